This design comes from an exercise in tuning for small area and a short achievable clock period on the open sky130 flow, not from production work.
The RTL was checked by simulation tests, not by an equivalence proof against the original design.
Runs are listed by start time; runs that overlapped did not see each other's results, and the first one shown may already differ from the original design.
Some runs may be left out. An edit can pass the tests and still lose a function that they never use.
No activity file was given, so power comes from the tool's default toggle rates.

$ cat constraint.sdc
create_clock -name core_clock -period 40.0 [get_ports {clk}]
set_input_delay 8.0000 -clock core_clock [delete_from_list [all_inputs] [get_ports {clk}]]
set_output_delay 8.0000 -clock core_clock [all_outputs]
set_load 0.01 [all_outputs]
$ cat run.sh
#!/bin/bash
# synth_recipe.tcl (not shown) runs the flow's synth.tcl, then flattens the netlist and writes it again
# the make line also repeats each setting of config.mk as NAME=value (left out here)
make -C /OpenROAD-flow-scripts/flow DESIGN_CONFIG=/design/flow/config.mk WORK_HOME=/design/flow/orfs CLKGATE_MAP_FILE= SYNTH_SCRIPT=/design/flow/synth_recipe.tcl finish
$ cat design.v
package noc_params;
  typedef enum logic [2:0] {LOCAL, NORTH, SOUTH, WEST, EAST} port_t;
  localparam int PORT_NUM  = 5;
  localparam int PORT_SIZE = (PORT_NUM <= 1) ? 1 : $clog2(PORT_NUM);
  localparam int VC_NUM    = 2;
  localparam int VC_SIZE   = (VC_NUM <= 1) ? 1 : $clog2(VC_NUM);
endpackage : noc_params
import noc_params::*;
module wavefront_allocator #(
  parameter int VC_NUM = 2
)(
  input  logic clk,
  input  logic RSTn,
  input  logic [PORT_NUM-1:0][VC_NUM-1:0] vc_request,
  input  logic [PORT_NUM-1:0][VC_NUM-1:0][2:0] vc_target_port,
  output logic [PORT_NUM-1:0][VC_NUM-1:0] vc_grant_final
);
  localparam int VC_PTR_W = (VC_NUM <= 1) ? 1 : $clog2(VC_NUM);
  logic [PORT_NUM-1:0][PORT_NUM-1:0] output_port_request;
  logic [PORT_NUM-1:0][PORT_NUM-1:0] output_port_winner;
  logic [PORT_SIZE-1:0] wf_start;
  logic [VC_PTR_W-1:0]  vc_start [PORT_NUM-1:0];
  logic [PORT_NUM-1:0]  in_matched;
  logic [VC_PTR_W-1:0]  selected_vc_idx [PORT_NUM-1:0];
  function automatic int unsigned add_wrap(
    input int unsigned a,
    input int unsigned b,
    input int unsigned n
  );
    int unsigned sum;
    begin
      sum = a + b;
      add_wrap = (sum >= n) ? (sum - n) : sum;
    end
  endfunction
  always_comb begin
    output_port_request = '0;
    for (int in_p = 0; in_p < PORT_NUM; in_p++) begin
      for (int vc = 0; vc < VC_NUM; vc++) begin
        if (vc_request[in_p][vc]) begin
          output_port_request[vc_target_port[in_p][vc]][in_p] = 1'b1;
        end
      end
    end
  end
  always_comb begin
    logic [PORT_NUM-1:0] in_taken;
    logic [PORT_NUM-1:0] out_taken;
    output_port_winner = '0;
    in_taken           = '0;
    out_taken          = '0;
    for (int k = 0; k < PORT_NUM; k++) begin
      int unsigned out_idx;
      out_idx = add_wrap(wf_start, k, PORT_NUM);
      for (int d = 0; d < PORT_NUM; d++) begin
        int unsigned in_idx;
        in_idx = add_wrap(out_idx, d, PORT_NUM);
        if (!out_taken[out_idx] && !in_taken[in_idx] && output_port_request[out_idx][in_idx]) begin
          output_port_winner[out_idx][in_idx] = 1'b1;
          out_taken[out_idx]                  = 1'b1;
          in_taken[in_idx]                    = 1'b1;
        end
      end
    end
  end
  always_comb begin
    vc_grant_final = '0;
    in_matched     = '0;
    for (int p = 0; p < PORT_NUM; p++) begin
      selected_vc_idx[p] = '0;
    end
    for (int out_p = 0; out_p < PORT_NUM; out_p++) begin
      for (int in_p = 0; in_p < PORT_NUM; in_p++) begin
        if (output_port_winner[out_p][in_p]) begin
          for (int ofs = 0; ofs < VC_NUM; ofs++) begin
            int unsigned vc_idx;
            vc_idx = add_wrap(vc_start[in_p], ofs, VC_NUM);
            if (!in_matched[in_p] && vc_request[in_p][vc_idx] && (vc_target_port[in_p][vc_idx] == 3'(out_p))) begin
              vc_grant_final[in_p][vc_idx] = 1'b1;
              in_matched[in_p]             = 1'b1;
              selected_vc_idx[in_p]        = vc_idx[VC_PTR_W-1:0];
            end
          end
        end
      end
    end
  end
  always_ff @(posedge clk) begin
    if (!RSTn) begin
      wf_start <= '0;
      for (int p = 0; p < PORT_NUM; p++) begin
        vc_start[p] <= '0;
      end
    end
    else begin
      if (|output_port_winner) begin
        wf_start <= (wf_start == PORT_NUM-1) ? '0 : (wf_start + 1'b1);
      end
      for (int p = 0; p < PORT_NUM; p++) begin
        if (in_matched[p]) begin
          vc_start[p] <= (selected_vc_idx[p] == VC_NUM-1) ? '0 : (selected_vc_idx[p] + 1'b1);
        end
      end
    end
  end
endmodule
$ cat config.mk
export PLATFORM = sky130hd
export DESIGN_NAME = wavefront_allocator
export DESIGN_NICKNAME = wavefront_allocator
export VERILOG_FILES = /design/flow/design.v
export SDC_FILE = /design/flow/constraint.sdc
export NUM_CORES = 4
export LEC_CHECK = 0
export CAP_MARGIN = 20
export CORE_MARGIN = 2
export CORE_UTILIZATION = 40
export SLEW_MARGIN = 20
==> metrics.cfg, run 1 <==
[die]
rows=169
initial_utilization_pct=40.3
ios=52
dieWidth_um=467
core_area_um2=213000
die_h_um=467
dieArea_um2=218000

[logic_synthesis]
synth.top_cell.area_share_pct=15.6
ys_warn_count=3
synth_edf_count=0
yosys.area.top_type=ha_1
synth-seq-cells=8
synth_area_um2=85600
ys_async_sr_fraction_pct=0
ys_seq_area_share_pct=0.187
synthCells=12700
synth_ff_type=dfxtp_1
synth_cell_types=146
synthTopCellsByArea=ha_1, xnor2_1, nor2_1, nand2_1, a21oi_1
syn_avg_cell_area_um2=6.76
synth.net_count=13800

[grt]
grt_max_degree=62
grt-ovfl-total=0
grt_antenna_before_repair=16
grt_pass1_wl_mm=556
grt_pass1_vias=90300
grt_usage_pct=32.2

[timing]
max_freq_ghz=0.0255
fin_setup_tns_ps=0
finalCriticalPeriod_ps=39270
hold_slack_ps=743
timing.final.hold_violations=0
max_slew.worst_pin.slew_ps=1290
slew_viol_final=0
post-route-period-util_pct=98.2
setup_viol=0
skew_ps=17.9
slew_headroom_pct=13.8

[critical_path]
criticalPathCategory=in2out
crit_family=compound AO/OA/AOI/OAI gates
required_ps=32000
endpoint_kind=output port
critPathMaxFanout=13
timing.rr.start=wf_start[0]
cp-startpoint=vc_target_port[12]
worstPathArrival_ps=31270
cp_num_buf_inv=11
cp_common_cell=buf_4
critPathMaxStageDelay_ps=660
cp_slowest_cell=or4b_1
start_kind=primary input

[finish]
drive_above_1_share_pct=7.00
final_core_util_pct=42.7
layout_common_cells=nor2_1, nand2_1, ha_1, a21oi_1, xnor2_1
final_cell_area_um2=90700
fillers=22800
areaGrowthSynthToFinish_pct=5.97
finalNetCount=13700
final_common_cell=nor2_1

[drt]
ant_nets=0
routedWlPerCell_um=24.0
routed_wl_mm=370
drtIter0Drc=11600
vias=99600
first_pass_iters=7
via_per_inst=6.47
route.detailed.drc=0

[clock_tree]
clock_path_buffers=2
cts_root_buf=clkbuf_16
clk_pin_slew_ps=80
insertion_delay_ps=290
htree_levels=1
cts_tree=built
ctsHoldBuffers=0
cts_sinks=8
numCtsBuffers=3

[worst_hold_path]
min_path_type=reg2reg

[status]
status=timing/DRC/antenna clean

[flow_run]
drv_cap=0

[place]
gp_congestion=1.07
dpl.hpwl_mm=303
portBuffers=51
place_area_um2=90300

## final timing paths
kind	to	slack, ps	cells after the start
hold / removal	register	740	3
setup reg to reg	register	12080	94
setup / recovery	vc_grant_final[4]	730	80
hold reg to reg	register	740	3
## tightest hold or removal path, delay by kind of cell (launching register included)
kind                   cells  cell delay, ps
and+or+nand+nor            1             110
AOI/OAI and AO/OA          1              60
DFF                        1             300
buffers and inverters      1             230
## per-stage QoR
stage | setup WS, ps | std cells
2_1_floorplan | 5760 | 12700
3_3_place_gp | -282 | 15400
3_5_place_dp | -667 | 15400
4_1_cts | 84.7 | 15400
5_1_grt | -41.9 | 15400
6_report | 726 | 15400
## metal layers
metal	vias to the layer above	GRT usage [%]	routed length, um
li1	47300	-	-
met1	46800	45.1	165000
met2	4702	49.5	156000
met3	747	5.26	34700
met4	14	10.8	14600
met5	-	0	98
## cell families after synthesis
| kind of cell | synth area share, % |
|---|---|
| flops | 0.187 |
| xor+xnor | 11.8 |
| fa+ha+maj | 16.2 |
| buf+inv | 4.90 |
| mux | 5.37 |
| compound gates | 29.6 |
| simple gates | 32.0 |
## final cells by class
cell class | count | area, um^2 | share of cell area [%]
timing repair buffer | 346 | 2740 | 3.02
tap | 2821 | 3530 | 3.89
clock buffer | 3 | 75.1 | 0.0828
inverter | 659 | 2470 | 2.73
multi-input combinational | 11600 | 81700 | 90.1
antenna | 4 | 10.0 | 0.0110
sequential | 8 | 160 | 0.177
## synth_stat cells, types with 38 or more instances
library cell	n
ha_1	1069
a31oi_1	142
a21oi_1	811
a2111oi_0	57
a211oi_1	80
nor3_1	634
o22ai_1	95
o21ai_0	533
o31ai_1	92
nand2b_1	339
o21a_1	199
nand3b_1	41
o221ai_1	102
or2_2	161
clkbuf_1	358
a21o_1	425
nor4_1	194
a221o_1	41
a41oi_1	38
nand4_1	184
o2111ai_1	53
o211ai_1	106
buf_1	38
nor2_1	1216
and2_1	129
xnor2_1	739
mux2i_1	83
nor3b_1	68
and3_1	117
or3_1	172
xor2_1	409
inv_1	629
a221oi_1	78
or4_1	81
a22oi_1	62
nand3_1	419
nand2_1	1164
o21ai_1	64
nor2b_1	247
o21bai_1	193
mux4_2	148
## what timing repair did
action,CTS,global route
resized for setup,7,52
setup buffers,1,8
endpoints found under the setup margin,8,10
pin swaps,1,8
Power of run 1 is not shown: default switching activity piles up to over one toggle a cycle in this logic, so the estimate is an artifact.
==> inputs of run 2 (changes only) <==
==> design.v (replaced) <==
package noc_params;
  typedef enum logic [2:0] {LOCAL, NORTH, SOUTH, WEST, EAST} port_t;
  localparam int PORT_NUM  = 5;
  localparam int PORT_SIZE = (PORT_NUM <= 1) ? 1 : $clog2(PORT_NUM);
  localparam int VC_NUM    = 2;
  localparam int VC_SIZE   = (VC_NUM <= 1) ? 1 : $clog2(VC_NUM);
endpackage : noc_params
import noc_params::*;
module wavefront_allocator #(
  parameter int VC_NUM = 2
)(
  input  logic clk,
  input  logic RSTn,
  input  logic [PORT_NUM-1:0][VC_NUM-1:0] vc_request,
  input  logic [PORT_NUM-1:0][VC_NUM-1:0][2:0] vc_target_port,
  output logic [PORT_NUM-1:0][VC_NUM-1:0] vc_grant_final
);
  logic [2:0] wf_start;
  logic [4:0] vc_start;
  logic [4:0][1:0][4:0] hit;
  logic [4:0][4:0] req;       
  logic [4:0][4:0] win;       
  logic [4:0]      avail;
  always_comb begin
    for (int i = 0; i < 5; i++)
      for (int v = 0; v < 2; v++) begin
        logic [2:0] t;
        logic       r;
        t = vc_target_port[i][v];
        r = vc_request[i][v];
        hit[i][v][0] = r & ~t[2] & ~t[1] & ~t[0];
        hit[i][v][1] = r & ~t[1] &  t[0];
        hit[i][v][2] = r &  t[1] & ~t[0];
        hit[i][v][3] = r &  t[1] &  t[0];
        hit[i][v][4] = r &  t[2];
      end
    for (int o = 0; o < 5; o++)
      for (int i = 0; i < 5; i++)
        req[o][i] = hit[i][0][o] | hit[i][1][o];
  end
  always_comb begin
    logic       np;
    logic       act;
    logic       c;
    avail = '1;
    win   = '0;
    for (int p = 0; p < 2; p++) begin
      for (int o = 0; o < 5; o++) begin
        act = (p == 0) ? (wf_start <= 3'(o)) : (wf_start > 3'(o));
        np = act;
        for (int d = 0; d < 5; d++) begin
          int i;
          i = (o + d) % 5;
          c = req[o][i] & np;
          win[o][i] = win[o][i] | (c & avail[i]);
          np = np & ~(req[o][i] & avail[i]);
          avail[i] = avail[i] & ~c;
        end
      end
    end
  end
  logic [4:0] sel1, eq;
  always_comb begin
    for (int i = 0; i < 5; i++) begin
      sel1[i] = 1'b0;
      for (int o = 0; o < 5; o++)
        sel1[i] = sel1[i] | (win[o][i] & hit[i][1][o]);
      eq[i] = vc_request[i][0] & (vc_target_port[i][0] == vc_target_port[i][1]);
      vc_grant_final[i][1] = sel1[i] & (vc_start[i] | ~eq[i]);
      vc_grant_final[i][0] = ~avail[i] & ~vc_grant_final[i][1];
    end
  end
  always_ff @(posedge clk) begin
    if (!RSTn) begin
      wf_start <= '0;
      vc_start <= '0;
    end else begin
      if (|vc_request)
        wf_start <= (wf_start == 3'd4) ? 3'd0 : wf_start + 3'd1;
      for (int i = 0; i < 5; i++)
        vc_start[i] <= vc_grant_final[i][0] | (vc_start[i] & ~vc_grant_final[i][1]);
    end
  end
endmodule
--- a/config.mk
+++ b/config.mk
@@ -6,4 +6,5 @@
 export NUM_CORES = 4
 export LEC_CHECK = 0
+export ABC_AREA = 1
 export CAP_MARGIN = 20
 export CORE_MARGIN = 2
==> run 2 against run 1 <==
  * Design area down 96%
  * Routed wire length down 98%
  * Fmax up 89%
  * Critical path type unchanged
  * Still clean on timing, DRC and antenna
  * Register-to-register slack better by 23000 ps
  * Via count down 97%
  * Sequential share of layout area up 4.7 points
==> metrics.cfg, run 2 <==
[logic_synthesis]
ys_seq_area_share_pct=6.07  ; +5.9 points
synth_area_um2=2640  ; -97%
synth-simple-area-share_pct=54.3  ; +22 points
synth.top_cell.area_share_pct=13.9  ; -1.7 points
synth-compound-area-share_pct=19.9  ; -9.7 points
yosys.area.top_type=nand2_1
synth_edf_count=0  ; unchanged
ys_warn_count=1  ; -2
synth.net_count=538  ; -96%
yosys.cell_count.top_type=nand2_1
synthTopCellsByCount=nand2_1, inv_1, nand3_1
synthTopCellsByArea=nand2_1, nand3_1, inv_1, nand3_2, inv_2
syn_avg_cell_area_um2=5.37  ; -21%
synthCells=491  ; -96%
ys_async_sr_fraction_pct=0  ; unchanged
synth-seq-cells=8  ; unchanged
synth_xor_area_share_pct=0.332  ; -11 points
muxShareOfSynthArea_pct=0  ; -5.4 points
synthAdderAreaFrac_pct=2.37  ; -14 points
synth_ff_type=dfxtp_1
synth_cell_types=40  ; -73%
synth_top_family_by_area=simple AND/OR/NAND/NOR gates

[die]
core_area_um2=6350  ; -97%
die_h_um=85.2  ; -82%
initial_utilization_pct=41.5  ; +1.3 points
dieWidth_um=85.2  ; -82%
dieArea_um2=7260  ; -97%
ios=52  ; unchanged
rows=29  ; -83%

[place]
dp_cells=620  ; -96%
gp_congestion=0.977  ; -8.4%
dpl.hpwl_mm=7.52  ; -98%
place_area_um2=3250  ; -96%
portBuffers=51  ; unchanged

[finish]
diodes=0  ; -4
final_cell_area_um2=3290  ; -96%
layout_common_cells=nand2_1, inv_1, nand3_1, clkdlybuf4s50_1, inv_2
largest_reg_flops=5
areaGrowthSynthToFinish_pct=24.9
finalNetCount=595  ; -96%
layout.cells.non_filler=623  ; -96%
regMostFlops=vc_start
drive_above_1_share_pct=20.0  ; +13 points
final_common_cell=nand2_1
reg_top3=vc_start: 5 flops, wf_start: 3 flops

[clock_tree]
numCtsBuffers=3  ; unchanged
post_cts_buffers=0  ; -1
htree_levels=1  ; unchanged
insertion_delay_ps=260  ; -30 ps
cts_tree=built
cts_root_buf=clkbuf_8
ctsResizeCount=0  ; -7
ctsHoldBuffers=0  ; unchanged
clk_pin_slew_ps=70  ; about the same
cts_sinks=8  ; unchanged
clock_path_buffers=2  ; unchanged

[critical_path]
critPathMaxFanout=5  ; -8
cp_slowest_cell=clkdlybuf4s50_1
required_ps=32000  ; about the same
cp_common_cell=nand3_1
start_kind=primary input
rrSetupSlack_ps=35500  ; +23420 ps
endpoint_kind=output port
critPathMaxStageDelay_ps=540  ; -120 ps
criticalPathCategory=in2out
worstPathArrival_ps=12770  ; -18500 ps

[power]
p_switching_mw=0.0438
p_sw_share_pct=53.2
power_frac_comb_pct=72.6
p_leak_nw=1.68
intPower_mw=0.0386
clkPwrFrac_pct=14.9
ir_drop_uv=16.0
power_frac_seq_pct=12.5
p_per_area_nw_per_um2=25.0

[grt]
grt_usage_pct=24.6  ; -7.6 points
grt_antenna_before_repair=0  ; -16
grt-ovfl-total=0  ; unchanged
grt_pass1_wl_mm=14.4  ; -97%
grt_max_degree=9  ; -85%
grt_pass1_vias=3119  ; -97%

[timing]
slew_headroom_pct=56.5  ; +43 points
timing.final.hold_violations=0  ; unchanged
post-route-period-util_pct=51.9  ; -46 points
skew_ps=16.2  ; -1.64 ps
finalCriticalPeriod_ps=20770  ; -18500 ps
slew_viol_final=0  ; unchanged
setup_viol=0  ; unchanged
max_freq_ghz=0.0481  ; +89%
max_slew.worst_pin.slew_ps=651  ; -643 ps
fin_setup_tns_ps=0  ; unchanged
rsz0062_at_grt=no

[drt]
first_pass_iters=5  ; -2
vias=3385  ; -97%
routedWlPerCell_um=14.2  ; -41%
ant_nets=0  ; unchanged
route.detailed.drc=0  ; unchanged
via_per_inst=5.43  ; -16%
drtIter0Drc=201  ; -98%
routed_wl_mm=8.86  ; -98%

[worst_hold_path]
min_path_type=reg2reg

[flow_run]
drv_cap=0  ; unchanged

[status]
status=timing/DRC/antenna clean

-- run 2: cell types whose count changed in the layout (fill, tap and decap cells not counted), sizes merged, moves of 630 or more --
cell,before,now
a21oi,820,18
ha,1069,5
nand2,1165,121
nor2,1220,43
nor3,637,7
xnor2,740,0
-- run 2: path summary, 6_finish.rpt --
check,from,endpoint,cells past startpoint
min,vc_start[0],vc_start[0],2
min reg2reg,vc_start[0],vc_start[0],2
max,vc_request[3],vc_grant_final[7],36
max reg2reg,wf_start[1],vc_start[3],39
-- run 2: critical path, delay by kind of cell --
family                 cells  cell delay, ps
buffers and inverters      8            1520
AND/OR/NAND/NOR           27            3030
AO/OA/AOI/OAI              1             210
-- run 2: metal layers --
layer | global-route usage, % | vias to the layer above | routed length [um]
met5 | 0 | - | 0
met4 | 6.78 | 0 | 146
met3 | 5.35 | 9 | 677
met2 | 40.1 | 115 | 3980
met1 | 32.6 | 1520 | 4060
li1 | - | 1741 | -
-- run 2: through the flow --
step                power [mW]  hold WS (ps)  worst slack [ps]  util, %
floorplan               0.0502           443             21090        -
global placement        0.0698           463             19280     51.2
detailed placement      0.0695           464             19310     51.2
CTS                     0.0818           476             19300     51.9
global route            0.0895           500             18730     51.9
finish                  0.0824           471             19230     51.9
-- run 2: cell families after synthesis --
| kind of cell | Yosys count |
|---|---|
| simple gates | 278 |
| buf+inv | 119 |
| compound gates | 80 |
| flops | 8 |
| fa+ha+maj | 5 |
| xor+xnor | 1 |
-- run 2: area by class of cell --
class	instances	area (um^2)
Fill cell	707	3060
Sequential cell	8	160
Inverter	119	448
Multi-Input combinational cell	364	2030
Timing Repair Buffer	52	518
Tap cell	77	96.3
Clock buffer	3	41.3
-- run 2: power by group through the flow --
stage / Sequential, mW / Combinational (mW) / Clock, mW
after floorplan: 0.0102 / 0.0400 / 0
after global placement: 0.0105 / 0.0593 / 0
after detailed placement: 0.0105 / 0.0590 / 0
after CTS: 0.0103 / 0.0593 / 0.0122
after global routing: 0.0106 / 0.0663 / 0.0126
final: 0.0103 / 0.0598 / 0.0123
==> inputs of run 3 (changes only) <==
==> flow/run.sh (new file) <==
#!/bin/bash
set -euo pipefail
W=$(pwd)
F=$W/flow

sed 's#log_cmd abc {\*}\$abc_args#log_cmd abc -script '"$F"'/area.abc {*}[lrange $abc_args 2 end]#' \
  "$FLOW_HOME/scripts/synth.tcl" > "$W/my_synth.tcl"
grep -q "area.abc" "$W/my_synth.tcl"
sed 's#\$::env(SCRIPTS_DIR)/synth.tcl#'"$W"'/my_synth.tcl#' synth_recipe.tcl > my_synth_recipe.tcl
grep -q my_synth.tcl my_synth_recipe.tcl

cp config.mk my_config.mk
echo 'export BUFFER_PORTS_ARGS = -buffer_cell sky130_fd_sc_hd__buf_1' >> my_config.mk

sed -e 's#SYNTH_SCRIPT=[^ ]*#SYNTH_SCRIPT='"$W"'/my_synth_recipe.tcl#' \
    -e 's#DESIGN_CONFIG=[^ ]*#DESIGN_CONFIG='"$W"'/my_config.mk#' standard.sh > my_standard.sh
grep -q my_synth_recipe.tcl my_standard.sh
grep -q my_config.mk my_standard.sh

bash my_standard.sh > flow.log 2>&1
==> flow/area.abc (new file) <==
strash
&get -n
&syn2
&dch -f
&nf -R 1000
&put
strash
&get -n
&dch -f
&nf -R 1000
&put
topo
==> standard.sh (new file) <==
#!/bin/bash
# synth_recipe.tcl (not shown) runs the flow's synth.tcl, then flattens the netlist and writes it again
# the make line also repeats each setting of config.mk as NAME=value (left out here)
make -C /OpenROAD-flow-scripts/flow DESIGN_CONFIG=/design/flow/config.mk WORK_HOME=/design/flow/orfs CLKGATE_MAP_FILE= SYNTH_SCRIPT=/design/flow/synth_recipe.tcl "${@:-finish}"
--- a/config.mk
+++ b/config.mk
@@ -6,5 +6,4 @@
 export NUM_CORES = 4
 export LEC_CHECK = 0
-export ABC_AREA = 1
 export CAP_MARGIN = 20
 export CORE_MARGIN = 2
removed: run.sh
==> run 3 against run 2 <==
  * Final cell count fell by 24%
  * Non-clock buffer count fell by 1
  * Fmax fell by 10%
  * Sequential share of layout area rose by 1.8 points
  * Critical path depth rose by 2
  * Largest cell class unchanged
  * Setup slack got worse by 2400 ps
  * Via count fell by 19%
  * Area after synthesis fell by 21%
  * Flip-flop and latch count did not move
  * Design area fell by 27%
  * Register-to-register slack got worse by 2900 ps
  * Clock-buffer cell count did not move
==> metrics.cfg, run 3 <==
[grt]
grt_usage_pct=23.5  ; -1.1 points
grt_pass1_wl_mm=11.4  ; -21%
grt_antenna_before_repair=0  ; unchanged
grt_max_degree=9  ; unchanged
grt-ovfl-total=0  ; unchanged
grt_pass1_vias=2443  ; -22%

[timing]
timing.final.hold_violations=0  ; unchanged
post-route-period-util_pct=57.8  ; +5.9 points
rsz0062_at_grt=no
fin_setup_tns_ps=0  ; unchanged
slew_headroom_pct=54.0  ; -2.5 points
slew_viol_final=0  ; unchanged
max_freq_ghz=0.0432  ; -10%
finalCriticalPeriod_ps=23140  ; +2370 ps
max_slew.worst_pin.slew_ps=683  ; +31.9 ps
setup_viol=0  ; unchanged
skew_ps=12.2  ; -4.02 ps

[worst_hold_path]
holdPathStages=2  ; unchanged
min_path_type=reg2reg

[critical_path]
critPathMaxStageDelay_ps=370  ; -170 ps
criticalPathCategory=in2out
worst_r2r_path_depth=38  ; -2.6%
critPathMaxFanout=8  ; +3
worstPathArrival_ps=15140  ; +2370 ps
cp_slowest_cell=o21ai_0
required_ps=32000  ; about the same
endpoint_kind=output port
start_kind=primary input

[place]
dpl.hpwl_mm=5.51  ; -27%
dp_cells=470  ; -24%
gp_congestion=0.946  ; -3.2%
portBuffers=51  ; unchanged

[drt]
route.detailed.drc=0  ; unchanged
routed_wl_mm=6.69  ; -24%
routedWlPerCell_um=14.2  ; -0.50%
drtIter0Drc=221  ; +10%
ant_nets=0  ; unchanged
via_per_inst=5.77  ; +6.2%
vias=2730  ; -19%
first_pass_iters=5  ; unchanged

[die]
initial_utilization_pct=41.1  ; -0.47 points
die_h_um=76.0  ; -11%
rows=26  ; -10%
core_area_um2=5040  ; -21%
dieArea_um2=5770  ; -21%
dieWidth_um=76.0  ; -11%
ios=52  ; unchanged

[logic_synthesis]
ys_seq_area_share_pct=7.73  ; +1.7 points
synth_edf_count=0  ; unchanged
synth-seq-cells=8  ; unchanged
synth.top_cell.area_share_pct=9.24  ; -4.7 points
yosys.area.top_type=nor2_1
syn_avg_cell_area_um2=5.93  ; +10%
synth.net_count=396  ; -26%
synthCells=349  ; -29%
ys_warn_count=1  ; unchanged
synth_ff_type=dfxtp_1
yosys.cell_count.top_type=nor2_1
synthTopCellsByCount=nor2_1, nand2_1, a21oi_1
synth_area_um2=2070  ; -21%
synth_cell_types=42  ; +5.0%
ys_async_sr_fraction_pct=0  ; unchanged
synthTopCellsByArea=nor2_1, a21oi_1, nand2_1, dfxtp_1, o21ai_0

[finish]
reg_top3=vc_start: 5 flops, wf_start: 3 flops
layout.cells.non_filler=473  ; -24%
areaGrowthSynthToFinish_pct=15.5
drive_above_1_share_pct=0.744  ; -19 points
regMostFlops=vc_start
largest_reg_flops=5  ; unchanged
diodes=0  ; unchanged
finalNetCount=452  ; -24%
layout_common_cells=nor2_1, buf_1, nand2_1, a21oi_1, o21ai_0

[clock_tree]
clk_pin_slew_ps=60  ; about the same
cts_tree=built
numCtsBuffers=3  ; unchanged
cts_sinks=8  ; unchanged
post_cts_buffers=0  ; unchanged
clock_path_buffers=2  ; unchanged
insertion_delay_ps=250  ; about the same
ctsResizeCount=0  ; unchanged
ctsHoldBuffers=0  ; unchanged
cts_root_buf=clkbuf_8
htree_levels=1  ; unchanged

[power]
p_per_area_nw_per_um2=28.6  ; +14%
power_frac_seq_pct=15.4  ; +2.9 points
p_switching_mw=0.0358  ; -18%
p_sw_share_pct=52.3  ; -0.85 points
power_frac_comb_pct=67.7  ; -4.9 points
clkPwrFrac_pct=16.9  ; +2.0 points
ir_drop_uv=18.1  ; +13%
intPower_mw=0.0327  ; -15%
p_leak_nw=0.890  ; -47%

[status]
status=timing/DRC/antenna clean

[flow_run]
drv_cap=0  ; unchanged

## run 3: cell types whose count changed after synthesis, moves of 21 or more
cell and delta:
inv_2 -46, nand2_1 -52, clkinv_1 +24, nand3_1 -51
inv_1 -72, nand3_2 -21
## run 3: logic make-up after synthesis
group | synth area share (%)
buffers and inverters | 4.35
and+or+nand+nor | 37.0
AOI/OAI and AO/OA | 41.6
xor gates and xnor gates | 6.34
DFF | 7.73
adders and majority gates | 3.02
## run 3: path summary, 6_finish.rpt
check	slack, ps	start	end
worst max-delay path	16860	vc_request[1]	vc_grant_final[6]
worst min-delay path	520	vc_start[0]	vc_start[0]
worst max register to register	32570	wf_start[0]	vc_start[3]
worst min register to register	520	vc_start[0]	vc_start[0]
## run 3: final cells by class
type / count / area (um^2)
clock buffers: 3 / 41.3
fillers: 559 / 2650
inverters: 24 / 90.1
multi-input cells: 317 / 1820
flip-flops and latches: 8 / 160
well taps: 70 / 87.6
repair buffers: 51 / 191
## run 3: stage by stage
step,total power [mW],cell area [um^2],worst slack [ps],util (%),hold slack [ps]
3_5_place_dp,0.0562,2350,16990,46.6,511
5_1_grt,0.0753,2390,16050,47.4,558
4_1_cts,0.0681,2390,16950,47.4,526
6_report,0.0685,2390,16860,47.4,520
2_1_floorplan,0.0428,2070,18370,-,480
3_3_place_gp,0.0565,2350,17270,46.6,500
## run 3: power by group through the flow
stage / logic [mW] / registers, mW / clock network [mW]
after floorplan: 0.0324 / 0.0104 / 0
after global placement: 0.0458 / 0.0106 / 0
after detailed placement: 0.0455 / 0.0107 / 0
after CTS: 0.0459 / 0.0105 / 0.0117
after global routing: 0.0526 / 0.0107 / 0.0120
final: 0.0464 / 0.0105 / 0.0116
## run 3: critical path, delay by kind of cell
family | cells | cell delay, ps
AO/OA/AOI/OAI | 22 | 4840
buffers and inverters | 7 | 910
AND/OR/NAND/NOR | 9 | 1390
## run 3: per-layer routing
metal  GRT usage [%]  share of wire [%]  vias to the layer above
met5               0                  0                        -
met4            5.45                1.9                        0
met3            3.10                6.2                       12
met2            38.5                 44                      101
met1            32.7                 48                     1231
li1                -                  -                     1386
==> inputs of run 4 (changes only) <==
--- a/design.v
+++ b/design.v
@@ -16,15 +16,16 @@
   output logic [PORT_NUM-1:0][VC_NUM-1:0] vc_grant_final
 );
-  logic [2:0] wf_start;
+  logic [3:0] wf_start;  
   logic [4:0] vc_start;
   logic [4:0][1:0][4:0] hit;
-  logic [4:0][4:0] req;       
-  logic [4:0][4:0] win;       
-  logic [4:0]      avail;
+  logic [4:0][4:0] req;
+  logic [4:0] avail;
+  logic [4:0] g1;
+  logic [1:0][4:0] act;
   always_comb begin
     for (int i = 0; i < 5; i++)
       for (int v = 0; v < 2; v++) begin
         logic [2:0] t;
-        logic       r;
+        logic r;
         t = vc_target_port[i][v];
         r = vc_request[i][v];
@@ -40,32 +41,29 @@
   end
   always_comb begin
-    logic       np;
-    logic       act;
-    logic       c;
+    for (int o = 0; o < 5; o++) begin
+      act[1][o] = (o < 4) ? wf_start[o] : 1'b0;
+      act[0][o] = ~act[1][o];
+    end
+  end
+  always_comb begin
+    logic np, c;
     avail = '1;
-    win   = '0;
-    for (int p = 0; p < 2; p++) begin
+    g1 = '0;
+    for (int p = 0; p < 2; p++)
       for (int o = 0; o < 5; o++) begin
-        act = (p == 0) ? (wf_start <= 3'(o)) : (wf_start > 3'(o));
-        np = act;
+        np = act[p][o];
         for (int d = 0; d < 5; d++) begin
           int i;
           i = (o + d) % 5;
           c = req[o][i] & np;
-          win[o][i] = win[o][i] | (c & avail[i]);
+          g1[i] = g1[i] | (avail[i] & np & hit[i][1][o]);
           np = np & ~(req[o][i] & avail[i]);
           avail[i] = avail[i] & ~c;
         end
       end
-    end
   end
-  logic [4:0] sel1, eq;
   always_comb begin
     for (int i = 0; i < 5; i++) begin
-      sel1[i] = 1'b0;
-      for (int o = 0; o < 5; o++)
-        sel1[i] = sel1[i] | (win[o][i] & hit[i][1][o]);
-      eq[i] = vc_request[i][0] & (vc_target_port[i][0] == vc_target_port[i][1]);
-      vc_grant_final[i][1] = sel1[i] & (vc_start[i] | ~eq[i]);
+      vc_grant_final[i][1] = g1[i] & (vc_start[i] | ~(|(hit[i][0] & hit[i][1])));
       vc_grant_final[i][0] = ~avail[i] & ~vc_grant_final[i][1];
     end
@@ -76,6 +74,7 @@
       vc_start <= '0;
     end else begin
-      if (|vc_request)
-        wf_start <= (wf_start == 3'd4) ? 3'd0 : wf_start + 3'd1;
+      if (|vc_request) begin
+        wf_start <= wf_start[3] ? 4'b0000 : {wf_start[2:0], 1'b1};
+      end
       for (int i = 0; i < 5; i++)
         vc_start[i] <= vc_grant_final[i][0] | (vc_start[i] & ~vc_grant_final[i][1]);
--- a/config.mk
+++ b/config.mk
@@ -9,3 +9,4 @@
 export CORE_MARGIN = 2
 export CORE_UTILIZATION = 40
+export CTS_BUF_LIST = sky130_fd_sc_hd__clkbuf_2
 export SLEW_MARGIN = 20
==> run 4 against run 3 <==
  * Area after synthesis fell by 9.0%
  * Clock-buffer cell count grew 1
  * Critical path depth decreased by 9
  * Routed wire length is 8.9% lower
  * Hold slack got worse by 59 ps
  * Global-route usage is 0.74 points higher
  * Largest power group unchanged
  * Fmax is 2.7% higher
  * Final cell count fell by 6.6%
  * Clock power down 43%
  * Non-clock buffer count did not move
==> metrics.cfg, run 4 <==
[status]
status=timing/DRC/antenna clean

[finish]
diodes=0  ; unchanged
regMostFlops=vc_start
largest_reg_flops=5  ; unchanged
fillers=481  ; -14%
drive_above_1_share_pct=1.03  ; +0.28 points
final_core_util_pct=48.6  ; +1.2 points
layout.cells.non_filler=442  ; -6.6%
areaGrowthSynthToFinish_pct=14.7
final_common_cell=nor2_1
finalNetCount=433  ; -4.2%
reg_top3=vc_start: 5 flops, wf_start: 4 flops
layout_common_cells=nor2_1, nand2_1, buf_1, o21ai_0, a21oi_1

[timing]
slew_viol_final=0  ; unchanged
finalCriticalPeriod_ps=22530  ; -609 ps
rsz0062_at_grt=no
max_freq_ghz=0.0444  ; +2.7%
slew_headroom_pct=49.1  ; -4.9 points
timing.final.hold_violations=0  ; unchanged
post-route-period-util_pct=56.3  ; -1.5 points
fin_setup_tns_ps=0  ; unchanged
setup_viol=0  ; unchanged
max_slew.worst_pin.slew_ps=753  ; +70.0 ps
skew_ps=7.82  ; -4.38 ps
setup_ws_ps=17470  ; +609 ps

[critical_path]
crit_family=simple AND/OR/NAND/NOR gates
criticalPathCategory=in2out
worstPathArrival_ps=14530  ; -610 ps
cp_num_buf_inv=2  ; -5
critPathMaxFanout=8  ; unchanged
cp_common_cell=a21oi_1
endpoint_kind=output port
critPathMaxStageDelay_ps=640  ; +270 ps
cp_slowest_cell=nor4b_1
start_kind=primary input
required_ps=32000  ; about the same

[clock_tree]
post_cts_buffers=0  ; unchanged
ctsResizeCount=0  ; unchanged
insertion_delay_ps=260  ; about the same
numCtsBuffers=3  ; unchanged
clock_path_buffers=2  ; unchanged
htree_levels=1  ; unchanged
ctsHoldBuffers=0  ; unchanged
clk_pin_slew_ps=120  ; +60 ps
cts_sinks=9  ; +1
cts_root_buf=clkbuf_2
cts_tree=built

[power]
ir_drop_uv=15.8  ; -13%
p_leak_nw=0.724  ; -19%
p_per_area_nw_per_um2=21.6  ; -25%
total_power_mw=0.0466  ; -32%

[place]
dp_cells=438  ; -6.8%
portBuffers=51  ; unchanged
dpl.hpwl_mm=5.04  ; -8.6%
post-place-ws_ps=17570  ; +587 ps
gp_congestion=0.962  ; +1.8%

[drt]
vias=2655  ; -2.7%
route.detailed.drc=0  ; unchanged
first_pass_iters=4  ; -1
ant_nets=0  ; unchanged
drtIter0Drc=134  ; -39%
via_per_inst=6.01  ; +4.1%
routed_wl_mm=6.10  ; -8.9%
routedWlPerCell_um=13.8  ; -2.5%

[die]
dieWidth_um=72.6  ; -4.4%
die_h_um=72.6  ; -4.4%
core_area_um2=4440  ; -12%
rows=24  ; -7.7%
ios=52  ; unchanged
initial_utilization_pct=42.4  ; +1.3 points
dieArea_um2=5280  ; -8.5%

[logic_synthesis]
yosys.area.top_type=nor2_1
synth_area_um2=1880  ; -9.0%
ys_seq_area_share_pct=9.56  ; +1.8 points
synth-seq-cells=9  ; +1
synth.net_count=377  ; -4.8%
yosys.cell_count.top_type=nor2_1
synth_ff_type=dfxtp_1
synthCells=335  ; -4.0%
ys_warn_count=1  ; unchanged
synthTopCellsByCount=nor2_1, nand2_1, o21ai_0
synth.top_cell.area_share_pct=11.6  ; +2.3 points
ys_async_sr_fraction_pct=0  ; unchanged
synth_cell_types=39  ; -7.1%
synthTopCellsByArea=nor2_1, nand2_1, dfxtp_1, o21ai_0, a21oi_1
synth_edf_count=0  ; unchanged
syn_avg_cell_area_um2=5.62  ; -5.2%

[grt]
grt_usage_pct=24.2  ; +0.74 points
grt_max_degree=10  ; +1
grt_antenna_before_repair=0  ; unchanged
grt_pass1_wl_mm=10.4  ; -8.9%
grt-ovfl-total=0  ; unchanged
grt_pass1_vias=2325  ; -4.8%

[flow_run]
drv_cap=0  ; unchanged

[worst_hold_path]
min_path_type=reg2reg

## run 4: changes by cell type after synthesis, sizes merged, moves of 6 or more
cell and delta:
a21oi -7, clkinv -8, nand2 +10, nand3b +10, nor2 +7, nor2b -14, nor3 +15, o22ai -6
xnor2 -7, xor2 -8
## run 4: kinds of logic (layout without fill, tap and decap cells)
| kind of cell | Yosys count | after routing | share of synthesized area (%) |
|---|---|---|---|
| and+or+nand+nor | 199 | 199 | 50.4 |
| muxes | 1 | 1 | 0.531 |
| AOI/OAI and AO/OA | 110 | 110 | 36.3 |
| DFF | 9 | 9 | 9.56 |
| buffers and inverters | 16 | 71 | 3.19 |
## run 4: per-stage QoR
stage / hold slack [ps] / area, um^2
2_1_floorplan: 422 / 1880
5_1_grt: 475 / 2160
3_3_place_gp: 446 / 2140
3_5_place_dp: 444 / 2140
4_1_cts: 464 / 2160
6_report: 461 / 2160
## run 4: worst min-delay path: cells and delay by family (launching register included)
family / cells / cell delay [ps]
AOI/OAI and AO/OA: 1 / 50
buffers and inverters: 1 / 50
DFF: 1 / 320
## run 4: cell type report
cell class / count / area (um^2) / area share, %
Inverter: 16 / 60.1 / 2.78
Tap cell: 52 / 65.1 / 3.01
Clock buffer: 4 / 20.0 / 0.926
Multi-Input combinational cell: 310 / 1640 / 76.1
Timing Repair Buffer: 51 / 191 / 8.86
Sequential cell: 9 / 180 / 8.34
## run 4: worst paths after layout
path            startpoint                end  slack (ps)  cells after the start
max          vc_request[3]  vc_grant_final[4]       17470                     29
min            vc_start[3]        vc_start[3]         460                      2
max reg2reg    wf_start[0]        vc_start[2]       34210                     25
min reg2reg    vc_start[3]        vc_start[3]         460                      2
## run 4: per-layer routing
metal	global-route usage, %	share of wire [%]	vias up
li1	-	-	1358
met1	34.3	48	1206
met2	39.8	45	88
met3	3.87	6.1	3
met4	2.67	0.31	0
met5	0	0	-
## run 4: power breakdown
group          switching (mW)  internal [mW]  total [mW]
Clock                 0.00395        0.00265     0.00660
Combinational          0.0192        0.00987      0.0290
Sequential           0.000895         0.0101      0.0110
Total                  0.0240         0.0226      0.0466
==> inputs of run 5 (changes only) <==
--- a/config.mk
+++ b/config.mk
@@ -9,4 +9,4 @@
 export CORE_MARGIN = 2
 export CORE_UTILIZATION = 40
-export CTS_BUF_LIST = sky130_fd_sc_hd__clkbuf_2
+export CTS_BUF_LIST = sky130_fd_sc_hd__clkbuf_4
 export SLEW_MARGIN = 20
==> run 5 against run 4 <==
  * Sequential power barely moved
  * Highest routed layer unchanged
  * Sequential share of layout area about the same
  * Setup slack got worse by 31 ps
==> metrics.cfg, run 5 <==
[status]
status=timing/DRC/antenna clean

[logic_synthesis]
ys_async_sr_fraction_pct=0  ; unchanged
synth-seq-cells=9  ; unchanged
syn_avg_cell_area_um2=5.62  ; unchanged
synth_area_um2=1880  ; unchanged
synth_edf_count=0  ; unchanged
yosys.cell_count.top_type=nor2_1
synth.top_cell.area_share_pct=11.6  ; unchanged
yosys.area.top_type=nor2_1
ys_warn_count=1  ; unchanged
synth.net_count=377  ; unchanged
synthTopCellsByArea=nor2_1, nand2_1, dfxtp_1, o21ai_0, a21oi_1
synthTopCellsByCount=nor2_1, nand2_1, o21ai_0
ys_seq_area_share_pct=9.56  ; unchanged
synth_cell_types=39  ; unchanged
synthCells=335  ; unchanged
synth_ff_type=dfxtp_1

[worst_hold_path]
min_path_type=reg2reg

[timing]
slew_headroom_pct=49.0  ; -0.081 points
finalCriticalPeriod_ps=22560  ; +30.7 ps
setup_viol=0  ; unchanged
skew_ps=0.532  ; -7.29 ps
max_freq_ghz=0.0443  ; -0.14%
timing.final.hold_violations=0  ; unchanged
rsz0062_at_grt=no
slew_viol_final=0  ; unchanged
post-route-period-util_pct=56.4  ; +0.077 points
max_slew.worst_pin.slew_ps=754  ; +1.20 ps
fin_setup_tns_ps=0  ; unchanged

[finish]
final_common_cell=nor2_1
reg_top3=vc_start: 5 flops, wf_start: 4 flops
regMostFlops=vc_start
layout_common_cells=nor2_1, nand2_1, buf_1, o21ai_0, a21oi_1
diodes=0  ; unchanged
areaGrowthSynthToFinish_pct=15.2
largest_reg_flops=5  ; unchanged
finalNetCount=433  ; unchanged
drive_above_1_share_pct=1.03  ; unchanged
fillers=482  ; +0.21%

[critical_path]
cp_common_cell=a21oi_1
critPathMaxFanout=8  ; unchanged
worstPathArrival_ps=14560  ; +30 ps
required_ps=32000  ; about the same
critPathMaxStageDelay_ps=660  ; +20 ps
endpoint_kind=output port
cp_slowest_cell=nor4b_1
criticalPathCategory=in2out
start_kind=primary input

[grt]
grt-ovfl-total=0  ; unchanged
grt_pass1_vias=2322  ; -0.13%
grt_antenna_before_repair=0  ; unchanged
grt_max_degree=10  ; unchanged
grt_usage_pct=24.2  ; unchanged
grt_pass1_wl_mm=10.4  ; about the same

[die]
core_area_um2=4440  ; unchanged
initial_utilization_pct=42.4  ; unchanged
rows=24  ; unchanged
ios=52  ; unchanged
dieArea_um2=5280  ; unchanged
die_h_um=72.6  ; unchanged
dieWidth_um=72.6  ; unchanged

[clock_tree]
cts_tree=built
cts_sinks=9  ; unchanged
ctsResizeCount=0  ; unchanged
clock_path_buffers=2  ; unchanged
post_cts_buffers=0  ; unchanged
clk_pin_slew_ps=80  ; -40 ps
htree_levels=1  ; unchanged
insertion_delay_ps=270  ; about the same
cts_root_buf=clkbuf_4
ctsHoldBuffers=0  ; unchanged
numCtsBuffers=3  ; unchanged

[power]
intPower_mw=0.0245  ; +8.4%
power_frac_comb_pct=59.5  ; -2.8 points
p_per_area_nw_per_um2=22.5  ; +4.1%
total_power_mw=0.0488  ; +4.6%
power_frac_seq_pct=22.5  ; -1.1 points
p_sw_share_pct=49.7  ; -1.8 points
ir_drop_uv=13.5  ; -14%
clkPwrFrac_pct=18.0  ; +3.9 points
p_leak_nw=0.725  ; +0.25%
p_switching_mw=0.0243  ; +0.99%

[drt]
via_per_inst=6.02  ; +0.26%
routed_wl_mm=6.12  ; +0.38%
vias=2662  ; +0.26%
route.detailed.drc=0  ; unchanged
first_pass_iters=5  ; +1
drtIter0Drc=149  ; +11%
routedWlPerCell_um=13.8  ; +0.38%
ant_nets=0  ; unchanged

[place]
dpl.hpwl_mm=5.04  ; unchanged
gp_congestion=0.962  ; unchanged
portBuffers=51  ; unchanged

[flow_run]
drv_cap=0  ; unchanged

==> run 5: changes by cell type in the layout (fill, tap and decap cells not counted) <==
| cell | delta |
|---|---|
| clkbuf_4 | +4 |
| clkbuf_2 | -4 |
==> run 5: layout make-up <==
class                           count  area [um^2]  area share [%]
Inverter                           16         60.1            2.77
Sequential cell                     9          180            8.30
Timing Repair Buffer               51          191            8.82
Clock buffer                        4         30.0            1.38
Multi-Input combinational cell    310         1640            75.7
Tap cell                           52         65.1            3.00
==> run 5: final timing paths <==
check	slack [ps]	start	cells past startpoint	to
hold / removal	460	vc_start[3]	2	vc_start[3]
hold reg to reg	460	vc_start[3]	2	vc_start[3]
setup / recovery	17440	vc_request[3]	29	vc_grant_final[4]
setup reg to reg	34190	wf_start[0]	25	vc_start[2]
==> run 5: power by group through the flow <==
stage          Clock, mW  Sequential [mW]  Combinational, mW
5_1_grt          0.00947           0.0111             0.0332
2_1_floorplan          0           0.0109             0.0195
4_1_cts          0.00900           0.0110             0.0287
3_5_place_dp           0           0.0112             0.0286
3_3_place_gp           0           0.0112             0.0285
6_report         0.00876           0.0110             0.0290
==> run 5: cell families after synthesis <==
family	after synthesis	share of synthesized area (%)
compound gates	110	36.3
buf+inv	16	3.19
flops	9	9.56
mux	1	0.531
simple gates	199	50.4
==> run 5: per-layer routing <==
| metal | global-route usage, % | vias up | share of wire, % |
|---|---|---|---|
| met5 | 0 | - | 0 |
| met3 | 3.87 | 4 | 7.2 |
| met4 | 2.67 | 0 | 0.39 |
| li1 | - | 1359 | - |
| met1 | 34.4 | 1195 | 47 |
| met2 | 39.7 | 104 | 45 |
==> run 5: worst max-delay path, delay by kind of cell <==
kind	cells	cell delay [ps]
AND/OR/NAND/NOR	14	3130
AO/OA/AOI/OAI	13	3050
buffers and inverters	2	360
==> run 5: through the flow <==
| stage | std cells | setup slack [ps] | utilization, % | area, um^2 | hold slack, ps |
|---|---|---|---|---|---|
| after floorplan | 335 | 18960 | - | 1880 | 422 |
| after CTS | 442 | 17550 | 48.8 | 2170 | 457 |
| after detailed placement | 438 | 17570 | 48.2 | 2140 | 444 |
| after global placement | 438 | 17540 | 48.2 | 2140 | 446 |
| after global routing | 442 | 16520 | 48.8 | 2170 | 470 |
| final | 442 | 17440 | 48.8 | 2170 | 455 |
==> inputs of run 6 (changes only) <==
--- a/flow/run.sh
+++ b/flow/run.sh
@@ -11,4 +11,5 @@
 
 cp config.mk my_config.mk
+echo 'export SETUP_SLACK_MARGIN = 19.5' >> my_config.mk
 echo 'export BUFFER_PORTS_ARGS = -buffer_cell sky130_fd_sc_hd__buf_1' >> my_config.mk
 
==> run 6 against run 5 <==
  * Synthesized cell count stayed put
  * Largest cell class unchanged
  * Clock skew is 11 ps higher
  * First-iteration DRC count is 130% higher
  * Area after synthesis stayed put
  * Routed wire length is 54% higher
  * Global-route usage is 6.0 points higher
  * Fmax is 7.1% higher
  * Non-clock buffer count is 61 higher
  * Critical endpoint unchanged
  * Combinational power is 95% higher
  * Sequential power is 4% higher
==> metrics.cfg, run 6 <==
[finish]
final_common_cell=buf_4
areaGrowthSynthToFinish_pct=73.2
layout.cells.non_filler=503  ; +14%
diodes=0  ; unchanged
drive_above_1_share_pct=35.5  ; +34 points
final_core_util_pct=73.4  ; +25 points
layout_common_cells=buf_4, nand2_1, nor2_1, buf_1, o21ai_0
finalNetCount=494  ; +14%
final_cell_area_um2=3260  ; +50%
regMostFlops=vc_start
reg_top3=vc_start: 5 flops, wf_start: 4 flops
largest_reg_flops=5  ; unchanged

[logic_synthesis]
syn_avg_cell_area_um2=5.62  ; unchanged
synth-simple-area-share_pct=50.4  ; unchanged
synthAdderAreaFrac_pct=0  ; unchanged
synthTopCellsByArea=nor2_1, nand2_1, dfxtp_1, o21ai_0, a21oi_1
synth-seq-cells=9  ; unchanged
ys_async_sr_fraction_pct=0  ; unchanged
synth_ff_type=dfxtp_1
ys_seq_area_share_pct=9.56  ; unchanged
muxShareOfSynthArea_pct=0.531  ; unchanged
yosys.cell_count.top_type=nor2_1
yosys.area.top_type=nor2_1
synth.net_count=377  ; unchanged
synthTopCellsByCount=nor2_1, nand2_1, o21ai_0
synthCells=335  ; unchanged
synth-compound-area-share_pct=36.3  ; unchanged
synth.top_cell.area_share_pct=11.6  ; unchanged
synth_xor_area_share_pct=0  ; unchanged
synth_top_family_by_area=simple AND/OR/NAND/NOR gates
synth_edf_count=0  ; unchanged
synth_cell_types=39  ; unchanged
synth_area_um2=1880  ; unchanged
ys_warn_count=1  ; unchanged

[critical_path]
cp-startpoint=vc_request[1]
crit_family=simple AND/OR/NAND/NOR gates
timing.rr.start=wf_start[0]
start_kind=primary input
criticalPathCategory=in2out
endpoint_kind=output port
critPathMaxStageDelay_ps=330  ; -330 ps
critPathMaxFanout=8  ; unchanged
rrSetupSlack_ps=34740  ; +550 ps
required_ps=32000  ; about the same
cp_slowest_cell=or3_1
cp_num_buf_inv=6  ; +4
cp_common_cell=nor2_4
worstPathArrival_ps=13070  ; -1490 ps

[die]
die_h_um=72.6  ; unchanged
core_area_um2=4440  ; unchanged
rows=24  ; unchanged
initial_utilization_pct=42.4  ; unchanged
ios=52  ; unchanged
dieWidth_um=72.6  ; unchanged
dieArea_um2=5280  ; unchanged

[timing]
slew_viol_final=0  ; unchanged
finalCriticalPeriod_ps=21070  ; -1490 ps
setup_ws_ps=18930  ; +1490 ps
slew_headroom_pct=36.6  ; -12 points
fin_setup_tns_ps=0  ; unchanged
setup_viol=0  ; unchanged
max_freq_ghz=0.0475  ; +7.1%
post-route-period-util_pct=52.7  ; -3.7 points
max_slew.worst_pin.slew_ps=941  ; +187 ps
rsz0062_at_grt=yes
timing.final.hold_violations=0  ; unchanged
skew_ps=11.5  ; +10.9 ps

[place]
dp_cells=438  ; unchanged
place_area_um2=2200  ; +2.7%
dpl.hpwl_mm=5.28  ; +4.8%
post-place-ws_ps=18260  ; +684 ps
gp_congestion=0.930  ; -3.3%
portBuffers=51  ; unchanged

[flow_run]
drv_cap=0  ; unchanged

[clock_tree]
clock_path_buffers=2  ; unchanged
numCtsBuffers=3  ; unchanged
htree_levels=1  ; unchanged
cts_sinks=9  ; unchanged
insertion_delay_ps=290  ; +20 ps
cts_root_buf=clkbuf_4
clk_pin_slew_ps=90  ; about the same
cts_tree=built
ctsHoldBuffers=0  ; unchanged

[drt]
route.detailed.drc=0  ; unchanged
drtIter0Drc=337  ; +130%
vias=3332  ; +25%
first_pass_iters=6  ; +1
routed_wl_mm=9.40  ; +54%
routedWlPerCell_um=18.7  ; +35%
ant_nets=0  ; unchanged
via_per_inst=6.62  ; +10%

[worst_hold_path]
min_path_type=reg2reg
hp-start=vc_start[3]

[power]
p_per_area_nw_per_um2=23.7  ; +5.5%
p_leak_nw=1.25  ; +72%
ir_drop_uv=12.0  ; -11%

[grt]
grt_usage_pct=30.1  ; +6.0 points
grt_max_degree=10  ; unchanged
grt-ovfl-total=0  ; unchanged
grt_pass1_wl_mm=12.7  ; +23%
grt_antenna_before_repair=0  ; unchanged
grt_pass1_vias=2820  ; +21%

[status]
status=timing/DRC/antenna clean

[run 6: worst paths after layout]
path / end / cells after the start
setup reg to reg: vc_start[0] / 33
hold reg to reg: vc_start[3] / 2
setup / recovery: vc_grant_final[4] / 38
hold / removal: vc_start[3] / 2
[run 6: cells by family after synthesis]
kind of cell,count (synthesis)
compound gates,110
buf+inv,16
flops,9
mux,1
simple gates,199
[run 6: area by class of cell]
| cell class | instances | area (um^2) |
|---|---|---|
| Multi-Input combinational cell | 310 | 2160 |
| Sequential cell | 9 | 180 |
| Inverter | 16 | 65.1 |
| Clock buffer | 4 | 30.0 |
| Fill cell | 353 | 1180 |
| Tap cell | 52 | 65.1 |
| Timing Repair Buffer | 112 | 758 |
[run 6: worst min-delay path, stage by stage, from the launching register on]
cell	delay, ps
dfxtp_1	320
clkinv_1	60
a211oi_1	60
[run 6: where the power goes]
group | total, mW | switching, mW | internal [mW]
combinational | 0.0566 | 0.0316 | 0.0250
clock | 0.00932 | 0.00477 | 0.00455
sequential | 0.0114 | 0.00131 | 0.0101
total | 0.0773 | 0.0377 | 0.0396
[run 6: metrics by stage]
| step | hold slack, ps | power (mW) |
|---|---|---|
| after global placement | 441 | 0.0409 |
| after detailed placement | 442 | 0.0409 |
| final | 475 | 0.0773 |
| after global routing | 510 | 0.0808 |
| after floorplan | 422 | 0.0312 |
| after CTS | 449 | 0.0653 |
[run 6: what timing repair did]
item | in CTS | in global routing
setup buffers | 49 | 12
resized for setup | 114 | 45
pin swaps | 41 | 35
endpoints found under the hold margin | 0 | 0
setup endpoints to repair | 10 | 10
[run 6: layer usage]
metal / wire length (um) / global-route usage (%)
met5: 0 / 0
met4: 719 / 14.4
met3: 811 / 1.93
met2: 4350 / 52.4
met1: 3520 / 37.7
==> inputs of run 7 (changes only) <==
--- a/flow/run.sh
+++ b/flow/run.sh
@@ -11,5 +11,5 @@
 
 cp config.mk my_config.mk
-echo 'export SETUP_SLACK_MARGIN = 19.5' >> my_config.mk
+echo 'export SETUP_SLACK_MARGIN = 18' >> my_config.mk
 echo 'export BUFFER_PORTS_ARGS = -buffer_cell sky130_fd_sc_hd__buf_1' >> my_config.mk
 
==> run 7 against run 6 <==
  * Via count down 18%
  * Die area unchanged
  * Highest routed layer unchanged
  * Clock-buffer cell count unchanged
  * Hold slack worse by 19 ps
  * Power down 32%
  * Synthesized cell count unchanged
  * Sequential power down 4%
  * Critical path depth down 3
==> metrics.cfg, run 7 <==
[status]
status=timing/DRC/antenna clean

[power]
p_sw_share_pct=50.4  ; +1.6 points
p_per_area_nw_per_um2=22.3  ; -6.0%
power_frac_seq_pct=21.1  ; +6.3 points
ir_drop_uv=13.4  ; +12%
intPower_mw=0.0259  ; -35%
power_frac_comb_pct=61.7  ; -12 points
clkPwrFrac_pct=17.2  ; +5.1 points
total_power_mw=0.0522  ; -32%
p_leak_nw=0.787  ; -37%
p_switching_mw=0.0263  ; -30%

[critical_path]
cp_common_cell=nand2_1
start_kind=primary input
critPathMaxFanout=8  ; unchanged
cp_num_buf_inv=4  ; -2
required_ps=32000  ; about the same
endpoint_kind=output port
rrSetupSlack_ps=34700  ; -40 ps
critPathMaxStageDelay_ps=390  ; +60 ps
criticalPathCategory=in2out
timing.rr.start=wf_start[0]
worstPathArrival_ps=13490  ; +420 ps
cp-startpoint=vc_request[1]
cp_slowest_cell=or3_1
crit_family=simple AND/OR/NAND/NOR gates

[place]
gp_congestion=0.962  ; +3.4%
dpl.hpwl_mm=5.04  ; -4.6%
portBuffers=51  ; unchanged
dp_cells=438  ; unchanged

[logic_synthesis]
muxShareOfSynthArea_pct=0.531  ; unchanged
synth-simple-area-share_pct=50.4  ; unchanged
synth_xor_area_share_pct=0  ; unchanged
synth_edf_count=0  ; unchanged
yosys.area.top_type=nor2_1
synth_area_um2=1880  ; unchanged
synthTopCellsByCount=nor2_1, nand2_1, o21ai_0
synthAdderAreaFrac_pct=0  ; unchanged
ys_seq_area_share_pct=9.56  ; unchanged
synth_top_family_by_area=simple AND/OR/NAND/NOR gates
synth.net_count=377  ; unchanged
ys_warn_count=1  ; unchanged
synth_cell_types=39  ; unchanged
synthCells=335  ; unchanged
syn_avg_cell_area_um2=5.62  ; unchanged
synth_ff_type=dfxtp_1
synthTopCellsByArea=nor2_1, nand2_1, dfxtp_1, o21ai_0, a21oi_1
synth.top_cell.area_share_pct=11.6  ; unchanged
yosys.cell_count.top_type=nor2_1
synth-seq-cells=9  ; unchanged
ys_async_sr_fraction_pct=0  ; unchanged
synth-compound-area-share_pct=36.3  ; unchanged

[timing]
setup_viol=0  ; unchanged
slew_viol_final=0  ; unchanged
skew_ps=1.11  ; -10.3 ps
max_slew.worst_pin.slew_ps=576  ; -364 ps
timing.final.hold_violations=0  ; unchanged
finalCriticalPeriod_ps=21490  ; +423 ps
slew_headroom_pct=61.0  ; +24 points
fin_setup_tns_ps=0  ; unchanged
max_freq_ghz=0.0465  ; -2.0%
post-route-period-util_pct=53.7  ; +1.1 points
rsz0062_at_grt=no
hold_slack_ps=455  ; -19.4 ps

[drt]
first_pass_iters=4  ; -2
route.detailed.drc=0  ; unchanged
ant_nets=0  ; unchanged
vias=2734  ; -18%
drtIter0Drc=185  ; -45%
routed_wl_mm=6.43  ; -32%
routedWlPerCell_um=14.4  ; -23%
via_per_inst=6.13  ; -7.5%

[clock_tree]
clk_pin_slew_ps=80  ; about the same
insertion_delay_ps=280  ; about the same
clock_path_buffers=2  ; unchanged
cts_root_buf=clkbuf_4
htree_levels=1  ; unchanged
cts_sinks=9  ; unchanged
numCtsBuffers=3  ; unchanged
cts_tree=built
ctsHoldBuffers=0  ; unchanged

[die]
dieArea_um2=5280  ; unchanged
core_area_um2=4440  ; unchanged
rows=24  ; unchanged
ios=52  ; unchanged
die_h_um=72.6  ; unchanged
dieWidth_um=72.6  ; unchanged
initial_utilization_pct=42.4  ; unchanged

[finish]
layout.cells.non_filler=446  ; -11%
diodes=0  ; unchanged
drive_above_1_share_pct=8.63  ; -27 points
reg_top3=vc_start: 5 flops, wf_start: 4 flops
areaGrowthSynthToFinish_pct=24.4
final_common_cell=nand2_1
layout_common_cells=nand2_1, nor2_1, buf_1, o21ai_0, a21oi_1
finalNetCount=437  ; -12%
final_core_util_pct=52.8  ; -21 points
largest_reg_flops=5  ; unchanged
regMostFlops=vc_start

[grt]
grt_pass1_vias=2322  ; -18%
busiest_layer=met2
grt_max_degree=10  ; unchanged
grt_util_met3_pct=3.87  ; +1.9 points
grt_usage_pct=24.2  ; -6.0 points
grt_pass1_wl_mm=10.4  ; -18%
grt.met2_usage_pct=39.7  ; -13 points
grt_antenna_before_repair=0  ; unchanged
use_met1_pct=34.4  ; -3.3 points
grt-ovfl-total=0  ; unchanged

[worst_hold_path]
min_path_type=reg2reg
hp-start=vc_start[3]

[flow_run]
drv_cap=0  ; unchanged

==> run 7: kinds of logic (layout without fill, tap and decap cells) <==
group                  count (synthesis)  in the layout
buffers and inverters                 16             75
flip-flops                             9              9
AO/OA/AOI/OAI                        110            110
multiplexers                           1              1
AND/OR/NAND/NOR                      199            199
==> run 7: final cells by class <==
| type | instances | area [um^2] |
|---|---|---|
| inverter | 16 | 60.1 |
| timing repair buffer | 55 | 224 |
| fill | 465 | 2100 |
| tap | 52 | 65.1 |
| clock buffer | 4 | 30.0 |
| multi-input combinational | 310 | 1790 |
| sequential | 9 | 180 |
==> run 7: path summary, 6_finish.rpt <==
check                                          to  cells past startpoint
worst min-delay path                  vc_start[3]                      2
worst min register to register        vc_start[3]                      2
worst max-delay path            vc_grant_final[4]                     35
worst max register to register        vc_start[2]                     31
==> run 7: what timing repair did <==
| action | CTS | global route |
|---|---|---|
| pin swaps | 0 | 2 |
| buffers inserted | 0 | 4 |
| cloned | 0 | 0 |
| setup endpoints to repair | 2 | 8 |
| gates resized for setup | 3 | 34 |
==> run 7: per-stage QoR <==
stage	setup slack [ps]	instance area [um^2]
2_1_floorplan	18960	1880
3_3_place_gp	17540	2140
3_5_place_dp	17570	2140
4_1_cts	18010	2190
5_1_grt	17970	2340
6_report	18510	2340
==> run 7: power by group through the flow <==
stage | Clock [mW] | Combinational (mW) | Sequential (mW)
2_1_floorplan | 0 | 0.0195 | 0.0109
5_1_grt | 0.00966 | 0.0362 | 0.0112
3_5_place_dp | 0 | 0.0286 | 0.0112
6_report | 0.00898 | 0.0322 | 0.0110
3_3_place_gp | 0 | 0.0285 | 0.0112
4_1_cts | 0.00900 | 0.0289 | 0.0110
==> run 7: per-layer routing <==
layer  up-vias  wire (um)  part of all wire, %
met3        14        462                  7.2
met5         -          0                    0
met4         0        102                  1.6
met2       104       2930                   45
li1       1367          -                    -
met1      1249       2940                   46
==> run 7: worst register-to-register path, delay by kind of cell (launching register included) <==
family,cells,cell delay (ps)
compound gates,11,1930
buf+inv,2,210
flops,1,410
simple gates,18,2660
==> inputs of run 8 (changes only) <==
==> design.v (replaced) <==
package noc_params;
  typedef enum logic [2:0] {LOCAL, NORTH, SOUTH, WEST, EAST} port_t;
  localparam int PORT_NUM  = 5;
  localparam int PORT_SIZE = (PORT_NUM <= 1) ? 1 : $clog2(PORT_NUM);
  localparam int VC_NUM    = 2;
  localparam int VC_SIZE   = (VC_NUM <= 1) ? 1 : $clog2(VC_NUM);
endpackage : noc_params
import noc_params::*;
module wavefront_allocator #(
  parameter int VC_NUM = 2
)(
  input  logic clk,
  input  logic RSTn,
  input  logic [PORT_NUM-1:0][VC_NUM-1:0] vc_request,
  input  logic [PORT_NUM-1:0][VC_NUM-1:0][2:0] vc_target_port,
  output logic [PORT_NUM-1:0][VC_NUM-1:0] vc_grant_final
);
  logic [3:0] wf_start;
  logic [4:0] vc_start;
  logic [4:0][1:0][4:0] hit;
  logic [4:0][4:0] req;
  for (genvar i = 0; i < 5; i++) begin : g_dec
    for (genvar v = 0; v < 2; v++) begin : g_vc
      wire [2:0] t = vc_target_port[i][v];
      wire       r = vc_request[i][v];
      assign hit[i][v][0] = r & ~t[2] & ~t[1] & ~t[0];
      assign hit[i][v][1] = r & ~t[1] &  t[0];
      assign hit[i][v][2] = r &  t[1] & ~t[0];
      assign hit[i][v][3] = r &  t[1] &  t[0];
      assign hit[i][v][4] = r &  t[2];
    end
    for (genvar o = 0; o < 5; o++) begin : g_req
      assign req[o][i] = hit[i][0][o] | hit[i][1][o];
    end
  end
  logic [9:0][4:0] avail;
  logic [8:0][4:0] pick;
  assign avail[0] = '1;
  for (genvar k = 0; k < 9; k++) begin : g_stage
    localparam int O = k % 5;
    wire act = (k < 5) ? ((O == 4) ? 1'b1 : ~wf_start[O]) : wf_start[O];
    wire [4:0] cand;      
    wire [5:0] free;      
    assign free[0] = act;
    for (genvar d = 0; d < 5; d++) begin : g_scan
      localparam int I = (O + d) % 5;
      assign cand[d]    = req[O][I] & avail[k][I];
      assign free[d+1]  = free[d] & ~cand[d];
      assign pick[k][I] = cand[d] & free[d];
      assign avail[k+1][I] = avail[k][I] & ~pick[k][I];
    end
  end
  for (genvar i = 0; i < 5; i++) begin : g_grant
    logic sel1;
    always_comb begin
      sel1 = 1'b0;
      for (int k = 0; k < 9; k++)
        sel1 = sel1 | (pick[k][i] & hit[i][1][k % 5]);
    end
    wire same = |(hit[i][0] & hit[i][1]);
    assign vc_grant_final[i][1] = sel1 & (vc_start[i] | ~same);
    assign vc_grant_final[i][0] = ~avail[9][i] & ~vc_grant_final[i][1];
  end
  always_ff @(posedge clk) begin
    if (!RSTn) begin
      wf_start <= '0;
      vc_start <= '0;
    end else begin
      if (|vc_request)
        wf_start <= wf_start[3] ? 4'b0000 : {wf_start[2:0], 1'b1};
      for (int i = 0; i < 5; i++)
        vc_start[i] <= vc_grant_final[i][0] | (vc_start[i] & ~vc_grant_final[i][1]);
    end
  end
endmodule
--- a/flow/run.sh
+++ b/flow/run.sh
@@ -11,5 +11,4 @@
 
 cp config.mk my_config.mk
-echo 'export SETUP_SLACK_MARGIN = 18' >> my_config.mk
 echo 'export BUFFER_PORTS_ARGS = -buffer_cell sky130_fd_sc_hd__buf_1' >> my_config.mk
 
==> flow/area.abc (replaced) <==
strash
&get -n
&deepsyn -T 60
&put
strash
&get -n
&dch -f
&nf -R 1000
&put
topo
--- a/config.mk
+++ b/config.mk
@@ -10,3 +10,5 @@
 export CORE_UTILIZATION = 40
 export CTS_BUF_LIST = sky130_fd_sc_hd__clkbuf_4
+export CTS_CLUSTER_DIAMETER = 300
+export CTS_CLUSTER_SIZE = 30
 export SLEW_MARGIN = 20
==> run 8 against run 7 <==
  * Still clean on timing, DRC and antenna
  * Power fell by 13%
  * Global-route usage shrank 0.71 points
  * Routed wire length fell by 12%
  * Area after synthesis shrank 4.9%
  * Flip-flop and latch count did not move
  * Clock power is 2.3% lower
  * Sequential share of layout area is 0.99 points higher
  * Design area fell by 11%
  * Core utilization down 4.7 points
  * Combinational power is 19% lower
==> metrics.cfg, run 8 <==
[die]
initial_utilization_pct=41.4  ; -0.96 points
ios=52  ; unchanged
dieArea_um2=5030  ; -4.7%
rows=24  ; unchanged
dieWidth_um=70.9  ; -2.4%
die_h_um=70.9  ; -2.4%
core_area_um2=4320  ; -2.7%

[logic_synthesis]
yosys.area.top_type=nand2_1
synth_cell_types=43  ; +10%
synthCells=313  ; -6.6%
synth-simple-area-share_pct=57.0  ; +6.6 points
ys_warn_count=1  ; unchanged
synth_ff_type=dfxtp_1
yosys.cell_count.top_type=nand2_1
muxShareOfSynthArea_pct=0  ; -0.53 points
synth_area_um2=1790  ; -4.9%
synth-compound-area-share_pct=30.7  ; -5.7 points
synth_edf_count=0  ; unchanged
syn_avg_cell_area_um2=5.72  ; +1.8%
synth_top_family_by_area=simple AND/OR/NAND/NOR gates
ys_async_sr_fraction_pct=0  ; unchanged
ys_seq_area_share_pct=10.1  ; +0.49 points
synth-seq-cells=9  ; unchanged
synth.top_cell.area_share_pct=11.7  ; +0.18 points
synthAdderAreaFrac_pct=0  ; unchanged
synth_xor_area_share_pct=0  ; unchanged
synth.net_count=355  ; -5.8%
synthTopCellsByArea=nand2_1, nor2_1, dfxtp_1, o21ai_0, a21oi_1
synthTopCellsByCount=nand2_1, nor2_1, o21ai_0

[drt]
vias=2430  ; -11%
route.detailed.drc=0  ; unchanged
via_per_inst=5.79  ; -5.6%
drtIter0Drc=130  ; -30%
routed_wl_mm=5.64  ; -12%
first_pass_iters=5  ; +1
ant_nets=0  ; unchanged
routedWlPerCell_um=13.4  ; -6.8%

[finish]
drive_above_1_share_pct=1.09  ; -7.5 points
diodes=0  ; unchanged
largest_reg_flops=5  ; unchanged
final_cell_area_um2=2080  ; -11%
final_common_cell=nand2_1
layout_common_cells=nand2_1, nor2_1, buf_1, o21ai_0, a21oi_1
areaGrowthSynthToFinish_pct=16.0
reg_top3=vc_start: 5 flops, wf_start: 4 flops
regMostFlops=vc_start
final_core_util_pct=48.1  ; -4.7 points
finalNetCount=411  ; -5.9%

[clock_tree]
post_cts_buffers=0  ; unchanged
ctsHoldBuffers=0  ; unchanged
cts_tree=built
ctsResizeCount=0  ; -3
cts_sinks=9  ; unchanged
htree_levels=1  ; unchanged
numCtsBuffers=3  ; unchanged
clock_path_buffers=2  ; unchanged
clk_pin_slew_ps=70  ; about the same
cts_root_buf=clkbuf_4
insertion_delay_ps=280  ; about the same

[worst_hold_path]
min_path_type=reg2reg
min_to=vc_start[0]
hp-start=vc_start[0]
holdPathStages=2  ; unchanged

[critical_path]
timing.rr.start=wf_start[0]
cp_slowest_cell=nor4_1
critPathMaxStageDelay_ps=550  ; +160 ps
critPathMaxFanout=6  ; -2
start_kind=primary input
endpoint_kind=output port
worst_r2r_path_depth=33  ; +6.5%
criticalPathCategory=in2out
worstPathArrival_ps=14930  ; +1440 ps
required_ps=32000  ; about the same
cp_common_cell=nor2_1
rrSetupSlack_ps=33270  ; -1430 ps
r2r_end=vc_start[2]

[place]
post-place-ws_ps=17170  ; -407 ps
dpl.hpwl_mm=4.72  ; -6.2%
place_area_um2=2050  ; -4.3%
gp_congestion=0.885  ; -8.1%
portBuffers=51  ; unchanged

[timing]
max_slew.worst_pin.slew_ps=598  ; +21.8 ps
skew_ps=1.14  ; +0.0342 ps
post-route-period-util_pct=57.3  ; +3.6 points
finalCriticalPeriod_ps=22930  ; +1440 ps
setup_ws_ps=17070  ; -1440 ps
max_freq_ghz=0.0436  ; -6.3%
setup_viol=0  ; unchanged
slew_headroom_pct=59.1  ; -1.9 points
slew_viol_final=0  ; unchanged
rsz0062_at_grt=no
timing.final.hold_violations=0  ; unchanged
fin_setup_tns_ps=0  ; unchanged

[grt]
grt_max_degree=10  ; unchanged
grt-ovfl-total=0  ; unchanged
grt_pass1_wl_mm=9.71  ; -6.5%
grt_antenna_before_repair=0  ; unchanged
grt_usage_pct=23.5  ; -0.71 points
grt_pass1_vias=2209  ; -4.9%

[power]
total_power_mw=0.0457  ; -13%
ir_drop_uv=11.7  ; -13%
p_per_area_nw_per_um2=22.0  ; -1.3%
p_leak_nw=0.690  ; -12%

[flow_run]
drv_cap=0  ; unchanged

[status]
status=timing/DRC/antenna clean

-- run 8: changes by cell type after synthesis, sizes merged, moves of 3 or more --
cell,delta
o21ai,-4
a31oi,-4
nor3,-7
nor2,-5
clkinv,-5
nor2b,+7
a21boi,+3
a211oi,-5
o311ai,-3
a21oi,-3
-- run 8: worst max path at each step --
stage | from | endpoint | slack, ps | cells past startpoint
3_5_place_dp | vc_request[1] | vc_grant_final[4] | 17170 | 33
6_report | vc_request[1] | vc_grant_final[4] | 17070 | 33
4_1_cts | vc_request[1] | vc_grant_final[4] | 17120 | 33
2_1_floorplan | vc_target_port[5] | vc_grant_final[0] | 18510 | 33
5_1_grt | vc_request[1] | vc_grant_final[4] | 16320 | 33
3_3_place_gp | vc_request[1] | vc_grant_final[4] | 17350 | 33
-- run 8: cells by family after synthesis --
family	count (synthesis)
AOI/OAI and AO/OA	89
buffers and inverters	11
and+or+nand+nor	204
DFF	9
-- run 8: routing by layer --
metal / routed length, um / up-vias / GRT usage, %
li1: - / 1267 / -
met1: 2760 / 1083 / 32.5
met2: 2490 / 72 / 37.6
met3: 306 / 8 / 3.70
met4: 91 / 0 / 7.13
met5: 0 / - / 0
-- run 8: critical path, delay by kind of cell --
kind	cells	cell delay (ps)
AND/OR/NAND/NOR	23	4270
AO/OA/AOI/OAI	7	2190
buffers and inverters	3	440
-- run 8: cell type report --
cell class              instances  area [um^2]
flip-flops and latches          9          180
well taps                      52         65.1
multi-input cells             293         1570
clock buffers                   4         30.0
fillers                       498         2250
repair buffers                 51          191
inverters                      11         41.3
-- run 8: metrics by stage --
step,cells,hold slack [ps]
floorplan,313,472
global placement,416,499
detailed placement,416,504
CTS,420,525
global route,420,561
finish,420,520
-- run 8: power breakdown --
group	leakage (nW)	internal (mW)	total [mW]	switching, mW
Combinational	0.597	0.00933	0.0260	0.0167
Clock	0.0184	0.00455	0.00877	0.00422
Sequential	0.0749	0.0100	0.0109	0.000899
==> inputs of run 9 (changes only) <==
--- a/config.mk
+++ b/config.mk
@@ -8,5 +8,5 @@
 export CAP_MARGIN = 20
 export CORE_MARGIN = 2
-export CORE_UTILIZATION = 40
+export CORE_UTILIZATION = 55
 export CTS_BUF_LIST = sky130_fd_sc_hd__clkbuf_4
 export CTS_CLUSTER_DIAMETER = 300
==> run 9 against run 8 <==
  * Routed wire length fell by 2.7%
  * Core utilization rose by 19 points
  * Register-to-register slack got worse by 40 ps
  * Area after synthesis did not move
  * Still clean on timing, DRC and antenna
  * Fmax fell by 0.45%
  * Via count rose by 2.8%
  * Clock skew rose by 13 ps
  * Setup slack got worse by 100 ps
  * Final cell count fell by 1.9%
==> metrics.cfg, run 9 <==
[status]
status=timing/DRC/antenna clean

[finish]
reg_top3=vc_start: 5 flops, wf_start: 4 flops
areaGrowthSynthToFinish_pct=15.3
layout.cells.non_filler=412  ; -1.9%
drive_above_1_share_pct=1.09  ; unchanged
diodes=0  ; unchanged
regMostFlops=vc_start
layout_common_cells=nand2_1, nor2_1, buf_1, o21ai_0, a21oi_1
final_cell_area_um2=2070  ; -0.60%
largest_reg_flops=5  ; unchanged
finalNetCount=411  ; unchanged
final_common_cell=nand2_1

[clock_tree]
clk_pin_slew_ps=70  ; about the same
cts_tree=built
clock_path_buffers=2  ; unchanged
ctsResizeCount=0  ; unchanged
insertion_delay_ps=300  ; +20 ps
cts_sinks=9  ; unchanged
post_cts_buffers=0  ; unchanged
htree_levels=1  ; unchanged
cts_root_buf=clkbuf_4
numCtsBuffers=3  ; unchanged
ctsHoldBuffers=0  ; unchanged

[power]
p_switching_mw=0.0225  ; +3.4%
p_leak_nw=0.690  ; about the same
intPower_mw=0.0231  ; -3.4%
ir_drop_uv=13.0  ; +11%
total_power_mw=0.0456  ; -0.17%
power_frac_comb_pct=57.2  ; +0.3 points
clkPwrFrac_pct=18.8  ; -0.4 points
p_sw_share_pct=49.4  ; +1.7 points
power_frac_seq_pct=23.9  ; about the same
p_per_area_nw_per_um2=22.1  ; +0.44%

[logic_synthesis]
muxShareOfSynthArea_pct=0  ; unchanged
ys_seq_area_share_pct=10.1  ; unchanged
syn_avg_cell_area_um2=5.72  ; unchanged
synth_edf_count=0  ; unchanged
synthAdderAreaFrac_pct=0  ; unchanged
synth-seq-cells=9  ; unchanged
ys_async_sr_fraction_pct=0  ; unchanged
synthTopCellsByCount=nand2_1, nor2_1, o21ai_0
synthCells=313  ; unchanged
synth_xor_area_share_pct=0  ; unchanged
synth.net_count=355  ; unchanged
synth-compound-area-share_pct=30.7  ; unchanged
synth_top_family_by_area=simple AND/OR/NAND/NOR gates
synth_ff_type=dfxtp_1
synthTopCellsByArea=nand2_1, nor2_1, dfxtp_1, o21ai_0, a21oi_1
ys_warn_count=1  ; unchanged
yosys.cell_count.top_type=nand2_1
yosys.area.top_type=nand2_1
synth_cell_types=43  ; unchanged
synth.top_cell.area_share_pct=11.7  ; unchanged
synth_area_um2=1790  ; unchanged
synth-simple-area-share_pct=57.0  ; unchanged

[place]
place_area_um2=2040  ; -0.49%
post-place-ws_ps=17200  ; +30.2 ps
portBuffers=51  ; unchanged
dpl.hpwl_mm=4.49  ; -4.9%
dp_cells=408  ; -1.9%
gp_congestion=0.975  ; +10%

[die]
die_h_um=61.1  ; -14%
dieArea_um2=3730  ; -26%
rows=20  ; -17%
core_area_um2=3080  ; -29%
initial_utilization_pct=58.2  ; +17 points
ios=52  ; unchanged
dieWidth_um=61.1  ; -14%

[timing]
finalCriticalPeriod_ps=23030  ; +104 ps
rsz0062_at_grt=no
slew_viol_final=0  ; unchanged
fin_setup_tns_ps=0  ; unchanged
skew_ps=14.6  ; +13.5 ps
slew_headroom_pct=54.5  ; -4.6 points
max_freq_ghz=0.0434  ; -0.45%
setup_ws_ps=16970  ; -104 ps
post-route-period-util_pct=57.6  ; +0.26 points
timing.final.hold_violations=0  ; unchanged
max_slew.worst_pin.slew_ps=673  ; +74.5 ps
setup_viol=0  ; unchanged

[grt]
grt_usage_pct=31.2  ; +7.7 points
grt-ovfl-total=0  ; unchanged
grt_pass1_wl_mm=8.96  ; -7.7%
grt_antenna_before_repair=0  ; unchanged
grt_max_degree=10  ; unchanged
grt_pass1_vias=2141  ; -3.1%

[critical_path]
cp_common_cell=nor2_1
r2r_end=vc_start[2]
critPathMaxFanout=6  ; unchanged
worst_r2r_path_depth=33  ; unchanged
criticalPathCategory=in2out
required_ps=32000  ; about the same
crit_family=simple AND/OR/NAND/NOR gates
rrSetupSlack_ps=33230  ; -40 ps
critPathMaxStageDelay_ps=590  ; +40 ps
worstPathArrival_ps=15030  ; +100 ps
endpoint_kind=output port
endpoint=vc_grant_final[4]
cp-startpoint=vc_request[1]
timing.rr.start=wf_start[0]
worst-path-stages=33  ; unchanged
start_kind=primary input
cp_num_buf_inv=3  ; unchanged
cp_slowest_cell=nor4b_1

[drt]
drtIter0Drc=210  ; +62%
first_pass_iters=7  ; +2
routed_wl_mm=5.49  ; -2.7%
routedWlPerCell_um=13.3  ; -0.84%
route.detailed.drc=0  ; unchanged
via_per_inst=6.06  ; +4.8%
ant_nets=0  ; unchanged
vias=2497  ; +2.8%

[worst_hold_path]
min_path_type=reg2reg

[flow_run]
drv_cap=0  ; unchanged

==> run 9: worst min path at each step <==
stage               slack, ps   startpoint  cells after the start     endpoint
finish                    520  vc_start[1]                      2  vc_start[1]
global route              550  vc_start[4]                      2  vc_start[4]
CTS                       530  vc_start[1]                      2  vc_start[1]
detailed placement        510  vc_start[1]                      2  vc_start[1]
global placement          500  vc_start[3]                      2  vc_start[3]
floorplan                 470  vc_start[0]                      2  vc_start[0]
==> run 9: power by group through the flow <==
stage,clock (mW),sequential [mW],combinational (mW)
6_report,0.00860,0.0109,0.0261
5_1_grt,0.00887,0.0110,0.0296
4_1_cts,0.00859,0.0109,0.0256
3_5_place_dp,0,0.0111,0.0255
3_3_place_gp,0,0.0111,0.0252
2_1_floorplan,0,0.0108,0.0177
==> run 9: layout make-up <==
type                       instances  area (um^2)
fill                             327         1010
tap                               44         55.1
timing repair buffer              51          191
inverter                          11         41.3
multi-input combinational        293         1570
clock buffer                       3         22.5
clock inverter                     1         5.00
sequential                         9          180
==> run 9: logic make-up after synthesis <==
logic type | count (synthesis)
simple gates | 204
flops | 9
compound gates | 89
buf+inv | 11
==> run 9: stage by stage <==
stage	util (%)	hold WS, ps
2_1_floorplan	-	472
3_3_place_gp	66.2	505
3_5_place_dp	66.2	510
4_1_cts	67.1	528
5_1_grt	67.1	553
6_report	67.1	524
==> run 9: worst min-delay path, stage by stage, from the launching register on <==
cell and delay [ps]:
dfxtp_1 340, o31ai_1 80, nor2_1 70
==> run 9: per-layer routing <==
metal	track usage, %	vias up	part of all wire, %
met5	0	-	0
met4	4.04	0	0.69
met3	5.88	7	7.6
met2	55.2	126	46
met1	40.3	1102	45
li1	-	1262	-
==> inputs of run 10 (changes only) <==
--- a/flow/run.sh
+++ b/flow/run.sh
@@ -11,4 +11,5 @@
 
 cp config.mk my_config.mk
+echo 'export CTS_ARGS = -sink_clustering_enable -repair_clock_nets -dont_use_dummy_load -sink_clustering_size 30 -sink_clustering_max_diameter 300 -buf_list sky130_fd_sc_hd__clkbuf_4' >> my_config.mk
 echo 'export BUFFER_PORTS_ARGS = -buffer_cell sky130_fd_sc_hd__buf_1' >> my_config.mk
 
--- a/config.mk
+++ b/config.mk
@@ -8,7 +8,6 @@
 export CAP_MARGIN = 20
 export CORE_MARGIN = 2
-export CORE_UTILIZATION = 55
+export CORE_UTILIZATION = 70
 export CTS_BUF_LIST = sky130_fd_sc_hd__clkbuf_4
-export CTS_CLUSTER_DIAMETER = 300
-export CTS_CLUSTER_SIZE = 30
+export PLACE_DENSITY = 0.85
 export SLEW_MARGIN = 20
==> run 10 against run 9 <==
  * Still clean on timing, DRC and antenna
  * Via count up 4.1%
  * Register-to-register slack worse by 150 ps
  * Setup slack better by 20 ps
  * Critical endpoint unchanged
  * Largest cell class unchanged
==> metrics.cfg, run 10 <==
[status]
status=timing/DRC/antenna clean

[critical_path]
worstPathArrival_ps=15010  ; -20 ps
required_ps=32000  ; about the same
critPathMaxFanout=6  ; unchanged
critPathMaxStageDelay_ps=540  ; -50 ps
start_kind=primary input
cp_slowest_cell=nor4_1
cp_common_cell=nor2_1
endpoint_kind=output port
cp_num_buf_inv=3  ; unchanged
crit_family=simple AND/OR/NAND/NOR gates
criticalPathCategory=in2out

[place]
portBuffers=51  ; unchanged
place_area_um2=2020  ; -0.86%
dpl.hpwl_mm=4.48  ; -0.28%
dp_cells=394  ; -3.4%
gp_congestion=1.06  ; +8.4%

[grt]
grt_usage_pct=38.5  ; +7.3 points
grt_pass1_wl_mm=8.49  ; -5.2%
grt_util_met3_pct=4.10  ; -1.8 points
use_met1_pct=47.1  ; +6.8 points
grt_max_degree=10  ; unchanged
grt-ovfl-total=0  ; unchanged
grt_antenna_before_repair=0  ; unchanged
grt.met2_usage_pct=66.7  ; +11 points
grt_pass1_vias=2140  ; -0.047%
busiest_layer=met2

[drt]
drtIter0Drc=190  ; -9.5%
via_per_inst=6.55  ; +8.0%
vias=2599  ; +4.1%
routedWlPerCell_um=13.9  ; +4.3%
routed_wl_mm=5.52  ; +0.53%
route.detailed.drc=0  ; unchanged
ant_nets=0  ; unchanged
first_pass_iters=5  ; -2

[clock_tree]
clk_pin_slew_ps=80  ; about the same
insertion_delay_ps=280  ; -20 ps
post_cts_buffers=0  ; unchanged
cts_sinks=9  ; unchanged
ctsHoldBuffers=0  ; unchanged
clock_path_buffers=2  ; unchanged
cts_root_buf=clkbuf_4
numCtsBuffers=3  ; unchanged
htree_levels=1  ; unchanged
ctsResizeCount=0  ; unchanged
cts_tree=built

[logic_synthesis]
synth_area_um2=1790  ; unchanged
synth.top_cell.area_share_pct=11.7  ; unchanged
synthTopCellsByCount=nand2_1, nor2_1, o21ai_0
synthCells=313  ; unchanged
ys_warn_count=1  ; unchanged
synth_edf_count=0  ; unchanged
yosys.area.top_type=nand2_1
synth_ff_type=dfxtp_1
ys_seq_area_share_pct=10.1  ; unchanged
syn_avg_cell_area_um2=5.72  ; unchanged
synth.net_count=355  ; unchanged
synthTopCellsByArea=nand2_1, nor2_1, dfxtp_1, o21ai_0, a21oi_1
synth-seq-cells=9  ; unchanged
yosys.cell_count.top_type=nand2_1
ys_async_sr_fraction_pct=0  ; unchanged
synth_cell_types=43  ; unchanged

[power]
p_leak_nw=0.686  ; -0.57%
p_per_area_nw_per_um2=22.1  ; +0.22%
ir_drop_uv=22.3  ; +72%

[die]
rows=18  ; -10%
die_h_um=54.6  ; -11%
initial_utilization_pct=73.0  ; +15 points
dieArea_um2=2980  ; -20%
ios=52  ; unchanged
core_area_um2=2450  ; -20%
dieWidth_um=54.6  ; -11%

[worst_hold_path]
min_path_type=reg2reg

[finish]
finalNetCount=411  ; unchanged
areaGrowthSynthToFinish_pct=14.0
reg_top3=vc_start: 5 flops, wf_start: 4 flops
largest_reg_flops=5  ; unchanged
diodes=0  ; unchanged
final_cell_area_um2=2040  ; -1.1%
final_common_cell=nand2_1
drive_above_1_share_pct=0.817  ; -0.27 points
layout_common_cells=nand2_1, nor2_1, buf_1, o21ai_0, a21oi_1
layout.cells.non_filler=397  ; -3.6%
regMostFlops=vc_start

[timing]
setup_viol=0  ; unchanged
post-route-period-util_pct=57.5  ; about the same
slew_headroom_pct=54.9  ; +0.38 points
skew_ps=5.91  ; -8.72 ps
rsz0062_at_grt=no
max_slew.worst_pin.slew_ps=659  ; -13.3 ps
max_freq_ghz=0.0435  ; about the same
slew_viol_final=0  ; unchanged
timing.final.hold_violations=0  ; unchanged
finalCriticalPeriod_ps=23010  ; -19.9 ps
fin_setup_tns_ps=0  ; unchanged

[flow_run]
drv_cap=0  ; unchanged

## run 10: metal layers
metal  routed length (um)  vias to the layer above
li1                     -                     1269
met3                  514                       22
met5                    0                        -
met1                 2360                     1156
met2                 2490                      152
met4                  150                        0
## run 10: per-stage QoR
| stage | hold WS [ps] | setup WS (ps) | util (%) | total power, mW |
|---|---|---|---|---|
| 2_1_floorplan | 472 | 18510 | - | 0.0285 |
| 3_3_place_gp | 497 | 17620 | 82.3 | 0.0359 |
| 3_5_place_dp | 500 | 17210 | 82.3 | 0.0366 |
| 4_1_cts | 518 | 17180 | 83.2 | 0.0441 |
| 5_1_grt | 533 | 16350 | 83.2 | 0.0484 |
| 6_report | 527 | 16990 | 83.2 | 0.0452 |
## run 10: path summary, 6_finish.rpt
kind / start / end / slack [ps] / depth (start not counted)
worst max-delay path: vc_request[1] / vc_grant_final[4] / 16990 / 33
worst max register to register: wf_start[0] / vc_start[2] / 33080 / 33
worst min-delay path: vc_start[4] / vc_start[4] / 530 / 2
worst min register to register: vc_start[4] / vc_start[4] / 530 / 2
## run 10: cells by family (layout without fill, tap and decap cells)
kind of cell    after synthesis  in the layout  share of synthesized area (%)
compound gates               89             89                           30.7
buf+inv                      11             65                           2.30
flops                         9              9                           10.1
simple gates                204            204                           57.0
## run 10: final cells by class
| cell class | count | area [um^2] |
|---|---|---|
| clock buffer | 3 | 22.5 |
| fill | 194 | 412 |
| timing repair buffer | 51 | 191 |
| tap | 30 | 37.5 |
| sequential | 9 | 180 |
| inverter | 11 | 41.3 |
| multi-input combinational | 293 | 1570 |
## run 10: tightest hold or removal path, stage by stage (launching register included)
cell     delay (ps)
dfxtp_1         330
o21ai_0          90
nor2_1           80
## run 10: power by group
part           internal [mW]  switching (mW)  total [mW]
clock network        0.00349         0.00448     0.00797
registers             0.0100        0.000855      0.0109
logic                0.00933          0.0170      0.0264
total                 0.0229          0.0224      0.0452
==> inputs of run 11 (changes only) <==
--- a/flow/run.sh
+++ b/flow/run.sh
@@ -12,4 +12,5 @@
 cp config.mk my_config.mk
 echo 'export CTS_ARGS = -sink_clustering_enable -repair_clock_nets -dont_use_dummy_load -sink_clustering_size 30 -sink_clustering_max_diameter 300 -buf_list sky130_fd_sc_hd__clkbuf_4' >> my_config.mk
+echo 'export SETUP_SLACK_MARGIN = 17.3' >> my_config.mk
 echo 'export BUFFER_PORTS_ARGS = -buffer_cell sky130_fd_sc_hd__buf_1' >> my_config.mk
 
==> run 11 against run 10 <==
  * Combinational power increased by 13%
  * Clock-buffer cell count did not move
  * First-iteration DRC count up 2.6%
  * Register-to-register slack improved by 540 ps
  * Power rose by 8.3%
  * Critical path depth rose by 2
  * Flip-flop and latch count unchanged
  * Sequential power hardly changed
  * Fmax is 2.2% higher
==> metrics.cfg, run 11 <==
[status]
status=timing/DRC/antenna clean

[logic_synthesis]
synth-compound-area-share_pct=30.7  ; unchanged
ys_async_sr_fraction_pct=0  ; unchanged
synth_edf_count=0  ; unchanged
synth.net_count=355  ; unchanged
ys_warn_count=1  ; unchanged
synth_ff_type=dfxtp_1
synth_area_um2=1790  ; unchanged
synthAdderAreaFrac_pct=0  ; unchanged
ys_seq_area_share_pct=10.1  ; unchanged
yosys.cell_count.top_type=nand2_1
muxShareOfSynthArea_pct=0  ; unchanged
synth-seq-cells=9  ; unchanged
syn_avg_cell_area_um2=5.72  ; unchanged
synth_xor_area_share_pct=0  ; unchanged
yosys.area.top_type=nand2_1
synth-simple-area-share_pct=57.0  ; unchanged
synth_top_family_by_area=simple AND/OR/NAND/NOR gates
synthCells=313  ; unchanged
synth.top_cell.area_share_pct=11.7  ; unchanged
synth_cell_types=43  ; unchanged
synthTopCellsByArea=nand2_1, nor2_1, dfxtp_1, o21ai_0, a21oi_1
synthTopCellsByCount=nand2_1, nor2_1, o21ai_0

[drt]
first_pass_iters=6  ; +1
via_per_inst=6.90  ; +5.4%
vias=2740  ; +5.4%
routedWlPerCell_um=16.2  ; +17%
ant_nets=0  ; unchanged
route.detailed.drc=0  ; unchanged
routed_wl_mm=6.43  ; +17%
drtIter0Drc=195  ; +2.6%

[grt]
grt_usage_pct=38.5  ; unchanged
grt-ovfl-total=0  ; unchanged
grt_pass1_wl_mm=8.49  ; unchanged
grt_max_degree=10  ; unchanged
grt_antenna_before_repair=0  ; unchanged
grt_pass1_vias=2140  ; unchanged

[place]
dp_cells=394  ; unchanged
portBuffers=51  ; unchanged
dpl.hpwl_mm=4.48  ; unchanged
gp_congestion=1.06  ; unchanged

[timing]
finalCriticalPeriod_ps=22510  ; -498 ps
post-route-period-util_pct=56.3  ; -1.2 points
max_slew.worst_pin.slew_ps=753  ; +93.3 ps
slew_viol_final=0  ; unchanged
fin_setup_tns_ps=0  ; unchanged
setup_viol=0  ; unchanged
hold_slack_ps=529  ; +2.13 ps
rsz0062_at_grt=no
max_freq_ghz=0.0444  ; +2.2%
slew_headroom_pct=49.8  ; -5.1 points
skew_ps=4.91  ; -1.00 ps
timing.final.hold_violations=0  ; unchanged

[worst_hold_path]
min_path_type=reg2reg

[clock_tree]
numCtsBuffers=3  ; unchanged
htree_levels=1  ; unchanged
cts_root_buf=clkbuf_4
cts_tree=built
clock_path_buffers=2  ; unchanged
clk_pin_slew_ps=90  ; about the same
cts_sinks=9  ; unchanged
insertion_delay_ps=280  ; about the same
post_cts_buffers=0  ; unchanged

[finish]
layout.cells.non_filler=397  ; unchanged
fillers=152  ; -22%
final_common_cell=nand2_1
layout_common_cells=nand2_1, nor2_1, buf_1, o21ai_0, a21oi_1
multi_input_area_um2=1700  ; +8.4%
largest_reg_flops=5  ; unchanged
diodes=0  ; unchanged
reg_top3=vc_start: 5 flops, wf_start: 4 flops
finalNetCount=411  ; unchanged
regMostFlops=vc_start
regArea_um2=180  ; unchanged
drive_above_1_share_pct=6.27  ; +5.4 points
areaGrowthSynthToFinish_pct=21.4

[critical_path]
cp_common_cell=nand2_1
endpoint_kind=output port
cp_slowest_cell=or4b_1
required_ps=32000  ; about the same
criticalPathCategory=in2out
critPathMaxFanout=6  ; unchanged
start_kind=primary input
worstPathArrival_ps=14510  ; -500 ps
critPathMaxStageDelay_ps=570  ; +30 ps

[flow_run]
drv_cap=0  ; unchanged

[die]
ios=52  ; unchanged
rows=18  ; unchanged
initial_utilization_pct=73.0  ; unchanged
dieWidth_um=54.6  ; unchanged
die_h_um=54.6  ; unchanged
dieArea_um2=2980  ; unchanged
core_area_um2=2450  ; unchanged

[power]
ir_drop_uv=23.5  ; +5.3%
p_leak_nw=0.718  ; +4.8%
p_per_area_nw_per_um2=22.5  ; +1.7%

run 11: changes by cell type in the layout (fill, tap and decap cells not counted), moves of 3 or more:
cell,delta
nor3b_2,+3
o21ai_1,+3
o21ai_0,-3
a21oi_2,+4
nor3b_1,-3
nor4b_1,-4
nor3_2,+3
nor3_1,-3
a21oi_1,-4
nor4b_2,+3
run 11: worst max-delay path, delay by kind of cell:
family          cells  cell delay [ps]
compound gates      8             1510
buf+inv             4              620
simple gates       23             4350
run 11: power by group:
group          internal (mW)  switching, mW  total (mW)
sequential            0.0100       0.000942      0.0110
clock                0.00350        0.00473     0.00823
combinational         0.0104         0.0194      0.0298
run 11: cells by family (layout without fill, tap and decap cells):
kind of cell	count (synthesis)	after routing
simple gates	204	204
flops	9	9
compound gates	89	89
buf+inv	11	65
run 11: metrics by stage:
stage | total power [mW] | setup slack (ps) | area (um^2) | utilization, %
after CTS | 0.0442 | 17380 | 2060 | 83.7
after detailed placement | 0.0366 | 17210 | 2020 | 82.3
after global placement | 0.0359 | 17620 | 2020 | 82.3
after floorplan | 0.0285 | 18510 | 1790 | -
final | 0.0490 | 17490 | 2180 | 88.6
after global routing | 0.0515 | 17190 | 2180 | 88.6
run 11: layout make-up:
class | instances | area share, %
inverter | 11 | 1.90
timing repair buffer | 51 | 8.80
tap | 30 | 1.73
sequential | 9 | 8.28
multi-input combinational | 293 | 78.3
clock buffer | 3 | 1.04
run 11: what timing repair did:
item | 4_1_cts | 5_1_grt
gates resized for setup | 2 | 27
pin swaps | 0 | 1
hold buffers | 0 | 0
setup endpoints to repair | 2 | 8
hold endpoints to repair | 0 | 0
run 11: path summary, 6_finish.rpt:
kind	startpoint	end	slack [ps]	cells past startpoint
max reg2reg	wf_start[0]	vc_start[1]	33620	33
max	vc_request[5]	vc_grant_final[2]	17490	35
min reg2reg	vc_start[4]	vc_start[4]	530	2
min	vc_start[4]	vc_start[4]	530	2
run 11: layer usage:
| metal | track usage (%) | up-vias | part of all wire [%] | routed length, um |
|---|---|---|---|---|
| met5 | 0 | - | 0 | 0 |
| li1 | - | 1284 | - | - |
| met1 | 47.1 | 1174 | 37 | 2370 |
| met4 | 17.5 | 0 | 5.2 | 336 |
| met2 | 66.7 | 232 | 46 | 2930 |
| met3 | 4.10 | 50 | 12 | 796 |
==> inputs of run 12 (changes only) <==
--- a/flow/run.sh
+++ b/flow/run.sh
@@ -12,5 +12,5 @@
 cp config.mk my_config.mk
 echo 'export CTS_ARGS = -sink_clustering_enable -repair_clock_nets -dont_use_dummy_load -sink_clustering_size 30 -sink_clustering_max_diameter 300 -buf_list sky130_fd_sc_hd__clkbuf_4' >> my_config.mk
-echo 'export SETUP_SLACK_MARGIN = 17.3' >> my_config.mk
+echo 'export SETUP_SLACK_MARGIN = 17.7' >> my_config.mk
 echo 'export BUFFER_PORTS_ARGS = -buffer_cell sky130_fd_sc_hd__buf_1' >> my_config.mk
 
==> run 12 against run 11 <==
  * The flow now stops in global routing (5_1_grt)
  * Area after synthesis unchanged
  * Synthesized cell count unchanged
==> metrics.cfg, run 12 <==
[place]
dpl.hpwl_mm=4.48  ; unchanged
gp_congestion=1.06  ; unchanged
portBuffers=51  ; unchanged

[clock_tree]
cts_sinks=9  ; unchanged
clock_path_buffers=2  ; unchanged
cts_root_buf=clkbuf_4
post_cts_buffers=0  ; unchanged
htree_levels=1  ; unchanged
numCtsBuffers=3  ; unchanged

[logic_synthesis]
yosys.cell_count.top_type=nand2_1
ys_warn_count=1  ; unchanged
syn_avg_cell_area_um2=5.72  ; unchanged
synthCells=313  ; unchanged
synth.net_count=355  ; unchanged
synth_cell_types=43  ; unchanged
yosys.area.top_type=nand2_1
synth_area_um2=1790  ; unchanged
synth_edf_count=0  ; unchanged
ys_async_sr_fraction_pct=0  ; unchanged
synthTopCellsByCount=nand2_1, nor2_1, o21ai_0
synthTopCellsByArea=nand2_1, nor2_1, dfxtp_1, o21ai_0, a21oi_1
synth-seq-cells=9  ; unchanged
ys_seq_area_share_pct=10.1  ; unchanged
synth.top_cell.area_share_pct=11.7  ; unchanged
synth_ff_type=dfxtp_1

[die]
initial_utilization_pct=73.0  ; unchanged
rows=18  ; unchanged
die_h_um=54.6  ; unchanged
dieWidth_um=54.6  ; unchanged
ios=52  ; unchanged

[timing]
worst-ep-kind=top-level output
worst_endpoint=vc_grant_final[4]

[grt]
grt_max_degree=10
grt-ovfl-total=18
grt_usage_pct=74.2

[status]
status=did not finish
stop_error=[ERROR GRT-0232] Routing congestion too high. Check the congestion heatmap in the GUI.
lastStage=global routing (5_1_grt)

-- run 12: cell counts after synthesis --
No cell type changed its count.
-- run 12: what timing repair did --
action	4_1_cts
setup endpoints to repair	6
resized for setup	8
cloned	0
hold buffers	0
pin swaps	0
-- run 12: cell families after synthesis --
group                  synth area share, %
AO/OA/AOI/OAI                         30.7
buffers and inverters                 2.30
flip-flops                            10.1
AND/OR/NAND/NOR                       57.0
-- run 12: metal layers --
metal  global-route usage (%)  GRT overflow
met1                     71.9             0
met2                     93.7            11
met3                     56.8             0
met4                     79.6             7
met5                     4.17             0
-- run 12: worst max-delay path by stage --
stage | slack (ps) | end | depth (start not counted)
floorplan | 18510 | vc_grant_final[0] | 33
global placement | 17620 | vc_grant_final[4] | 33
detailed placement | 17210 | vc_grant_final[4] | 33
CTS | 17730 | vc_grant_final[4] | 34
-- run 12: metrics by stage --
step                setup slack (ps)  cells  cell area, um^2
floorplan                      18510    313             1790
global placement               17620    394             2020
detailed placement             17210    394             2020
CTS                            17730    397             2080
==> inputs of run 13 (changes only) <==
--- a/flow/run.sh
+++ b/flow/run.sh
@@ -12,5 +12,4 @@
 cp config.mk my_config.mk
 echo 'export CTS_ARGS = -sink_clustering_enable -repair_clock_nets -dont_use_dummy_load -sink_clustering_size 30 -sink_clustering_max_diameter 300 -buf_list sky130_fd_sc_hd__clkbuf_4' >> my_config.mk
-echo 'export SETUP_SLACK_MARGIN = 17.7' >> my_config.mk
 echo 'export BUFFER_PORTS_ARGS = -buffer_cell sky130_fd_sc_hd__buf_1' >> my_config.mk
 
--- a/config.mk
+++ b/config.mk
@@ -8,6 +8,7 @@
 export CAP_MARGIN = 20
 export CORE_MARGIN = 2
-export CORE_UTILIZATION = 70
+export CORE_UTILIZATION = 40
 export CTS_BUF_LIST = sky130_fd_sc_hd__clkbuf_4
-export PLACE_DENSITY = 0.85
+export CTS_CLUSTER_DIAMETER = 300
+export CTS_CLUSTER_SIZE = 30
 export SLEW_MARGIN = 20
==> run 13 against run 12 <==
  * The run now finishes clean
  * Area after synthesis is the same
  * Synthesized cell count unchanged
==> metrics.cfg, run 13 <==
[status]
status=timing/DRC/antenna clean

[die]
die_h_um=70.9  ; +30%
dieWidth_um=70.9  ; +30%
initial_utilization_pct=41.4  ; -32 points
dieArea_um2=5030
core_area_um2=4320
ios=52  ; unchanged
rows=24  ; +6

[flow_run]
drv_cap=0

[logic_synthesis]
synthCells=313  ; unchanged
ys_warn_count=1  ; unchanged
synth.net_count=355  ; unchanged
yosys.cell_count.top_type=nand2_1
ys_async_sr_fraction_pct=0  ; unchanged
synthTopCellsByCount=nand2_1, nor2_1, o21ai_0
syn_avg_cell_area_um2=5.72  ; unchanged
synth_edf_count=0  ; unchanged
synth.top_cell.area_share_pct=11.7  ; unchanged
ys_seq_area_share_pct=10.1  ; unchanged
synth_cell_types=43  ; unchanged
synth_ff_type=dfxtp_1
yosys.area.top_type=nand2_1
synthTopCellsByArea=nand2_1, nor2_1, dfxtp_1, o21ai_0, a21oi_1
synth-seq-cells=9  ; unchanged
synth_area_um2=1790  ; unchanged

[drt]
drtIter0Drc=134
via_per_inst=5.79
ant_nets=0
route.detailed.drc=0
first_pass_iters=4
vias=2425
routedWlPerCell_um=13.5
routed_wl_mm=5.64

[critical_path]
crit_family=simple AND/OR/NAND/NOR gates
cp-startpoint=vc_request[1]
endpoint_kind=output port
critPathMaxStageDelay_ps=550
critPathMaxFanout=6
cp_common_cell=nor2_1
criticalPathCategory=in2out
cp_slowest_cell=nor4_1
worstPathArrival_ps=14970
timing.rr.start=wf_start[0]
cp_num_buf_inv=3
required_ps=32000
start_kind=primary input

[timing]
skew_ps=2.44
fin_setup_tns_ps=0
finalCriticalPeriod_ps=22970
max_freq_ghz=0.0435
max_slew.worst_pin.slew_ps=609
post-route-period-util_pct=57.4
slew_viol_final=0
rsz0062_at_grt=no
slew_headroom_pct=58.3
timing.final.hold_violations=0
setup_viol=0

[finish]
layout_common_cells=nand2_1, nor2_1, buf_1, o21ai_0, a21oi_1
final_cell_area_um2=2070
areaGrowthSynthToFinish_pct=15.6
reg_top3=vc_start: 5 flops, wf_start: 4 flops
diodes=0
final_common_cell=nand2_1
drive_above_1_share_pct=0.817
finalNetCount=411
layout.cells.non_filler=419
largest_reg_flops=5
regMostFlops=vc_start

[worst_hold_path]
min_path_type=reg2reg
hp-start=vc_start[0]

[grt]
grt_pass1_vias=2205
grt-ovfl-total=0
grt_util_met3_pct=3.56
grt_antenna_before_repair=0
grt_usage_pct=23.5
use_met1_pct=32.6
grt_max_degree=10
busiest_layer=met2
grt.met2_usage_pct=37.4
grt_pass1_wl_mm=9.69

[place]
portBuffers=51  ; unchanged
dp_cells=416  ; +5.6%
place_area_um2=2050  ; +1.4%
gp_congestion=0.885  ; -16%
dpl.hpwl_mm=4.72  ; +5.5%

[clock_tree]
htree_levels=1  ; unchanged
cts_root_buf=clkbuf_4
clk_pin_slew_ps=70
numCtsBuffers=3  ; unchanged
clock_path_buffers=2  ; unchanged
insertion_delay_ps=280
post_cts_buffers=0  ; unchanged
ctsResizeCount=0  ; -8
cts_tree=built
cts_sinks=9  ; unchanged
ctsHoldBuffers=0  ; unchanged

[power]
ir_drop_uv=11.5
p_leak_nw=0.686
p_per_area_nw_per_um2=21.4

-- run 13: per-stage QoR --
stage / setup slack, ps / power [mW] / utilization, % / hold WS (ps)
final: 17030 / 0.0444 / 47.9 / 515
after floorplan: 18510 / 0.0285 / - / 472
after detailed placement: 17170 / 0.0368 / 47.4 / 504
after global placement: 17350 / 0.0369 / 47.4 / 499
after global routing: 16320 / 0.0490 / 47.9 / 561
after CTS: 17120 / 0.0443 / 47.9 / 525
-- run 13: worst paths after layout --
| check | to | slack [ps] | cells after the start |
|---|---|---|---|
| min reg2reg | vc_start[0] | 510 | 2 |
| min | vc_start[0] | 510 | 2 |
| max | vc_grant_final[4] | 17030 | 33 |
| max reg2reg | vc_start[2] | 33230 | 33 |
-- run 13: tightest hold or removal path: stages, from the launching register on --
cell     delay [ps]
dfxtp_1         330
o41ai_1          80
nor2_1           70
-- run 13: power by group --
group	switching (mW)	internal (mW)	total [mW]
registers	0.000888	0.0101	0.0109
clock network	0.00395	0.00349	0.00745
logic	0.0167	0.00933	0.0260
total	0.0215	0.0229	0.0444
-- run 13: area by class of cell --
cell class	count	area, um^2
inverter	11	41.3
clock buffer	3	22.5
fill	500	2250
sequential	9	180
tap	52	65.1
multi-input combinational	293	1570
timing repair buffer	51	191
-- run 13: cells by family (layout without fill, tap and decap cells) --
logic type | after synthesis | in the layout | share of synthesized area (%)
compound gates | 89 | 89 | 30.7
buf+inv | 11 | 65 | 2.30
flops | 9 | 9 | 10.1
simple gates | 204 | 204 | 57.0
-- run 13: per-layer routing --
| metal | vias up | routed length, um | part of all wire (%) |
|---|---|---|---|
| met5 | - | 0 | 0 |
| met4 | 0 | 107 | 1.9 |
| met3 | 10 | 333 | 5.9 |
| met2 | 84 | 2460 | 44 |
| met1 | 1067 | 2740 | 49 |
| li1 | 1264 | - | - |

==> separate check: timing with driven ports <==
Ports are ideal in the flow. The routed layouts listed here were re-timed in OpenROAD.
Step 1 (the two cells are an assumption about what drives the block):
set clk [get_ports {clk}]
set_driving_cell -lib_cell sky130_fd_sc_hd__clkbuf_16 $clk
set_driving_cell -lib_cell sky130_fd_sc_hd__buf_2 [delete_from_list [all_inputs] $clk]
Step 2, shift: input delay + t, output delay - t, t = (earliest + latest rising clock arrival at the registers) / 2. This alone moves slack from input paths to output paths.
Three values: ideal, step 1, step 2; two values: the first two.
run	t (ns)	setup WS [ns]	slew at the worst register clock pin (ns)
run 1	0.324	0.726 / 0.700 / 0.700	0.08 / 0.08
run 2	0.284	19.230 / 19.208 / 19.208	0.07 / 0.07
run 3	0.272	16.862 / 16.833 / 16.833	0.06 / 0.06
run 4	0.281	17.471 / 17.446 / 17.446	0.12 / 0.12
run 5	0.295	17.441 / 17.415 / 17.415	0.08 / 0.08
run 6	0.302	18.933 / 18.889 / 18.889	0.09 / 0.09
run 7	0.309	18.510 / 18.484 / 18.484	0.08 / 0.08
run 8	0.302	17.072 / 17.051 / 17.051	0.07 / 0.07
run 9	0.311	16.968 / 16.946 / 16.946	0.09 / 0.09
run 10	0.302	16.988 / 16.966 / 16.966	0.08 / 0.08
run 11	0.303	17.486 / 17.464 / 17.464	0.09 / 0.09
run 13	0.299	17.033 / 17.012 / 17.012	0.07 / 0.07
After both steps setup and hold are still met in every run listed. For run 6, which loses most, drivers alone change the setup slack by -0.044 ns; drivers and shift together by -0.044 ns.
